Source: an optimization exercise on an open RTL-to-GDS flow (aim: small area). Production flows keep margins and buffers that such runs may drop. In this exercise RTL edits were held to simulation tests only and were not proved equivalent to the original. The runs stand in the order in which they began. Some may have run side by side, so a run need not build on the results above it, and the first need not be the original design. Not every run is shown, and edits may drop behaviour that the tests do not exercise.

**design/flow/constraint.sdc**
```tcl
create_clock -name core_clock -period 10.0 [get_ports {clk}]
set_input_delay 2.0000 -clock core_clock [delete_from_list [all_inputs] [get_ports {clk}]]
set_output_delay 2.0000 -clock core_clock [all_outputs]
set_load 0.01 [all_outputs]
```
**design/flow/config.mk**
```make
export PLATFORM = sky130hd
export DESIGN_NAME = fir_wishbone
export DESIGN_NICKNAME = fir_wishbone
export VERILOG_FILES = /design/flow/design.v
export SDC_FILE = /design/flow/constraint.sdc
export NUM_CORES = 4
export LEC_CHECK = 0
export CAP_MARGIN = 20
export CORE_MARGIN = 2
export CORE_UTILIZATION = 40
export SLEW_MARGIN = 20
```
**design/flow/run.sh**
```bash
#!/bin/bash
# synth_recipe.tcl (not shown) runs the flow's synth.tcl, then flattens the netlist and writes it again
# the make line also repeats each setting of config.mk as NAME=value (left out here)
make -C /OpenROAD-flow-scripts/flow DESIGN_CONFIG=/design/flow/config.mk WORK_HOME=/design/flow/orfs CLKGATE_MAP_FILE= SYNTH_SCRIPT=/design/flow/synth_recipe.tcl finish
```
**design/flow/design.v**
```verilog
	module FIR #(parameter N=4, DATA_WIDTH=16) (
		 input wire clk,
		 input wire rst,
		 input wire valid,
		 input wire [DATA_WIDTH-1:0] sample,
		 output reg [DATA_WIDTH-1:0] result,
		 input wire we_coeff,
		 input wire [3:0] addr_coeff,
		 input wire [DATA_WIDTH-1:0] data_coeff_i,
		 input wire [3:0] rd_addr,
		 output wire [DATA_WIDTH-1:0] data_coeff_o
	);
		 reg signed [DATA_WIDTH-1:0] coeffs [0:N-1];
		 reg signed [DATA_WIDTH-1:0] samples [0:N-1];
		 reg signed [DATA_WIDTH*2-1:0] mult_stage [0:N-1];
		 reg signed [DATA_WIDTH*2-1:0] sum_stage [0:N-1];
		 integer i;
		 assign data_coeff_o = (rd_addr < N) ? coeffs[rd_addr[1:0]] : {DATA_WIDTH{1'b0}};
		 always @(posedge clk) begin
			  if (rst) begin
					for (i = 0; i < N; i = i + 1) begin
						 coeffs[i] <= 0;
						 samples[i] <= 0;
						 mult_stage[i] <= 0;
						 sum_stage[i] <= 0;
					end
					result <= 0;
			  end else begin
					if (we_coeff)
						 coeffs[addr_coeff] <= data_coeff_i;
					if (valid) begin
						 for (i = N-1; i > 0; i = i - 1)
							  samples[i] <= samples[i-1];
						 samples[0] <= sample;
					end
					for (i = 0; i < N; i = i + 1)
						 mult_stage[i] <= coeffs[i] * samples[i];
					sum_stage[0] <= mult_stage[0] + mult_stage[1];
					sum_stage[1] <= mult_stage[2] + mult_stage[3];
					sum_stage[2] <= sum_stage[0] + sum_stage[1];
					result <= sum_stage[2][DATA_WIDTH-1:0];
			  end
		 end
	endmodule
module wishbone #(parameter N=4, DATA_WIDTH=16) (
    input wire clk_i,
    input wire rst_i,
    input wire [3:0] adr_i,
    input wire [DATA_WIDTH-1:0] dat_i,
    output reg [DATA_WIDTH-1:0] dat_o,
    input wire we_i,
    input wire stb_i,
    input wire cyc_i,
    output reg ack_o,
    output reg we_coeff,
    output reg [3:0] addr_coeff,
    output wire [3:0] rd_addr,
    output reg [DATA_WIDTH-1:0] data_coeff_i,
    input wire [DATA_WIDTH-1:0] data_coeff_o,
    output reg valid,
    output reg [DATA_WIDTH-1:0] sample,
    input wire [DATA_WIDTH-1:0] result
);
assign rd_addr = adr_i;
always @(posedge clk_i or posedge rst_i) begin
    if (rst_i) begin
        ack_o <= 0;
        we_coeff <= 0;
        valid <= 0;
        addr_coeff <= 0;
        dat_o <= 0;
        sample <= 0;
        data_coeff_i <= 0;
    end else begin
        ack_o <= 0;
        we_coeff <= 0;
        valid <= 0;
        if (cyc_i && stb_i && !ack_o) begin
            ack_o <= 1;   
            addr_coeff <= adr_i;
            if (we_i) begin
                if (adr_i < N) begin
                    we_coeff <= 1;           
                    data_coeff_i <= dat_i;
                end else if (adr_i == N) begin
                    sample <= dat_i;         
                    valid <= 1;              
                end
            end else begin
                if (adr_i < N) begin
                    dat_o <= data_coeff_o;   
                end else if (adr_i == N + 1) begin
                    dat_o <= result;        
                end else begin
                    dat_o <= 0;              
                end
            end
        end
    end
end
endmodule
module fir_wishbone #(
    parameter N = 4,
    parameter DATA_WIDTH = 16
)(
    input  wire                  clk,
    input  wire                  rst,
    input  wire [3:0]            adr_i,
    input  wire [DATA_WIDTH-1:0] dat_i,
    output wire [DATA_WIDTH-1:0] dat_o,
    input  wire                  we_i,
    input  wire                  stb_i,
    input  wire                  cyc_i,
    output wire                  ack_o
);
    wire we_coeff;
    wire [3:0] addr_coeff, rd_addr;
    wire [DATA_WIDTH-1:0] data_coeff_i, data_coeff_o;
    wire valid;
    wire [DATA_WIDTH-1:0] sample, result;
    wishbone wb_inst (
        .clk_i(clk),
        .rst_i(rst),
        .adr_i(adr_i),
        .dat_i(dat_i),
        .dat_o(dat_o),
        .we_i(we_i),
        .stb_i(stb_i),
        .cyc_i(cyc_i),
        .ack_o(ack_o),
        .we_coeff(we_coeff),
        .addr_coeff(addr_coeff),
        .rd_addr(rd_addr),
        .data_coeff_i(data_coeff_i),
        .data_coeff_o(data_coeff_o),
        .valid(valid),
        .sample(sample),
        .result(result)
    );
    FIR fir_inst (
        .clk(clk),
        .rst(rst),
        .valid(valid),
        .sample(sample),
        .result(result),
        .we_coeff(we_coeff),
        .addr_coeff(addr_coeff),
        .rd_addr(rd_addr),
        .data_coeff_i(data_coeff_i),
        .data_coeff_o(data_coeff_o)
    );
endmodule
```
==> run_results.csv, run 1 <==
group,metric,value,unit
outcome,status,"no timing/DRC/antenna violations",
drt,dr.pass1.iters,5,
critical_path,cpPeakStageDelay,0.89,ns
placement,hpwlAfterDp,56300,um
critical_path,path_class,"flip-flop to flip-flop",
global_routing,met2_usage,33.1,%
clock_network,numCtsBuffers,36,
job,cap_viol_max_count,0,
sta,post-route-min-period,5.74,ns
layout,multi_input_area,19400,um2
sta,max_freq,174,MHz
yosys,synth-main-ff-cell,"dfxtp_1",
global_routing,grt_pass1_wl,117000,um
yosys,synthCells,3051,
clock_network,cts_buffer_depth,3,
clock_network,ctsHoldBuffers,0,
sta,finalHoldViolCount,0,
critical_path,rr_worst_depth,16,
critical_path,cp.arrival,6.20,ns
sta,rsz0062_at_grt,"false",
global_routing,overflow,0,
die,fp-row-count,98,
drt,drc,0,
critical_path,cp_max_fo,17,
clock_network,clkTransAtPathRegs,0.06,ns
sta,skew,0.0257,ns
layout,final_cell_mix,"506 x inv_1, 348 x nand2_1, 329 x and2_1",
clock_network,post_cts_resized,0,
yosys,ys_warn_count,5,
placement,place.port_buffers,41,
layout,syn2layout_area_growth,8.69,%
critical_path,slowest_stage,"dfxtp_1",
drt,avgViaCountPerCell,4.91,
global_routing,antenna_found_initial,0,
clock_network,clock_sinks,309,
die,start_util,40.4,%
clock_network,cts-root-buf,"clkbuf_16",
layout,drive_gt1_share,4.69,%
global_routing,grt_pass1_vias,20128,
sta,slew_violations,0,
yosys,synth_edf_count,64,
die,die_area,74400,um2
yosys,syn-cell-area,28900,um2
sta,slew_headroom,29.9,%
layout,nNetsFinal,3657,
die,fp.dieW,273,um
placement,gp_congestion,0.862,
layout,n_antenna_cell,0,
global_routing,grt_use_total,20.5,%
global_routing,grt_max_degree,72,
clock_network,cts_tree,"yes",
critical_path,cpMostUsedCell,"fa_1",
global_routing,use_met1,28.0,%
layout,post-route-util,43.9,%
clock_network,htreeDepth,2,
yosys,async_reset_ff_share,17.2,%
drt,drtIter0Drc,1137,
drt,vias,19645,
yosys,synth_nets,3684,
critical_path,startpoint_type,"flip-flop",
yosys,synth_area_per_cell,9.47,um2
sta,final.period_utilization,57.4,%
layout,nFillCells,6926,
clock_network,postCtsSetupBuffers,0,
global_routing,use_met3,3.20,%
die,ioPinCount,42,
critical_path,setup.worst_path.end_class,"flip-flop",
yosys,seq_area_frac_synth,24.6,%
drt,drtAntennaViolNets,0,
die,coreArea,71500,um2
sta,finalSetupTns,0,ns
hold_path,worstHoldPathType,"flip-flop to flip-flop",
layout,ff_latch_area,7100,um2
critical_path,worstPathRequired,10.46,ns
sta,setup_viol,0,
critical_path,crit_chain,"nand2_1, fa_1, fa_1, fa_1, fa_1, inv_1, fa_1, inv_1, fa_1, inv_1, ha_1, nand3_1, nor3_2, a2111oi_4, a21oi_2, mux2_4",
clock_network,clk_latency,0.57,ns
yosys,synth_seq_cells,309,
drt,wl_per_cell,18.5,um
drt,routed_wl,74200,um
yosys,synth_cell_types,64,
hold_path,hold_depth,1,
global_routing,grt_busiest_layer,"met2",
layout,mostFrequentLayoutCell,"inv_1",
sta,tightest_slew,1.05,ns
die,die_h,273,um
## per-layer routing
metal | part of all wire [%] | vias to the layer above
met5 | 0 | -
met1 | 45 | 9674
met4 | 3.5 | 0
met3 | 5.2 | 111
li1 | - | 9433
met2 | 46 | 427
## synth_stat cells, types with 3 or more instances
library cell	count	area share [%]
mux2_2	20	0.78
nor3_1	24	0.42
nor4_1	4	0.087
nor2_1	183	2.4
a22oi_1	16	0.42
nand3_1	8	0.14
nand2_1	348	4.5
edfxtp_1	64	6.7
nor3_2	3	0.10
a2111oi_4	6	0.57
xnor3_1	4	0.31
nor3b_1	3	0.078
o31ai_1	7	0.18
mux4_2	16	1.2
mux2_4	3	0.16
mux2i_1	66	2.3
a21oi_2	3	0.091
xor2_1	53	1.6
nand2b_1	22	0.48
or2_2	11	0.24
nor2b_1	52	1.1
or3_1	3	0.065
a211oi_1	7	0.18
xnor2_1	128	3.9
a21oi_1	67	1.2
o21ai_0	18	0.31
a21o_1	24	0.62
buf_1	13	0.17
a41oi_1	5	0.15
and3_1	16	0.35
o21a_1	17	0.44
inv_1	507	6.6
ha_1	289	13
a31oi_1	8	0.17
o31a_1	3	0.091
clkbuf_1	106	1.4
dfxtp_1	192	13
dfrtp_1	53	4.6
and2_1	329	7.1
fa_1	319	22
## worst max-delay path, delay by kind of cell (launching register included)
family                     cells  cell delay [ns]
muxes                          1             0.30
DFF                            1             0.89
and+or+nand+nor                3             0.37
adders and majority gates      7             3.45
AOI/OAI and AO/OA              2             0.50
buffers and inverters          3             0.14
## flip-flops by register name (all words and copies together), names as in the netlist
signal and count:
fir_inst.coeffs 64, fir_inst.mult_stage 64, fir_inst.samples 64, fir_inst.sum_stage 48
fir_inst.result 16, wb_inst.dat_o 16, wb_inst.data_coeff_i 16, wb_inst.sample 16
wb_inst.addr_coeff 2, wb_inst.ack_o 1, wb_inst.valid 1, wb_inst.we_coeff 1
## stage by stage
step	instance area, um2	hold slack, ns	instances	setup WS [ns]
3_3_place_gp	30200	0.417	3936	4.38
4_1_cts	31400	0.441	4002	4.29
2_1_floorplan	28900	0.414	3051	4.62
6_report	31400	0.439	4002	4.26
3_5_place_dp	30200	0.424	3936	4.30
5_1_grt	31400	0.448	4002	4.00
## worst paths after layout
path | to | slack [ns] | start
max in group asynchronous | wb_inst.valid | 7.68 | rst
min reg2reg | fir_inst.result[3] | 0.44 | fir_inst.sum_stage[2][3]
max | fir_inst.mult_stage[0][14] | 4.26 | fir_inst.samples[0][1]
min in group asynchronous | wb_inst.dat_o[6] | 1.89 | rst
max reg2reg | fir_inst.mult_stage[0][14] | 4.26 | fir_inst.samples[0][1]
min | fir_inst.result[3] | 0.44 | fir_inst.sum_stage[2][3]
## cell type report
cell class | instances | area share [%]
clock buffer | 49 | 3.15
inverter | 508 | 6.08
multi-input combinational | 2113 | 61.9
tap | 950 | 3.79
timing repair buffer | 56 | 1.71
clock inverter | 17 | 0.722
sequential | 309 | 22.6
## cell families after synthesis
group | Yosys count | synth area share [%]
DFF | 309 | 24.6
xor gates and xnor gates | 185 | 5.80
muxes | 105 | 4.47
and+or+nand+nor | 1013 | 17.3
AOI/OAI and AO/OA | 202 | 5.04
adders and majority gates | 608 | 34.6
buffers and inverters | 629 | 8.18
Power of run 1 is not shown: the default activity estimate is doubtful for this run.
==> run 2, diff against run 1 <==
==> design/flow/design.v (replaced) <==
module dot2 (
    input wire [15:0] a0,
    input wire [15:0] b0,
    input wire [15:0] a1,
    input wire [15:0] b1,
    input wire [15:0] p,
    output wire [15:0] y
);
    wire pp0_0_0 = a0[0] & b0[0];
    wire pp0_0_1 = a0[0] & b0[1];
    wire pp0_0_2 = a0[0] & b0[2];
    wire pp0_0_3 = a0[0] & b0[3];
    wire pp0_0_4 = a0[0] & b0[4];
    wire pp0_0_5 = a0[0] & b0[5];
    wire pp0_0_6 = a0[0] & b0[6];
    wire pp0_0_7 = a0[0] & b0[7];
    wire pp0_0_8 = a0[0] & b0[8];
    wire pp0_0_9 = a0[0] & b0[9];
    wire pp0_0_10 = a0[0] & b0[10];
    wire pp0_0_11 = a0[0] & b0[11];
    wire pp0_0_12 = a0[0] & b0[12];
    wire pp0_0_13 = a0[0] & b0[13];
    wire pp0_0_14 = a0[0] & b0[14];
    wire pp0_0_15 = a0[0] & b0[15];
    wire pp0_1_0 = a0[1] & b0[0];
    wire pp0_1_1 = a0[1] & b0[1];
    wire pp0_1_2 = a0[1] & b0[2];
    wire pp0_1_3 = a0[1] & b0[3];
    wire pp0_1_4 = a0[1] & b0[4];
    wire pp0_1_5 = a0[1] & b0[5];
    wire pp0_1_6 = a0[1] & b0[6];
    wire pp0_1_7 = a0[1] & b0[7];
    wire pp0_1_8 = a0[1] & b0[8];
    wire pp0_1_9 = a0[1] & b0[9];
    wire pp0_1_10 = a0[1] & b0[10];
    wire pp0_1_11 = a0[1] & b0[11];
    wire pp0_1_12 = a0[1] & b0[12];
    wire pp0_1_13 = a0[1] & b0[13];
    wire pp0_1_14 = a0[1] & b0[14];
    wire pp0_2_0 = a0[2] & b0[0];
    wire pp0_2_1 = a0[2] & b0[1];
    wire pp0_2_2 = a0[2] & b0[2];
    wire pp0_2_3 = a0[2] & b0[3];
    wire pp0_2_4 = a0[2] & b0[4];
    wire pp0_2_5 = a0[2] & b0[5];
    wire pp0_2_6 = a0[2] & b0[6];
    wire pp0_2_7 = a0[2] & b0[7];
    wire pp0_2_8 = a0[2] & b0[8];
    wire pp0_2_9 = a0[2] & b0[9];
    wire pp0_2_10 = a0[2] & b0[10];
    wire pp0_2_11 = a0[2] & b0[11];
    wire pp0_2_12 = a0[2] & b0[12];
    wire pp0_2_13 = a0[2] & b0[13];
    wire pp0_3_0 = a0[3] & b0[0];
    wire pp0_3_1 = a0[3] & b0[1];
    wire pp0_3_2 = a0[3] & b0[2];
    wire pp0_3_3 = a0[3] & b0[3];
    wire pp0_3_4 = a0[3] & b0[4];
    wire pp0_3_5 = a0[3] & b0[5];
    wire pp0_3_6 = a0[3] & b0[6];
    wire pp0_3_7 = a0[3] & b0[7];
    wire pp0_3_8 = a0[3] & b0[8];
    wire pp0_3_9 = a0[3] & b0[9];
    wire pp0_3_10 = a0[3] & b0[10];
    wire pp0_3_11 = a0[3] & b0[11];
    wire pp0_3_12 = a0[3] & b0[12];
    wire pp0_4_0 = a0[4] & b0[0];
    wire pp0_4_1 = a0[4] & b0[1];
    wire pp0_4_2 = a0[4] & b0[2];
    wire pp0_4_3 = a0[4] & b0[3];
    wire pp0_4_4 = a0[4] & b0[4];
    wire pp0_4_5 = a0[4] & b0[5];
    wire pp0_4_6 = a0[4] & b0[6];
    wire pp0_4_7 = a0[4] & b0[7];
    wire pp0_4_8 = a0[4] & b0[8];
    wire pp0_4_9 = a0[4] & b0[9];
    wire pp0_4_10 = a0[4] & b0[10];
    wire pp0_4_11 = a0[4] & b0[11];
    wire pp0_5_0 = a0[5] & b0[0];
    wire pp0_5_1 = a0[5] & b0[1];
    wire pp0_5_2 = a0[5] & b0[2];
    wire pp0_5_3 = a0[5] & b0[3];
    wire pp0_5_4 = a0[5] & b0[4];
    wire pp0_5_5 = a0[5] & b0[5];
    wire pp0_5_6 = a0[5] & b0[6];
    wire pp0_5_7 = a0[5] & b0[7];
    wire pp0_5_8 = a0[5] & b0[8];
    wire pp0_5_9 = a0[5] & b0[9];
    wire pp0_5_10 = a0[5] & b0[10];
    wire pp0_6_0 = a0[6] & b0[0];
    wire pp0_6_1 = a0[6] & b0[1];
    wire pp0_6_2 = a0[6] & b0[2];
    wire pp0_6_3 = a0[6] & b0[3];
    wire pp0_6_4 = a0[6] & b0[4];
    wire pp0_6_5 = a0[6] & b0[5];
    wire pp0_6_6 = a0[6] & b0[6];
    wire pp0_6_7 = a0[6] & b0[7];
    wire pp0_6_8 = a0[6] & b0[8];
    wire pp0_6_9 = a0[6] & b0[9];
    wire pp0_7_0 = a0[7] & b0[0];
    wire pp0_7_1 = a0[7] & b0[1];
    wire pp0_7_2 = a0[7] & b0[2];
    wire pp0_7_3 = a0[7] & b0[3];
    wire pp0_7_4 = a0[7] & b0[4];
    wire pp0_7_5 = a0[7] & b0[5];
    wire pp0_7_6 = a0[7] & b0[6];
    wire pp0_7_7 = a0[7] & b0[7];
    wire pp0_7_8 = a0[7] & b0[8];
    wire pp0_8_0 = a0[8] & b0[0];
    wire pp0_8_1 = a0[8] & b0[1];
    wire pp0_8_2 = a0[8] & b0[2];
    wire pp0_8_3 = a0[8] & b0[3];
    wire pp0_8_4 = a0[8] & b0[4];
    wire pp0_8_5 = a0[8] & b0[5];
    wire pp0_8_6 = a0[8] & b0[6];
    wire pp0_8_7 = a0[8] & b0[7];
    wire pp0_9_0 = a0[9] & b0[0];
    wire pp0_9_1 = a0[9] & b0[1];
    wire pp0_9_2 = a0[9] & b0[2];
    wire pp0_9_3 = a0[9] & b0[3];
    wire pp0_9_4 = a0[9] & b0[4];
    wire pp0_9_5 = a0[9] & b0[5];
    wire pp0_9_6 = a0[9] & b0[6];
    wire pp0_10_0 = a0[10] & b0[0];
    wire pp0_10_1 = a0[10] & b0[1];
    wire pp0_10_2 = a0[10] & b0[2];
    wire pp0_10_3 = a0[10] & b0[3];
    wire pp0_10_4 = a0[10] & b0[4];
    wire pp0_10_5 = a0[10] & b0[5];
    wire pp0_11_0 = a0[11] & b0[0];
    wire pp0_11_1 = a0[11] & b0[1];
    wire pp0_11_2 = a0[11] & b0[2];
    wire pp0_11_3 = a0[11] & b0[3];
    wire pp0_11_4 = a0[11] & b0[4];
    wire pp0_12_0 = a0[12] & b0[0];
    wire pp0_12_1 = a0[12] & b0[1];
    wire pp0_12_2 = a0[12] & b0[2];
    wire pp0_12_3 = a0[12] & b0[3];
    wire pp0_13_0 = a0[13] & b0[0];
    wire pp0_13_1 = a0[13] & b0[1];
    wire pp0_13_2 = a0[13] & b0[2];
    wire pp0_14_0 = a0[14] & b0[0];
    wire pp0_14_1 = a0[14] & b0[1];
    wire pp0_15_0 = a0[15] & b0[0];
    wire pp1_0_0 = a1[0] & b1[0];
    wire pp1_0_1 = a1[0] & b1[1];
    wire pp1_0_2 = a1[0] & b1[2];
    wire pp1_0_3 = a1[0] & b1[3];
    wire pp1_0_4 = a1[0] & b1[4];
    wire pp1_0_5 = a1[0] & b1[5];
    wire pp1_0_6 = a1[0] & b1[6];
    wire pp1_0_7 = a1[0] & b1[7];
    wire pp1_0_8 = a1[0] & b1[8];
    wire pp1_0_9 = a1[0] & b1[9];
    wire pp1_0_10 = a1[0] & b1[10];
    wire pp1_0_11 = a1[0] & b1[11];
    wire pp1_0_12 = a1[0] & b1[12];
    wire pp1_0_13 = a1[0] & b1[13];
    wire pp1_0_14 = a1[0] & b1[14];
    wire pp1_0_15 = a1[0] & b1[15];
    wire pp1_1_0 = a1[1] & b1[0];
    wire pp1_1_1 = a1[1] & b1[1];
    wire pp1_1_2 = a1[1] & b1[2];
    wire pp1_1_3 = a1[1] & b1[3];
    wire pp1_1_4 = a1[1] & b1[4];
    wire pp1_1_5 = a1[1] & b1[5];
    wire pp1_1_6 = a1[1] & b1[6];
    wire pp1_1_7 = a1[1] & b1[7];
    wire pp1_1_8 = a1[1] & b1[8];
    wire pp1_1_9 = a1[1] & b1[9];
    wire pp1_1_10 = a1[1] & b1[10];
    wire pp1_1_11 = a1[1] & b1[11];
    wire pp1_1_12 = a1[1] & b1[12];
    wire pp1_1_13 = a1[1] & b1[13];
    wire pp1_1_14 = a1[1] & b1[14];
    wire pp1_2_0 = a1[2] & b1[0];
    wire pp1_2_1 = a1[2] & b1[1];
    wire pp1_2_2 = a1[2] & b1[2];
    wire pp1_2_3 = a1[2] & b1[3];
    wire pp1_2_4 = a1[2] & b1[4];
    wire pp1_2_5 = a1[2] & b1[5];
    wire pp1_2_6 = a1[2] & b1[6];
    wire pp1_2_7 = a1[2] & b1[7];
    wire pp1_2_8 = a1[2] & b1[8];
    wire pp1_2_9 = a1[2] & b1[9];
    wire pp1_2_10 = a1[2] & b1[10];
    wire pp1_2_11 = a1[2] & b1[11];
    wire pp1_2_12 = a1[2] & b1[12];
    wire pp1_2_13 = a1[2] & b1[13];
    wire pp1_3_0 = a1[3] & b1[0];
    wire pp1_3_1 = a1[3] & b1[1];
    wire pp1_3_2 = a1[3] & b1[2];
    wire pp1_3_3 = a1[3] & b1[3];
    wire pp1_3_4 = a1[3] & b1[4];
    wire pp1_3_5 = a1[3] & b1[5];
    wire pp1_3_6 = a1[3] & b1[6];
    wire pp1_3_7 = a1[3] & b1[7];
    wire pp1_3_8 = a1[3] & b1[8];
    wire pp1_3_9 = a1[3] & b1[9];
    wire pp1_3_10 = a1[3] & b1[10];
    wire pp1_3_11 = a1[3] & b1[11];
    wire pp1_3_12 = a1[3] & b1[12];
    wire pp1_4_0 = a1[4] & b1[0];
    wire pp1_4_1 = a1[4] & b1[1];
    wire pp1_4_2 = a1[4] & b1[2];
    wire pp1_4_3 = a1[4] & b1[3];
    wire pp1_4_4 = a1[4] & b1[4];
    wire pp1_4_5 = a1[4] & b1[5];
    wire pp1_4_6 = a1[4] & b1[6];
    wire pp1_4_7 = a1[4] & b1[7];
    wire pp1_4_8 = a1[4] & b1[8];
    wire pp1_4_9 = a1[4] & b1[9];
    wire pp1_4_10 = a1[4] & b1[10];
    wire pp1_4_11 = a1[4] & b1[11];
    wire pp1_5_0 = a1[5] & b1[0];
    wire pp1_5_1 = a1[5] & b1[1];
    wire pp1_5_2 = a1[5] & b1[2];
    wire pp1_5_3 = a1[5] & b1[3];
    wire pp1_5_4 = a1[5] & b1[4];
    wire pp1_5_5 = a1[5] & b1[5];
    wire pp1_5_6 = a1[5] & b1[6];
    wire pp1_5_7 = a1[5] & b1[7];
    wire pp1_5_8 = a1[5] & b1[8];
    wire pp1_5_9 = a1[5] & b1[9];
    wire pp1_5_10 = a1[5] & b1[10];
    wire pp1_6_0 = a1[6] & b1[0];
    wire pp1_6_1 = a1[6] & b1[1];
    wire pp1_6_2 = a1[6] & b1[2];
    wire pp1_6_3 = a1[6] & b1[3];
    wire pp1_6_4 = a1[6] & b1[4];
    wire pp1_6_5 = a1[6] & b1[5];
    wire pp1_6_6 = a1[6] & b1[6];
    wire pp1_6_7 = a1[6] & b1[7];
    wire pp1_6_8 = a1[6] & b1[8];
    wire pp1_6_9 = a1[6] & b1[9];
    wire pp1_7_0 = a1[7] & b1[0];
    wire pp1_7_1 = a1[7] & b1[1];
    wire pp1_7_2 = a1[7] & b1[2];
    wire pp1_7_3 = a1[7] & b1[3];
    wire pp1_7_4 = a1[7] & b1[4];
    wire pp1_7_5 = a1[7] & b1[5];
    wire pp1_7_6 = a1[7] & b1[6];
    wire pp1_7_7 = a1[7] & b1[7];
    wire pp1_7_8 = a1[7] & b1[8];
    wire pp1_8_0 = a1[8] & b1[0];
    wire pp1_8_1 = a1[8] & b1[1];
    wire pp1_8_2 = a1[8] & b1[2];
    wire pp1_8_3 = a1[8] & b1[3];
    wire pp1_8_4 = a1[8] & b1[4];
    wire pp1_8_5 = a1[8] & b1[5];
    wire pp1_8_6 = a1[8] & b1[6];
    wire pp1_8_7 = a1[8] & b1[7];
    wire pp1_9_0 = a1[9] & b1[0];
    wire pp1_9_1 = a1[9] & b1[1];
    wire pp1_9_2 = a1[9] & b1[2];
    wire pp1_9_3 = a1[9] & b1[3];
    wire pp1_9_4 = a1[9] & b1[4];
    wire pp1_9_5 = a1[9] & b1[5];
    wire pp1_9_6 = a1[9] & b1[6];
    wire pp1_10_0 = a1[10] & b1[0];
    wire pp1_10_1 = a1[10] & b1[1];
    wire pp1_10_2 = a1[10] & b1[2];
    wire pp1_10_3 = a1[10] & b1[3];
    wire pp1_10_4 = a1[10] & b1[4];
    wire pp1_10_5 = a1[10] & b1[5];
    wire pp1_11_0 = a1[11] & b1[0];
    wire pp1_11_1 = a1[11] & b1[1];
    wire pp1_11_2 = a1[11] & b1[2];
    wire pp1_11_3 = a1[11] & b1[3];
    wire pp1_11_4 = a1[11] & b1[4];
    wire pp1_12_0 = a1[12] & b1[0];
    wire pp1_12_1 = a1[12] & b1[1];
    wire pp1_12_2 = a1[12] & b1[2];
    wire pp1_12_3 = a1[12] & b1[3];
    wire pp1_13_0 = a1[13] & b1[0];
    wire pp1_13_1 = a1[13] & b1[1];
    wire pp1_13_2 = a1[13] & b1[2];
    wire pp1_14_0 = a1[14] & b1[0];
    wire pp1_14_1 = a1[14] & b1[1];
    wire pp1_15_0 = a1[15] & b1[0];
    wire t1 = p[0] ^ pp0_0_0 ^ pp1_0_0;
    wire t2 = (p[0] & pp0_0_0) | (p[0] & pp1_0_0) | (pp0_0_0 & pp1_0_0);
    assign y[0] = t1;   
    wire t3 = p[1] ^ pp0_0_1 ^ pp0_1_0;
    wire t4 = (p[1] & pp0_0_1) | (p[1] & pp0_1_0) | (pp0_0_1 & pp0_1_0);
    wire t5 = pp1_0_1 ^ pp1_1_0 ^ t2;
    wire t6 = (pp1_0_1 & pp1_1_0) | (pp1_0_1 & t2) | (pp1_1_0 & t2);
    wire t7 = t3 ^ t5;
    wire t8 = t3 & t5;
    assign y[1] = t7;   
    wire t9 = p[2] ^ pp0_0_2 ^ pp0_1_1;
    wire t10 = (p[2] & pp0_0_2) | (p[2] & pp0_1_1) | (pp0_0_2 & pp0_1_1);
    wire t11 = pp0_2_0 ^ pp1_0_2 ^ pp1_1_1;
    wire t12 = (pp0_2_0 & pp1_0_2) | (pp0_2_0 & pp1_1_1) | (pp1_0_2 & pp1_1_1);
    wire t13 = pp1_2_0 ^ t4 ^ t11;
    wire t14 = (pp1_2_0 & t4) | (pp1_2_0 & t11) | (t4 & t11);
    wire t15 = t9 ^ t6 ^ t13;
    wire t16 = (t9 & t6) | (t9 & t13) | (t6 & t13);
    wire t17 = t8 ^ t15;
    wire t18 = t8 & t15;
    assign y[2] = t17;   
    wire t19 = p[3] ^ pp0_0_3 ^ pp0_1_2;
    wire t20 = (p[3] & pp0_0_3) | (p[3] & pp0_1_2) | (pp0_0_3 & pp0_1_2);
    wire t21 = pp0_2_1 ^ pp0_3_0 ^ pp1_0_3;
    wire t22 = (pp0_2_1 & pp0_3_0) | (pp0_2_1 & pp1_0_3) | (pp0_3_0 & pp1_0_3);
    wire t23 = pp1_1_2 ^ pp1_2_1 ^ pp1_3_0;
    wire t24 = (pp1_1_2 & pp1_2_1) | (pp1_1_2 & pp1_3_0) | (pp1_2_1 & pp1_3_0);
    wire t25 = t10 ^ t12 ^ t19;
    wire t26 = (t10 & t12) | (t10 & t19) | (t12 & t19);
    wire t27 = t21 ^ t23 ^ t14;
    wire t28 = (t21 & t23) | (t21 & t14) | (t23 & t14);
    wire t29 = t25 ^ t16 ^ t27;
    wire t30 = (t25 & t16) | (t25 & t27) | (t16 & t27);
    wire t31 = t18 ^ t29;
    wire t32 = t18 & t29;
    assign y[3] = t31;   
    wire t33 = p[4] ^ pp0_0_4 ^ pp0_1_3;
    wire t34 = (p[4] & pp0_0_4) | (p[4] & pp0_1_3) | (pp0_0_4 & pp0_1_3);
    wire t35 = pp0_2_2 ^ pp0_3_1 ^ pp0_4_0;
    wire t36 = (pp0_2_2 & pp0_3_1) | (pp0_2_2 & pp0_4_0) | (pp0_3_1 & pp0_4_0);
    wire t37 = pp1_0_4 ^ pp1_1_3 ^ pp1_2_2;
    wire t38 = (pp1_0_4 & pp1_1_3) | (pp1_0_4 & pp1_2_2) | (pp1_1_3 & pp1_2_2);
    wire t39 = pp1_3_1 ^ pp1_4_0 ^ t20;
    wire t40 = (pp1_3_1 & pp1_4_0) | (pp1_3_1 & t20) | (pp1_4_0 & t20);
    wire t41 = t22 ^ t24 ^ t33;
    wire t42 = (t22 & t24) | (t22 & t33) | (t24 & t33);
    wire t43 = t35 ^ t37 ^ t39;
    wire t44 = (t35 & t37) | (t35 & t39) | (t37 & t39);
    wire t45 = t26 ^ t41 ^ t28;
    wire t46 = (t26 & t41) | (t26 & t28) | (t41 & t28);
    wire t47 = t43 ^ t30 ^ t45;
    wire t48 = (t43 & t30) | (t43 & t45) | (t30 & t45);
    wire t49 = t32 ^ t47;
    wire t50 = t32 & t47;
    assign y[4] = t49;   
    wire t51 = p[5] ^ pp0_0_5 ^ pp0_1_4;
    wire t52 = (p[5] & pp0_0_5) | (p[5] & pp0_1_4) | (pp0_0_5 & pp0_1_4);
    wire t53 = pp0_2_3 ^ pp0_3_2 ^ pp0_4_1;
    wire t54 = (pp0_2_3 & pp0_3_2) | (pp0_2_3 & pp0_4_1) | (pp0_3_2 & pp0_4_1);
    wire t55 = pp0_5_0 ^ pp1_0_5 ^ pp1_1_4;
    wire t56 = (pp0_5_0 & pp1_0_5) | (pp0_5_0 & pp1_1_4) | (pp1_0_5 & pp1_1_4);
    wire t57 = pp1_2_3 ^ pp1_3_2 ^ pp1_4_1;
    wire t58 = (pp1_2_3 & pp1_3_2) | (pp1_2_3 & pp1_4_1) | (pp1_3_2 & pp1_4_1);
    wire t59 = pp1_5_0 ^ t34 ^ t36;
    wire t60 = (pp1_5_0 & t34) | (pp1_5_0 & t36) | (t34 & t36);
    wire t61 = t38 ^ t51 ^ t53;
    wire t62 = (t38 & t51) | (t38 & t53) | (t51 & t53);
    wire t63 = t55 ^ t57 ^ t40;
    wire t64 = (t55 & t57) | (t55 & t40) | (t57 & t40);
    wire t65 = t59 ^ t42 ^ t61;
    wire t66 = (t59 & t42) | (t59 & t61) | (t42 & t61);
    wire t67 = t63 ^ t44 ^ t65;
    wire t68 = (t63 & t44) | (t63 & t65) | (t44 & t65);
    wire t69 = t46 ^ t67 ^ t48;
    wire t70 = (t46 & t67) | (t46 & t48) | (t67 & t48);
    wire t71 = t50 ^ t69;
    wire t72 = t50 & t69;
    assign y[5] = t71;   
    wire t73 = p[6] ^ pp0_0_6 ^ pp0_1_5;
    wire t74 = (p[6] & pp0_0_6) | (p[6] & pp0_1_5) | (pp0_0_6 & pp0_1_5);
    wire t75 = pp0_2_4 ^ pp0_3_3 ^ pp0_4_2;
    wire t76 = (pp0_2_4 & pp0_3_3) | (pp0_2_4 & pp0_4_2) | (pp0_3_3 & pp0_4_2);
    wire t77 = pp0_5_1 ^ pp0_6_0 ^ pp1_0_6;
    wire t78 = (pp0_5_1 & pp0_6_0) | (pp0_5_1 & pp1_0_6) | (pp0_6_0 & pp1_0_6);
    wire t79 = pp1_1_5 ^ pp1_2_4 ^ pp1_3_3;
    wire t80 = (pp1_1_5 & pp1_2_4) | (pp1_1_5 & pp1_3_3) | (pp1_2_4 & pp1_3_3);
    wire t81 = pp1_4_2 ^ pp1_5_1 ^ pp1_6_0;
    wire t82 = (pp1_4_2 & pp1_5_1) | (pp1_4_2 & pp1_6_0) | (pp1_5_1 & pp1_6_0);
    wire t83 = t52 ^ t54 ^ t56;
    wire t84 = (t52 & t54) | (t52 & t56) | (t54 & t56);
    wire t85 = t58 ^ t73 ^ t75;
    wire t86 = (t58 & t73) | (t58 & t75) | (t73 & t75);
    wire t87 = t77 ^ t79 ^ t81;
    wire t88 = (t77 & t79) | (t77 & t81) | (t79 & t81);
    wire t89 = t60 ^ t83 ^ t62;
    wire t90 = (t60 & t83) | (t60 & t62) | (t83 & t62);
    wire t91 = t85 ^ t87 ^ t64;
    wire t92 = (t85 & t87) | (t85 & t64) | (t87 & t64);
    wire t93 = t66 ^ t89 ^ t91;
    wire t94 = (t66 & t89) | (t66 & t91) | (t89 & t91);
    wire t95 = t68 ^ t93 ^ t70;
    wire t96 = (t68 & t93) | (t68 & t70) | (t93 & t70);
    wire t97 = t72 ^ t95;
    wire t98 = t72 & t95;
    assign y[6] = t97;   
    wire t99 = p[7] ^ pp0_0_7 ^ pp0_1_6;
    wire t100 = (p[7] & pp0_0_7) | (p[7] & pp0_1_6) | (pp0_0_7 & pp0_1_6);
    wire t101 = pp0_2_5 ^ pp0_3_4 ^ pp0_4_3;
    wire t102 = (pp0_2_5 & pp0_3_4) | (pp0_2_5 & pp0_4_3) | (pp0_3_4 & pp0_4_3);
    wire t103 = pp0_5_2 ^ pp0_6_1 ^ pp0_7_0;
    wire t104 = (pp0_5_2 & pp0_6_1) | (pp0_5_2 & pp0_7_0) | (pp0_6_1 & pp0_7_0);
    wire t105 = pp1_0_7 ^ pp1_1_6 ^ pp1_2_5;
    wire t106 = (pp1_0_7 & pp1_1_6) | (pp1_0_7 & pp1_2_5) | (pp1_1_6 & pp1_2_5);
    wire t107 = pp1_3_4 ^ pp1_4_3 ^ pp1_5_2;
    wire t108 = (pp1_3_4 & pp1_4_3) | (pp1_3_4 & pp1_5_2) | (pp1_4_3 & pp1_5_2);
    wire t109 = pp1_6_1 ^ pp1_7_0 ^ t74;
    wire t110 = (pp1_6_1 & pp1_7_0) | (pp1_6_1 & t74) | (pp1_7_0 & t74);
    wire t111 = t76 ^ t78 ^ t80;
    wire t112 = (t76 & t78) | (t76 & t80) | (t78 & t80);
    wire t113 = t82 ^ t101 ^ t103;
    wire t114 = (t82 & t101) | (t82 & t103) | (t101 & t103);
    wire t115 = t105 ^ t107 ^ t99;
    wire t116 = (t105 & t107) | (t105 & t99) | (t107 & t99);
    wire t117 = t84 ^ t109 ^ t111;
    wire t118 = (t84 & t109) | (t84 & t111) | (t109 & t111);
    wire t119 = t86 ^ t88 ^ t113;
    wire t120 = (t86 & t88) | (t86 & t113) | (t88 & t113);
    wire t121 = t115 ^ t90 ^ t117;
    wire t122 = (t115 & t90) | (t115 & t117) | (t90 & t117);
    wire t123 = t119 ^ t92 ^ t121;
    wire t124 = (t119 & t92) | (t119 & t121) | (t92 & t121);
    wire t125 = t94 ^ t123 ^ t96;
    wire t126 = (t94 & t123) | (t94 & t96) | (t123 & t96);
    wire t127 = t98 ^ t125;
    wire t128 = t98 & t125;
    assign y[7] = t127;   
    wire t129 = p[8] ^ pp0_0_8 ^ pp0_1_7;
    wire t130 = (p[8] & pp0_0_8) | (p[8] & pp0_1_7) | (pp0_0_8 & pp0_1_7);
    wire t131 = pp0_2_6 ^ pp0_3_5 ^ pp0_4_4;
    wire t132 = (pp0_2_6 & pp0_3_5) | (pp0_2_6 & pp0_4_4) | (pp0_3_5 & pp0_4_4);
    wire t133 = pp0_5_3 ^ pp0_6_2 ^ pp0_7_1;
    wire t134 = (pp0_5_3 & pp0_6_2) | (pp0_5_3 & pp0_7_1) | (pp0_6_2 & pp0_7_1);
    wire t135 = pp0_8_0 ^ pp1_0_8 ^ pp1_1_7;
    wire t136 = (pp0_8_0 & pp1_0_8) | (pp0_8_0 & pp1_1_7) | (pp1_0_8 & pp1_1_7);
    wire t137 = pp1_2_6 ^ pp1_3_5 ^ pp1_4_4;
    wire t138 = (pp1_2_6 & pp1_3_5) | (pp1_2_6 & pp1_4_4) | (pp1_3_5 & pp1_4_4);
    wire t139 = pp1_5_3 ^ pp1_6_2 ^ pp1_7_1;
    wire t140 = (pp1_5_3 & pp1_6_2) | (pp1_5_3 & pp1_7_1) | (pp1_6_2 & pp1_7_1);
    wire t141 = pp1_8_0 ^ t100 ^ t102;
    wire t142 = (pp1_8_0 & t100) | (pp1_8_0 & t102) | (t100 & t102);
    wire t143 = t104 ^ t106 ^ t108;
    wire t144 = (t104 & t106) | (t104 & t108) | (t106 & t108);
    wire t145 = t129 ^ t131 ^ t133;
    wire t146 = (t129 & t131) | (t129 & t133) | (t131 & t133);
    wire t147 = t135 ^ t137 ^ t139;
    wire t148 = (t135 & t137) | (t135 & t139) | (t137 & t139);
    wire t149 = t110 ^ t112 ^ t141;
    wire t150 = (t110 & t112) | (t110 & t141) | (t112 & t141);
    wire t151 = t143 ^ t114 ^ t116;
    wire t152 = (t143 & t114) | (t143 & t116) | (t114 & t116);
    wire t153 = t145 ^ t147 ^ t118;
    wire t154 = (t145 & t147) | (t145 & t118) | (t147 & t118);
    wire t155 = t120 ^ t149 ^ t151;
    wire t156 = (t120 & t149) | (t120 & t151) | (t149 & t151);
    wire t157 = t122 ^ t153 ^ t155;
    wire t158 = (t122 & t153) | (t122 & t155) | (t153 & t155);
    wire t159 = t124 ^ t157 ^ t126;
    wire t160 = (t124 & t157) | (t124 & t126) | (t157 & t126);
    wire t161 = t128 ^ t159;
    wire t162 = t128 & t159;
    assign y[8] = t161;   
    wire t163 = p[9] ^ pp0_0_9 ^ pp0_1_8;
    wire t164 = (p[9] & pp0_0_9) | (p[9] & pp0_1_8) | (pp0_0_9 & pp0_1_8);
    wire t165 = pp0_2_7 ^ pp0_3_6 ^ pp0_4_5;
    wire t166 = (pp0_2_7 & pp0_3_6) | (pp0_2_7 & pp0_4_5) | (pp0_3_6 & pp0_4_5);
    wire t167 = pp0_5_4 ^ pp0_6_3 ^ pp0_7_2;
    wire t168 = (pp0_5_4 & pp0_6_3) | (pp0_5_4 & pp0_7_2) | (pp0_6_3 & pp0_7_2);
    wire t169 = pp0_8_1 ^ pp0_9_0 ^ pp1_0_9;
    wire t170 = (pp0_8_1 & pp0_9_0) | (pp0_8_1 & pp1_0_9) | (pp0_9_0 & pp1_0_9);
    wire t171 = pp1_1_8 ^ pp1_2_7 ^ pp1_3_6;
    wire t172 = (pp1_1_8 & pp1_2_7) | (pp1_1_8 & pp1_3_6) | (pp1_2_7 & pp1_3_6);
    wire t173 = pp1_4_5 ^ pp1_5_4 ^ pp1_6_3;
    wire t174 = (pp1_4_5 & pp1_5_4) | (pp1_4_5 & pp1_6_3) | (pp1_5_4 & pp1_6_3);
    wire t175 = pp1_7_2 ^ pp1_8_1 ^ pp1_9_0;
    wire t176 = (pp1_7_2 & pp1_8_1) | (pp1_7_2 & pp1_9_0) | (pp1_8_1 & pp1_9_0);
    wire t177 = t130 ^ t132 ^ t134;
    wire t178 = (t130 & t132) | (t130 & t134) | (t132 & t134);
    wire t179 = t136 ^ t138 ^ t140;
    wire t180 = (t136 & t138) | (t136 & t140) | (t138 & t140);
    wire t181 = t163 ^ t165 ^ t167;
    wire t182 = (t163 & t165) | (t163 & t167) | (t165 & t167);
    wire t183 = t169 ^ t171 ^ t173;
    wire t184 = (t169 & t171) | (t169 & t173) | (t171 & t173);
    wire t185 = t175 ^ t142 ^ t144;
    wire t186 = (t175 & t142) | (t175 & t144) | (t142 & t144);
    wire t187 = t177 ^ t179 ^ t146;
    wire t188 = (t177 & t179) | (t177 & t146) | (t179 & t146);
    wire t189 = t148 ^ t181 ^ t183;
    wire t190 = (t148 & t181) | (t148 & t183) | (t181 & t183);
    wire t191 = t185 ^ t150 ^ t152;
    wire t192 = (t185 & t150) | (t185 & t152) | (t150 & t152);
    wire t193 = t187 ^ t189 ^ t154;
    wire t194 = (t187 & t189) | (t187 & t154) | (t189 & t154);
    wire t195 = t156 ^ t191 ^ t193;
    wire t196 = (t156 & t191) | (t156 & t193) | (t191 & t193);
    wire t197 = t158 ^ t195 ^ t160;
    wire t198 = (t158 & t195) | (t158 & t160) | (t195 & t160);
    wire t199 = t162 ^ t197;
    wire t200 = t162 & t197;
    assign y[9] = t199;   
    wire t201 = p[10] ^ pp0_0_10 ^ pp0_10_0;
    wire t202 = (p[10] & pp0_0_10) | (p[10] & pp0_10_0) | (pp0_0_10 & pp0_10_0);
    wire t203 = pp0_1_9 ^ pp0_2_8 ^ pp0_3_7;
    wire t204 = (pp0_1_9 & pp0_2_8) | (pp0_1_9 & pp0_3_7) | (pp0_2_8 & pp0_3_7);
    wire t205 = pp0_4_6 ^ pp0_5_5 ^ pp0_6_4;
    wire t206 = (pp0_4_6 & pp0_5_5) | (pp0_4_6 & pp0_6_4) | (pp0_5_5 & pp0_6_4);
    wire t207 = pp0_7_3 ^ pp0_8_2 ^ pp0_9_1;
    wire t208 = (pp0_7_3 & pp0_8_2) | (pp0_7_3 & pp0_9_1) | (pp0_8_2 & pp0_9_1);
    wire t209 = pp1_0_10 ^ pp1_10_0 ^ pp1_1_9;
    wire t210 = (pp1_0_10 & pp1_10_0) | (pp1_0_10 & pp1_1_9) | (pp1_10_0 & pp1_1_9);
    wire t211 = pp1_2_8 ^ pp1_3_7 ^ pp1_4_6;
    wire t212 = (pp1_2_8 & pp1_3_7) | (pp1_2_8 & pp1_4_6) | (pp1_3_7 & pp1_4_6);
    wire t213 = pp1_5_5 ^ pp1_6_4 ^ pp1_7_3;
    wire t214 = (pp1_5_5 & pp1_6_4) | (pp1_5_5 & pp1_7_3) | (pp1_6_4 & pp1_7_3);
    wire t215 = pp1_8_2 ^ pp1_9_1 ^ t164;
    wire t216 = (pp1_8_2 & pp1_9_1) | (pp1_8_2 & t164) | (pp1_9_1 & t164);
    wire t217 = t166 ^ t168 ^ t170;
    wire t218 = (t166 & t168) | (t166 & t170) | (t168 & t170);
    wire t219 = t172 ^ t174 ^ t176;
    wire t220 = (t172 & t174) | (t172 & t176) | (t174 & t176);
    wire t221 = t201 ^ t203 ^ t205;
    wire t222 = (t201 & t203) | (t201 & t205) | (t203 & t205);
    wire t223 = t207 ^ t209 ^ t211;
    wire t224 = (t207 & t209) | (t207 & t211) | (t209 & t211);
    wire t225 = t213 ^ t178 ^ t180;
    wire t226 = (t213 & t178) | (t213 & t180) | (t178 & t180);
    wire t227 = t215 ^ t217 ^ t219;
    wire t228 = (t215 & t217) | (t215 & t219) | (t217 & t219);
    wire t229 = t182 ^ t184 ^ t221;
    wire t230 = (t182 & t184) | (t182 & t221) | (t184 & t221);
    wire t231 = t223 ^ t186 ^ t225;
    wire t232 = (t223 & t186) | (t223 & t225) | (t186 & t225);
    wire t233 = t188 ^ t190 ^ t227;
    wire t234 = (t188 & t190) | (t188 & t227) | (t190 & t227);
    wire t235 = t229 ^ t192 ^ t231;
    wire t236 = (t229 & t192) | (t229 & t231) | (t192 & t231);
    wire t237 = t233 ^ t194 ^ t235;
    wire t238 = (t233 & t194) | (t233 & t235) | (t194 & t235);
    wire t239 = t196 ^ t237 ^ t198;
    wire t240 = (t196 & t237) | (t196 & t198) | (t237 & t198);
    wire t241 = t200 ^ t239;
    wire t242 = t200 & t239;
    assign y[10] = t241;   
    wire t243 = p[11] ^ pp0_0_11 ^ pp0_10_1;
    wire t244 = (p[11] & pp0_0_11) | (p[11] & pp0_10_1) | (pp0_0_11 & pp0_10_1);
    wire t245 = pp0_11_0 ^ pp0_1_10 ^ pp0_2_9;
    wire t246 = (pp0_11_0 & pp0_1_10) | (pp0_11_0 & pp0_2_9) | (pp0_1_10 & pp0_2_9);
    wire t247 = pp0_3_8 ^ pp0_4_7 ^ pp0_5_6;
    wire t248 = (pp0_3_8 & pp0_4_7) | (pp0_3_8 & pp0_5_6) | (pp0_4_7 & pp0_5_6);
    wire t249 = pp0_6_5 ^ pp0_7_4 ^ pp0_8_3;
    wire t250 = (pp0_6_5 & pp0_7_4) | (pp0_6_5 & pp0_8_3) | (pp0_7_4 & pp0_8_3);
    wire t251 = pp0_9_2 ^ pp1_0_11 ^ pp1_10_1;
    wire t252 = (pp0_9_2 & pp1_0_11) | (pp0_9_2 & pp1_10_1) | (pp1_0_11 & pp1_10_1);
    wire t253 = pp1_11_0 ^ pp1_1_10 ^ pp1_2_9;
    wire t254 = (pp1_11_0 & pp1_1_10) | (pp1_11_0 & pp1_2_9) | (pp1_1_10 & pp1_2_9);
    wire t255 = pp1_3_8 ^ pp1_4_7 ^ pp1_5_6;
    wire t256 = (pp1_3_8 & pp1_4_7) | (pp1_3_8 & pp1_5_6) | (pp1_4_7 & pp1_5_6);
    wire t257 = pp1_6_5 ^ pp1_7_4 ^ pp1_8_3;
    wire t258 = (pp1_6_5 & pp1_7_4) | (pp1_6_5 & pp1_8_3) | (pp1_7_4 & pp1_8_3);
    wire t259 = pp1_9_2 ^ t202 ^ t204;
    wire t260 = (pp1_9_2 & t202) | (pp1_9_2 & t204) | (t202 & t204);
    wire t261 = t206 ^ t208 ^ t210;
    wire t262 = (t206 & t208) | (t206 & t210) | (t208 & t210);
    wire t263 = t212 ^ t214 ^ t243;
    wire t264 = (t212 & t214) | (t212 & t243) | (t214 & t243);
    wire t265 = t245 ^ t247 ^ t249;
    wire t266 = (t245 & t247) | (t245 & t249) | (t247 & t249);
    wire t267 = t251 ^ t253 ^ t255;
    wire t268 = (t251 & t253) | (t251 & t255) | (t253 & t255);
    wire t269 = t257 ^ t216 ^ t218;
    wire t270 = (t257 & t216) | (t257 & t218) | (t216 & t218);
    wire t271 = t220 ^ t259 ^ t261;
    wire t272 = (t220 & t259) | (t220 & t261) | (t259 & t261);
    wire t273 = t222 ^ t224 ^ t263;
    wire t274 = (t222 & t224) | (t222 & t263) | (t224 & t263);
    wire t275 = t265 ^ t267 ^ t226;
    wire t276 = (t265 & t267) | (t265 & t226) | (t267 & t226);
    wire t277 = t269 ^ t228 ^ t230;
    wire t278 = (t269 & t228) | (t269 & t230) | (t228 & t230);
    wire t279 = t271 ^ t273 ^ t232;
    wire t280 = (t271 & t273) | (t271 & t232) | (t273 & t232);
    wire t281 = t275 ^ t234 ^ t277;
    wire t282 = (t275 & t234) | (t275 & t277) | (t234 & t277);
    wire t283 = t236 ^ t279 ^ t281;
    wire t284 = (t236 & t279) | (t236 & t281) | (t279 & t281);
    wire t285 = t238 ^ t283 ^ t240;
    wire t286 = (t238 & t283) | (t238 & t240) | (t283 & t240);
    wire t287 = t242 ^ t285;
    wire t288 = t242 & t285;
    assign y[11] = t287;   
    wire t289 = p[12] ^ pp0_0_12 ^ pp0_10_2;
    wire t290 = (p[12] & pp0_0_12) | (p[12] & pp0_10_2) | (pp0_0_12 & pp0_10_2);
    wire t291 = pp0_11_1 ^ pp0_12_0 ^ pp0_1_11;
    wire t292 = (pp0_11_1 & pp0_12_0) | (pp0_11_1 & pp0_1_11) | (pp0_12_0 & pp0_1_11);
    wire t293 = pp0_2_10 ^ pp0_3_9 ^ pp0_4_8;
    wire t294 = (pp0_2_10 & pp0_3_9) | (pp0_2_10 & pp0_4_8) | (pp0_3_9 & pp0_4_8);
    wire t295 = pp0_5_7 ^ pp0_6_6 ^ pp0_7_5;
    wire t296 = (pp0_5_7 & pp0_6_6) | (pp0_5_7 & pp0_7_5) | (pp0_6_6 & pp0_7_5);
    wire t297 = pp0_8_4 ^ pp0_9_3 ^ pp1_0_12;
    wire t298 = (pp0_8_4 & pp0_9_3) | (pp0_8_4 & pp1_0_12) | (pp0_9_3 & pp1_0_12);
    wire t299 = pp1_10_2 ^ pp1_11_1 ^ pp1_12_0;
    wire t300 = (pp1_10_2 & pp1_11_1) | (pp1_10_2 & pp1_12_0) | (pp1_11_1 & pp1_12_0);
    wire t301 = pp1_1_11 ^ pp1_2_10 ^ pp1_3_9;
    wire t302 = (pp1_1_11 & pp1_2_10) | (pp1_1_11 & pp1_3_9) | (pp1_2_10 & pp1_3_9);
    wire t303 = pp1_4_8 ^ pp1_5_7 ^ pp1_6_6;
    wire t304 = (pp1_4_8 & pp1_5_7) | (pp1_4_8 & pp1_6_6) | (pp1_5_7 & pp1_6_6);
    wire t305 = pp1_7_5 ^ pp1_8_4 ^ pp1_9_3;
    wire t306 = (pp1_7_5 & pp1_8_4) | (pp1_7_5 & pp1_9_3) | (pp1_8_4 & pp1_9_3);
    wire t307 = t244 ^ t246 ^ t248;
    wire t308 = (t244 & t246) | (t244 & t248) | (t246 & t248);
    wire t309 = t250 ^ t252 ^ t254;
    wire t310 = (t250 & t252) | (t250 & t254) | (t252 & t254);
    wire t311 = t256 ^ t258 ^ t289;
    wire t312 = (t256 & t258) | (t256 & t289) | (t258 & t289);
    wire t313 = t291 ^ t293 ^ t295;
    wire t314 = (t291 & t293) | (t291 & t295) | (t293 & t295);
    wire t315 = t297 ^ t299 ^ t301;
    wire t316 = (t297 & t299) | (t297 & t301) | (t299 & t301);
    wire t317 = t303 ^ t305 ^ t260;
    wire t318 = (t303 & t305) | (t303 & t260) | (t305 & t260);
    wire t319 = t262 ^ t307 ^ t309;
    wire t320 = (t262 & t307) | (t262 & t309) | (t307 & t309);
    wire t321 = t264 ^ t266 ^ t268;
    wire t322 = (t264 & t266) | (t264 & t268) | (t266 & t268);
    wire t323 = t311 ^ t313 ^ t315;
    wire t324 = (t311 & t313) | (t311 & t315) | (t313 & t315);
    wire t325 = t270 ^ t317 ^ t272;
    wire t326 = (t270 & t317) | (t270 & t272) | (t317 & t272);
    wire t327 = t274 ^ t319 ^ t321;
    wire t328 = (t274 & t319) | (t274 & t321) | (t319 & t321);
    wire t329 = t323 ^ t276 ^ t278;
    wire t330 = (t323 & t276) | (t323 & t278) | (t276 & t278);
    wire t331 = t325 ^ t327 ^ t280;
    wire t332 = (t325 & t327) | (t325 & t280) | (t327 & t280);
    wire t333 = t282 ^ t329 ^ t331;
    wire t334 = (t282 & t329) | (t282 & t331) | (t329 & t331);
    wire t335 = t284 ^ t333 ^ t286;
    wire t336 = (t284 & t333) | (t284 & t286) | (t333 & t286);
    wire t337 = t288 ^ t335;
    wire t338 = t288 & t335;
    assign y[12] = t337;   
    wire t339 = p[13] ^ pp0_0_13 ^ pp0_10_3;
    wire t340 = (p[13] & pp0_0_13) | (p[13] & pp0_10_3) | (pp0_0_13 & pp0_10_3);
    wire t341 = pp0_11_2 ^ pp0_12_1 ^ pp0_13_0;
    wire t342 = (pp0_11_2 & pp0_12_1) | (pp0_11_2 & pp0_13_0) | (pp0_12_1 & pp0_13_0);
    wire t343 = pp0_1_12 ^ pp0_2_11 ^ pp0_3_10;
    wire t344 = (pp0_1_12 & pp0_2_11) | (pp0_1_12 & pp0_3_10) | (pp0_2_11 & pp0_3_10);
    wire t345 = pp0_4_9 ^ pp0_5_8 ^ pp0_6_7;
    wire t346 = (pp0_4_9 & pp0_5_8) | (pp0_4_9 & pp0_6_7) | (pp0_5_8 & pp0_6_7);
    wire t347 = pp0_7_6 ^ pp0_8_5 ^ pp0_9_4;
    wire t348 = (pp0_7_6 & pp0_8_5) | (pp0_7_6 & pp0_9_4) | (pp0_8_5 & pp0_9_4);
    wire t349 = pp1_0_13 ^ pp1_10_3 ^ pp1_11_2;
    wire t350 = (pp1_0_13 & pp1_10_3) | (pp1_0_13 & pp1_11_2) | (pp1_10_3 & pp1_11_2);
    wire t351 = pp1_12_1 ^ pp1_13_0 ^ pp1_1_12;
    wire t352 = (pp1_12_1 & pp1_13_0) | (pp1_12_1 & pp1_1_12) | (pp1_13_0 & pp1_1_12);
    wire t353 = pp1_2_11 ^ pp1_3_10 ^ pp1_4_9;
    wire t354 = (pp1_2_11 & pp1_3_10) | (pp1_2_11 & pp1_4_9) | (pp1_3_10 & pp1_4_9);
    wire t355 = pp1_5_8 ^ pp1_6_7 ^ pp1_7_6;
    wire t356 = (pp1_5_8 & pp1_6_7) | (pp1_5_8 & pp1_7_6) | (pp1_6_7 & pp1_7_6);
    wire t357 = pp1_8_5 ^ pp1_9_4 ^ t290;
    wire t358 = (pp1_8_5 & pp1_9_4) | (pp1_8_5 & t290) | (pp1_9_4 & t290);
    wire t359 = t292 ^ t294 ^ t296;
    wire t360 = (t292 & t294) | (t292 & t296) | (t294 & t296);
    wire t361 = t298 ^ t300 ^ t302;
    wire t362 = (t298 & t300) | (t298 & t302) | (t300 & t302);
    wire t363 = t304 ^ t306 ^ t339;
    wire t364 = (t304 & t306) | (t304 & t339) | (t306 & t339);
    wire t365 = t341 ^ t343 ^ t345;
    wire t366 = (t341 & t343) | (t341 & t345) | (t343 & t345);
    wire t367 = t347 ^ t349 ^ t351;
    wire t368 = (t347 & t349) | (t347 & t351) | (t349 & t351);
    wire t369 = t353 ^ t355 ^ t308;
    wire t370 = (t353 & t355) | (t353 & t308) | (t355 & t308);
    wire t371 = t310 ^ t357 ^ t359;
    wire t372 = (t310 & t357) | (t310 & t359) | (t357 & t359);
    wire t373 = t361 ^ t312 ^ t314;
    wire t374 = (t361 & t312) | (t361 & t314) | (t312 & t314);
    wire t375 = t316 ^ t363 ^ t365;
    wire t376 = (t316 & t363) | (t316 & t365) | (t363 & t365);
    wire t377 = t367 ^ t318 ^ t369;
    wire t378 = (t367 & t318) | (t367 & t369) | (t318 & t369);
    wire t379 = t320 ^ t322 ^ t324;
    wire t380 = (t320 & t322) | (t320 & t324) | (t322 & t324);
    wire t381 = t371 ^ t373 ^ t375;
    wire t382 = (t371 & t373) | (t371 & t375) | (t373 & t375);
    wire t383 = t326 ^ t377 ^ t328;
    wire t384 = (t326 & t377) | (t326 & t328) | (t377 & t328);
    wire t385 = t379 ^ t381 ^ t330;
    wire t386 = (t379 & t381) | (t379 & t330) | (t381 & t330);
    wire t387 = t383 ^ t332 ^ t385;
    wire t388 = (t383 & t332) | (t383 & t385) | (t332 & t385);
    wire t389 = t334 ^ t387 ^ t336;
    wire t390 = (t334 & t387) | (t334 & t336) | (t387 & t336);
    wire t391 = t338 ^ t389;
    wire t392 = t338 & t389;
    assign y[13] = t391;   
    wire t393 = p[14] ^ pp0_0_14 ^ pp0_10_4;
    wire t394 = (p[14] & pp0_0_14) | (p[14] & pp0_10_4) | (pp0_0_14 & pp0_10_4);
    wire t395 = pp0_11_3 ^ pp0_12_2 ^ pp0_13_1;
    wire t396 = (pp0_11_3 & pp0_12_2) | (pp0_11_3 & pp0_13_1) | (pp0_12_2 & pp0_13_1);
    wire t397 = pp0_14_0 ^ pp0_1_13 ^ pp0_2_12;
    wire t398 = (pp0_14_0 & pp0_1_13) | (pp0_14_0 & pp0_2_12) | (pp0_1_13 & pp0_2_12);
    wire t399 = pp0_3_11 ^ pp0_4_10 ^ pp0_5_9;
    wire t400 = (pp0_3_11 & pp0_4_10) | (pp0_3_11 & pp0_5_9) | (pp0_4_10 & pp0_5_9);
    wire t401 = pp0_6_8 ^ pp0_7_7 ^ pp0_8_6;
    wire t402 = (pp0_6_8 & pp0_7_7) | (pp0_6_8 & pp0_8_6) | (pp0_7_7 & pp0_8_6);
    wire t403 = pp0_9_5 ^ pp1_0_14 ^ pp1_10_4;
    wire t404 = (pp0_9_5 & pp1_0_14) | (pp0_9_5 & pp1_10_4) | (pp1_0_14 & pp1_10_4);
    wire t405 = pp1_11_3 ^ pp1_12_2 ^ pp1_13_1;
    wire t406 = (pp1_11_3 & pp1_12_2) | (pp1_11_3 & pp1_13_1) | (pp1_12_2 & pp1_13_1);
    wire t407 = pp1_14_0 ^ pp1_1_13 ^ pp1_2_12;
    wire t408 = (pp1_14_0 & pp1_1_13) | (pp1_14_0 & pp1_2_12) | (pp1_1_13 & pp1_2_12);
    wire t409 = pp1_3_11 ^ pp1_4_10 ^ pp1_5_9;
    wire t410 = (pp1_3_11 & pp1_4_10) | (pp1_3_11 & pp1_5_9) | (pp1_4_10 & pp1_5_9);
    wire t411 = pp1_6_8 ^ pp1_7_7 ^ pp1_8_6;
    wire t412 = (pp1_6_8 & pp1_7_7) | (pp1_6_8 & pp1_8_6) | (pp1_7_7 & pp1_8_6);
    wire t413 = pp1_9_5 ^ t340 ^ t342;
    wire t414 = (pp1_9_5 & t340) | (pp1_9_5 & t342) | (t340 & t342);
    wire t415 = t344 ^ t346 ^ t348;
    wire t416 = (t344 & t346) | (t344 & t348) | (t346 & t348);
    wire t417 = t350 ^ t352 ^ t354;
    wire t418 = (t350 & t352) | (t350 & t354) | (t352 & t354);
    wire t419 = t356 ^ t393 ^ t395;
    wire t420 = (t356 & t393) | (t356 & t395) | (t393 & t395);
    wire t421 = t397 ^ t399 ^ t401;
    wire t422 = (t397 & t399) | (t397 & t401) | (t399 & t401);
    wire t423 = t403 ^ t405 ^ t407;
    wire t424 = (t403 & t405) | (t403 & t407) | (t405 & t407);
    wire t425 = t409 ^ t411 ^ t358;
    wire t426 = (t409 & t411) | (t409 & t358) | (t411 & t358);
    wire t427 = t360 ^ t362 ^ t413;
    wire t428 = (t360 & t362) | (t360 & t413) | (t362 & t413);
    wire t429 = t415 ^ t417 ^ t364;
    wire t430 = (t415 & t417) | (t415 & t364) | (t417 & t364);
    wire t431 = t366 ^ t368 ^ t419;
    wire t432 = (t366 & t368) | (t366 & t419) | (t368 & t419);
    wire t433 = t421 ^ t423 ^ t370;
    wire t434 = (t421 & t423) | (t421 & t370) | (t423 & t370);
    wire t435 = t425 ^ t372 ^ t374;
    wire t436 = (t425 & t372) | (t425 & t374) | (t372 & t374);
    wire t437 = t376 ^ t427 ^ t429;
    wire t438 = (t376 & t427) | (t376 & t429) | (t427 & t429);
    wire t439 = t431 ^ t378 ^ t433;
    wire t440 = (t431 & t378) | (t431 & t433) | (t378 & t433);
    wire t441 = t380 ^ t435 ^ t382;
    wire t442 = (t380 & t435) | (t380 & t382) | (t435 & t382);
    wire t443 = t437 ^ t384 ^ t439;
    wire t444 = (t437 & t384) | (t437 & t439) | (t384 & t439);
    wire t445 = t441 ^ t386 ^ t443;
    wire t446 = (t441 & t386) | (t441 & t443) | (t386 & t443);
    wire t447 = t388 ^ t445 ^ t390;
    wire t448 = (t388 & t445) | (t388 & t390) | (t445 & t390);
    wire t449 = t392 ^ t447;
    wire t450 = t392 & t447;
    assign y[14] = t449;   
    wire t451 = p[15] ^ pp0_0_15 ^ pp0_10_5;
    wire t452 = pp0_11_4 ^ pp0_12_3 ^ pp0_13_2;
    wire t453 = pp0_14_1 ^ pp0_15_0 ^ pp0_1_14;
    wire t454 = pp0_2_13 ^ pp0_3_12 ^ pp0_4_11;
    wire t455 = pp0_5_10 ^ pp0_6_9 ^ pp0_7_8;
    wire t456 = pp0_8_7 ^ pp0_9_6 ^ pp1_0_15;
    wire t457 = pp1_10_5 ^ pp1_11_4 ^ pp1_12_3;
    wire t458 = pp1_13_2 ^ pp1_14_1 ^ pp1_15_0;
    wire t459 = pp1_1_14 ^ pp1_2_13 ^ pp1_3_12;
    wire t460 = pp1_4_11 ^ pp1_5_10 ^ pp1_6_9;
    wire t461 = pp1_7_8 ^ pp1_8_7 ^ pp1_9_6;
    wire t462 = t394 ^ t396 ^ t398;
    wire t463 = t400 ^ t402 ^ t404;
    wire t464 = t406 ^ t408 ^ t410;
    wire t465 = t412 ^ t451 ^ t452;
    wire t466 = t453 ^ t454 ^ t455;
    wire t467 = t456 ^ t457 ^ t458;
    wire t468 = t459 ^ t460 ^ t461;
    wire t469 = t414 ^ t416 ^ t418;
    wire t470 = t462 ^ t463 ^ t464;
    wire t471 = t420 ^ t422 ^ t424;
    wire t472 = t465 ^ t466 ^ t467;
    wire t473 = t468 ^ t426 ^ t469;
    wire t474 = t428 ^ t430 ^ t432;
    wire t475 = t470 ^ t471 ^ t472;
    wire t476 = t434 ^ t436 ^ t473;
    wire t477 = t438 ^ t474 ^ t475;
    wire t478 = t440 ^ t442 ^ t476;
    wire t479 = t477 ^ t444 ^ t478;
    wire t480 = t446 ^ t479 ^ t448;
    wire t481 = t450 ^ t480;
    assign y[15] = t481;   
endmodule
module fir_wishbone #(
    parameter N = 4,
    parameter DATA_WIDTH = 16
)(
    input  wire                  clk,
    input  wire                  rst,
    input  wire [3:0]            adr_i,
    input  wire [DATA_WIDTH-1:0] dat_i,
    output wire [DATA_WIDTH-1:0] dat_o,
    input  wire                  we_i,
    input  wire                  stb_i,
    input  wire                  cyc_i,
    output reg                   ack_o
);
    wire acc = cyc_i & stb_i & ~ack_o;
    wire wr  = acc & we_i;
    reg [15:0] c0, c1, c2, c3;
    wire [15:0] cd = rst ? 16'd0 : dat_i;
    always @(posedge clk) begin
        if (rst || (wr && adr_i == 4'd0)) c0 <= cd;
        if (rst || (wr && adr_i == 4'd1)) c1 <= cd;
        if (rst || (wr && adr_i == 4'd2)) c2 <= cd;
        if (rst || (wr && adr_i == 4'd3)) c3 <= cd;
    end
    reg [15:0] x0, x1, x2, x3;
    reg [3:0]  v;
    wire push = wr && adr_i == 4'd4;
    always @(posedge clk)
        if (push) begin
            x0 <= dat_i; x1 <= x0; x2 <= x1; x3 <= x2;
        end
    reg a1, a2, a3, a4;
    always @(posedge clk or posedge rst) begin
        if (rst) begin
            ack_o <= 1'b0; a1 <= 1'b0; a2 <= 1'b0; a3 <= 1'b0; a4 <= 1'b0;
            v <= 4'd0;
        end else begin
            ack_o <= acc; a1 <= ack_o; a2 <= a1; a3 <= a2; a4 <= a3;
            if (push) v <= {v[2:0], 1'b1};
        end
    end
    wire        ph = ack_o;
    wire [15:0] ca = ph ? c0 : c2;
    wire [15:0] cb = ph ? c1 : c3;
    wire        va = ph ? v[0] : v[2];
    wire        vb = ph ? v[1] : v[3];
    wire [15:0] xa = (ph ? x0 : x2) & {16{va}};
    wire [15:0] xb = (ph ? x1 : x3) & {16{vb}};
    reg  [15:0] p;
    wire [15:0] m;
    dot2 tree (.a0(ca), .b0(xa), .a1(cb), .b1(xb), .p(p & {16{~ph}}), .y(m));
    always @(posedge clk) p <= m;
    reg [15:0] y, r1, r2;
    always @(posedge clk or posedge rst)
        if (rst) y <= 16'd0;
        else if (a1) y <= m;
    always @(posedge clk) begin
        if (!a2) r1 <= y;
        if (!a4) r2 <= r1;
    end
    reg [3:0] rs;
    reg       rr;
    always @(posedge clk) begin
        rs <= {adr_i == 4'd3, adr_i == 4'd2, adr_i == 4'd1, adr_i == 4'd0};
        rr <= (adr_i == 4'd5);
    end
    assign dat_o = (c0 & {16{rs[0]}}) | (c1 & {16{rs[1]}}) |
                   (c2 & {16{rs[2]}}) | (c3 & {16{rs[3]}}) | (r2 & {16{rr}});
endmodule
==> run 2 against run 1 <==
Global-route usage increased by 3.9 points. Count of clock-buffer cells in the layout decreased by 16. Cell count decreased by 54%. Worst hold slack worse by 0.085 ns. Maximum frequency down 40%. Critical path depth grew 15. Largest cell class unchanged. First-iteration DRC count grew 3.3%. Die area is 48% lower.
==> run_results.csv, run 2 <==
group,metric,value,unit
global_routing,grt_max_degree,43,
yosys,synth_edf_count,160,
global_routing,use_met1,34.0,%
die,start_util,40.7,%
layout,nFillCells,3342,
outcome,status,"no timing/DRC/antenna violations",
global_routing,grt_use_total,24.4,%
clock_network,cts-root-buf,"clkbuf_16",
layout,nNetsFinal,1619,
sta,slew_violations,0,
critical_path,cpMostUsedCell,"fa_1",
die,die_area,38800,um2
critical_path,startpoint_type,"flip-flop",
layout,ff_latch_area,5850,um2
clock_network,clkTransAtPathRegs,0.06,ns
sta,skew,0.0306,ns
yosys,synth.most_common_cell,"inv_1",
yosys,seq_area_frac_synth,39.3,%
global_routing,antenna_found_initial,0,
yosys,synthCells,1278,
layout,final_cell_mix,"217 x inv_1, 209 x fa_1, 208 x nor2_1",
layout,drive_gt1_share,13.0,%
placement,dp_slack,0.0487,ns
layout,mostFrequentLayoutCell,"inv_1",
layout,n_antenna_cell,0,
sta,tightest_slew,0.889,ns
critical_path,cpPeakStageDelay,0.54,ns
critical_path,path_class,"flip-flop to flip-flop",
sta,max_freq,104,MHz
global_routing,overflow,0,
placement,place.port_buffers,41,
layout,post-route-util,46.6,%
clock_network,htreeDepth,1,
drt,drtIter0Drc,1175,
critical_path,cp_max_fo,12,
yosys,ys_top_cells_by_area,"edfxtp_1 32%, fa_1 28%, inv_1 5.5%",
yosys,syn-cell-area,14900,um2
drt,vias,10103,
sta,rsz0062_at_grt,"false",
global_routing,grt_pass1_vias,10869,
yosys,yosys-top-cells-count,"217 x inv_1, 211 x fa_1, 208 x nor2_1, 160 x edfxtp_1, 47 x a22oi_1",
global_routing,grt_busiest_layer,"met2",
yosys,synth_area_per_cell,11.7,um2
yosys,synth_top_cell_area_share,32.2,%
yosys,synth_nets,1528,
sta,post-route-min-period,9.65,ns
yosys,synth-main-ff-cell,"edfxtp_1",
sta,setup_viol,0,
sta,finalSetupTns,0,ns
sta,slew_headroom,40.7,%
layout,multi_input_area,8090,um2
placement,hpwlAfterDp,36200,um
drt,dr.pass1.iters,7,
global_routing,grt_pass1_wl,68900,um
clock_network,numCtsBuffers,22,
critical_path,worstPathRequired,10.41,ns
die,fp.dieW,197,um
sta,finalHoldViolCount,0,
yosys,ys_warn_count,1,
global_routing,met2_usage,37.4,%
clock_network,clk_latency,0.53,ns
die,fp-row-count,70,
yosys,synth_seq_cells,206,
critical_path,cp.arrival,10.06,ns
global_routing,use_met3,5.75,%
placement,gp_congestion,0.963,
clock_network,clock_sinks,206,
die,ioPinCount,42,
drt,drc,0,
yosys,async_reset_ff_share,12.1,%
job,cap_viol_max_count,0,
drt,avgViaCountPerCell,5.45,
clock_network,cts_buffer_depth,3,
sta,final.period_utilization,96.5,%
drt,routed_wl,45400,um
critical_path,slowest_stage,"fa_1",
layout,syn2layout_area_growth,14.4,%
clock_network,ctsHoldBuffers,0,
hold_path,worstHoldPathType,"flip-flop to flip-flop",
drt,drtAntennaViolNets,0,
yosys,synth_top_area_cell,"edfxtp_1",
critical_path,setup.worst_path.end_class,"flip-flop",
sta,setup_slack,0.349,ns
die,coreArea,36600,um2
clock_network,cts_tree,"yes",
die,die_h,197,um
yosys,synth_cell_types,48,
drt,wl_per_cell,24.5,um
==> run 2: cell count changes after synthesis, sizes merged, moves of 33 or more <==
cell	delta
a22oi	+33
ha	-275
xnor2	-87
edfxtp	+96
and2	-326
a21oi	-65
inv	-290
fa	-108
nand2	-308
clkbuf	-72
xor2	-44
dfxtp	-171
==> run 2: routing by layer <==
layer,wire (um),share of wire [%]
met5,0,0
met4,1970,4.3
met3,4420,9.7
met2,20000,44
met1,19100,42
==> run 2: cell type report <==
cell class / instances / area share (%)
Clock buffer: 33 / 3.65
Clock inverter: 7 / 0.440
Inverter: 217 / 4.78
Multi-Input combinational cell: 807 / 47.4
Sequential cell: 206 / 34.3
Tap cell: 468 / 3.43
Timing Repair Buffer: 115 / 5.91
==> run 2: per-stage QoR <==
| stage | hold WS, ns | cell area (um2) | instances |
|---|---|---|---|
| finish | 0.354 | 17100 | 1853 |
| global route | 0.366 | 17100 | 1853 |
| CTS | 0.361 | 17000 | 1849 |
| detailed placement | 0.347 | 16300 | 1809 |
| global placement | 0.333 | 16300 | 1809 |
| floorplan | 0.331 | 14900 | 1278 |
==> run 2: worst paths after layout <==
| check | end | depth (start not counted) | start | slack [ns] |
|---|---|---|---|---|
| max | y[15] | 31 | ack_o | 0.35 |
| min | a4 | 0 | a3 | 0.35 |
| max reg2reg | y[15] | 31 | ack_o | 0.35 |
| min reg2reg | a4 | 0 | a3 | 0.35 |
| max in group asynchronous | y[11] | 4 | rst | 7.44 |
| min in group asynchronous | v[0] | 4 | rst | 2.23 |
==> run 2: timing repair <==
item / in CTS / in global routing
buffers inserted: 0 / 4
endpoints found under the setup margin: 0 / 2
resized for setup: 0 / 16
==> run 2: logic make-up after synthesis <==
group / after synthesis / synth area share, %
AND/OR/NAND/NOR: 363 / 11.1
adder cells (fa/ha/maj): 225 / 29.5
XOR/XNOR: 53 / 3.44
AO/OA/AOI/OAI: 104 / 5.47
buffers and inverters: 265 / 6.88
multiplexers: 62 / 4.34
flip-flops: 206 / 39.3
==> run 2: critical path, delay by kind of cell (launching register included) <==
| kind | cells | cell delay (ns) |
|---|---|---|
| mux | 2 | 0.54 |
| xor+xnor | 7 | 1.43 |
| buf+inv | 6 | 0.63 |
| fa+ha+maj | 15 | 6.28 |
| flops | 1 | 0.52 |
| simple gates | 1 | 0.09 |
Power of run 2 is not shown: the default activity estimate is doubtful for this run.
==> run 3, diff against run 2 <==
==> design/flow/design.v (replaced) <==
module dot2 (
    input wire [15:0] a0,
    input wire [15:0] b0,
    input wire [15:0] a1,
    input wire [15:0] b1,
    input wire [15:0] p,
    output wire [15:0] y
);
    wire one0_0 = b0[0] ^ 1'b0;
    wire two0_0 = (b0[1] & ~b0[0] & ~1'b0) | (~b0[1] & b0[0] & 1'b0);
    wire neg0_0 = b0[1];
    wire pp0_0_0 = (a0[0] & one0_0) ^ neg0_0;
    wire pp0_0_1 = ((a0[1] & one0_0) | (a0[0] & two0_0)) ^ neg0_0;
    wire pp0_0_2 = ((a0[2] & one0_0) | (a0[1] & two0_0)) ^ neg0_0;
    wire pp0_0_3 = ((a0[3] & one0_0) | (a0[2] & two0_0)) ^ neg0_0;
    wire pp0_0_4 = ((a0[4] & one0_0) | (a0[3] & two0_0)) ^ neg0_0;
    wire pp0_0_5 = ((a0[5] & one0_0) | (a0[4] & two0_0)) ^ neg0_0;
    wire pp0_0_6 = ((a0[6] & one0_0) | (a0[5] & two0_0)) ^ neg0_0;
    wire pp0_0_7 = ((a0[7] & one0_0) | (a0[6] & two0_0)) ^ neg0_0;
    wire pp0_0_8 = ((a0[8] & one0_0) | (a0[7] & two0_0)) ^ neg0_0;
    wire pp0_0_9 = ((a0[9] & one0_0) | (a0[8] & two0_0)) ^ neg0_0;
    wire pp0_0_10 = ((a0[10] & one0_0) | (a0[9] & two0_0)) ^ neg0_0;
    wire pp0_0_11 = ((a0[11] & one0_0) | (a0[10] & two0_0)) ^ neg0_0;
    wire pp0_0_12 = ((a0[12] & one0_0) | (a0[11] & two0_0)) ^ neg0_0;
    wire pp0_0_13 = ((a0[13] & one0_0) | (a0[12] & two0_0)) ^ neg0_0;
    wire pp0_0_14 = ((a0[14] & one0_0) | (a0[13] & two0_0)) ^ neg0_0;
    wire pp0_0_15 = ((a0[15] & one0_0) | (a0[14] & two0_0)) ^ neg0_0;
    wire one0_1 = b0[2] ^ b0[1];
    wire two0_1 = (b0[3] & ~b0[2] & ~b0[1]) | (~b0[3] & b0[2] & b0[1]);
    wire neg0_1 = b0[3];
    wire pp0_1_0 = (a0[0] & one0_1) ^ neg0_1;
    wire pp0_1_1 = ((a0[1] & one0_1) | (a0[0] & two0_1)) ^ neg0_1;
    wire pp0_1_2 = ((a0[2] & one0_1) | (a0[1] & two0_1)) ^ neg0_1;
    wire pp0_1_3 = ((a0[3] & one0_1) | (a0[2] & two0_1)) ^ neg0_1;
    wire pp0_1_4 = ((a0[4] & one0_1) | (a0[3] & two0_1)) ^ neg0_1;
    wire pp0_1_5 = ((a0[5] & one0_1) | (a0[4] & two0_1)) ^ neg0_1;
    wire pp0_1_6 = ((a0[6] & one0_1) | (a0[5] & two0_1)) ^ neg0_1;
    wire pp0_1_7 = ((a0[7] & one0_1) | (a0[6] & two0_1)) ^ neg0_1;
    wire pp0_1_8 = ((a0[8] & one0_1) | (a0[7] & two0_1)) ^ neg0_1;
    wire pp0_1_9 = ((a0[9] & one0_1) | (a0[8] & two0_1)) ^ neg0_1;
    wire pp0_1_10 = ((a0[10] & one0_1) | (a0[9] & two0_1)) ^ neg0_1;
    wire pp0_1_11 = ((a0[11] & one0_1) | (a0[10] & two0_1)) ^ neg0_1;
    wire pp0_1_12 = ((a0[12] & one0_1) | (a0[11] & two0_1)) ^ neg0_1;
    wire pp0_1_13 = ((a0[13] & one0_1) | (a0[12] & two0_1)) ^ neg0_1;
    wire one0_2 = b0[4] ^ b0[3];
    wire two0_2 = (b0[5] & ~b0[4] & ~b0[3]) | (~b0[5] & b0[4] & b0[3]);
    wire neg0_2 = b0[5];
    wire pp0_2_0 = (a0[0] & one0_2) ^ neg0_2;
    wire pp0_2_1 = ((a0[1] & one0_2) | (a0[0] & two0_2)) ^ neg0_2;
    wire pp0_2_2 = ((a0[2] & one0_2) | (a0[1] & two0_2)) ^ neg0_2;
    wire pp0_2_3 = ((a0[3] & one0_2) | (a0[2] & two0_2)) ^ neg0_2;
    wire pp0_2_4 = ((a0[4] & one0_2) | (a0[3] & two0_2)) ^ neg0_2;
    wire pp0_2_5 = ((a0[5] & one0_2) | (a0[4] & two0_2)) ^ neg0_2;
    wire pp0_2_6 = ((a0[6] & one0_2) | (a0[5] & two0_2)) ^ neg0_2;
    wire pp0_2_7 = ((a0[7] & one0_2) | (a0[6] & two0_2)) ^ neg0_2;
    wire pp0_2_8 = ((a0[8] & one0_2) | (a0[7] & two0_2)) ^ neg0_2;
    wire pp0_2_9 = ((a0[9] & one0_2) | (a0[8] & two0_2)) ^ neg0_2;
    wire pp0_2_10 = ((a0[10] & one0_2) | (a0[9] & two0_2)) ^ neg0_2;
    wire pp0_2_11 = ((a0[11] & one0_2) | (a0[10] & two0_2)) ^ neg0_2;
    wire one0_3 = b0[6] ^ b0[5];
    wire two0_3 = (b0[7] & ~b0[6] & ~b0[5]) | (~b0[7] & b0[6] & b0[5]);
    wire neg0_3 = b0[7];
    wire pp0_3_0 = (a0[0] & one0_3) ^ neg0_3;
    wire pp0_3_1 = ((a0[1] & one0_3) | (a0[0] & two0_3)) ^ neg0_3;
    wire pp0_3_2 = ((a0[2] & one0_3) | (a0[1] & two0_3)) ^ neg0_3;
    wire pp0_3_3 = ((a0[3] & one0_3) | (a0[2] & two0_3)) ^ neg0_3;
    wire pp0_3_4 = ((a0[4] & one0_3) | (a0[3] & two0_3)) ^ neg0_3;
    wire pp0_3_5 = ((a0[5] & one0_3) | (a0[4] & two0_3)) ^ neg0_3;
    wire pp0_3_6 = ((a0[6] & one0_3) | (a0[5] & two0_3)) ^ neg0_3;
    wire pp0_3_7 = ((a0[7] & one0_3) | (a0[6] & two0_3)) ^ neg0_3;
    wire pp0_3_8 = ((a0[8] & one0_3) | (a0[7] & two0_3)) ^ neg0_3;
    wire pp0_3_9 = ((a0[9] & one0_3) | (a0[8] & two0_3)) ^ neg0_3;
    wire one0_4 = b0[8] ^ b0[7];
    wire two0_4 = (b0[9] & ~b0[8] & ~b0[7]) | (~b0[9] & b0[8] & b0[7]);
    wire neg0_4 = b0[9];
    wire pp0_4_0 = (a0[0] & one0_4) ^ neg0_4;
    wire pp0_4_1 = ((a0[1] & one0_4) | (a0[0] & two0_4)) ^ neg0_4;
    wire pp0_4_2 = ((a0[2] & one0_4) | (a0[1] & two0_4)) ^ neg0_4;
    wire pp0_4_3 = ((a0[3] & one0_4) | (a0[2] & two0_4)) ^ neg0_4;
    wire pp0_4_4 = ((a0[4] & one0_4) | (a0[3] & two0_4)) ^ neg0_4;
    wire pp0_4_5 = ((a0[5] & one0_4) | (a0[4] & two0_4)) ^ neg0_4;
    wire pp0_4_6 = ((a0[6] & one0_4) | (a0[5] & two0_4)) ^ neg0_4;
    wire pp0_4_7 = ((a0[7] & one0_4) | (a0[6] & two0_4)) ^ neg0_4;
    wire one0_5 = b0[10] ^ b0[9];
    wire two0_5 = (b0[11] & ~b0[10] & ~b0[9]) | (~b0[11] & b0[10] & b0[9]);
    wire neg0_5 = b0[11];
    wire pp0_5_0 = (a0[0] & one0_5) ^ neg0_5;
    wire pp0_5_1 = ((a0[1] & one0_5) | (a0[0] & two0_5)) ^ neg0_5;
    wire pp0_5_2 = ((a0[2] & one0_5) | (a0[1] & two0_5)) ^ neg0_5;
    wire pp0_5_3 = ((a0[3] & one0_5) | (a0[2] & two0_5)) ^ neg0_5;
    wire pp0_5_4 = ((a0[4] & one0_5) | (a0[3] & two0_5)) ^ neg0_5;
    wire pp0_5_5 = ((a0[5] & one0_5) | (a0[4] & two0_5)) ^ neg0_5;
    wire one0_6 = b0[12] ^ b0[11];
    wire two0_6 = (b0[13] & ~b0[12] & ~b0[11]) | (~b0[13] & b0[12] & b0[11]);
    wire neg0_6 = b0[13];
    wire pp0_6_0 = (a0[0] & one0_6) ^ neg0_6;
    wire pp0_6_1 = ((a0[1] & one0_6) | (a0[0] & two0_6)) ^ neg0_6;
    wire pp0_6_2 = ((a0[2] & one0_6) | (a0[1] & two0_6)) ^ neg0_6;
    wire pp0_6_3 = ((a0[3] & one0_6) | (a0[2] & two0_6)) ^ neg0_6;
    wire one0_7 = b0[14] ^ b0[13];
    wire two0_7 = (b0[15] & ~b0[14] & ~b0[13]) | (~b0[15] & b0[14] & b0[13]);
    wire neg0_7 = b0[15];
    wire pp0_7_0 = (a0[0] & one0_7) ^ neg0_7;
    wire pp0_7_1 = ((a0[1] & one0_7) | (a0[0] & two0_7)) ^ neg0_7;
    wire one1_0 = b1[0] ^ 1'b0;
    wire two1_0 = (b1[1] & ~b1[0] & ~1'b0) | (~b1[1] & b1[0] & 1'b0);
    wire neg1_0 = b1[1];
    wire pp1_0_0 = (a1[0] & one1_0) ^ neg1_0;
    wire pp1_0_1 = ((a1[1] & one1_0) | (a1[0] & two1_0)) ^ neg1_0;
    wire pp1_0_2 = ((a1[2] & one1_0) | (a1[1] & two1_0)) ^ neg1_0;
    wire pp1_0_3 = ((a1[3] & one1_0) | (a1[2] & two1_0)) ^ neg1_0;
    wire pp1_0_4 = ((a1[4] & one1_0) | (a1[3] & two1_0)) ^ neg1_0;
    wire pp1_0_5 = ((a1[5] & one1_0) | (a1[4] & two1_0)) ^ neg1_0;
    wire pp1_0_6 = ((a1[6] & one1_0) | (a1[5] & two1_0)) ^ neg1_0;
    wire pp1_0_7 = ((a1[7] & one1_0) | (a1[6] & two1_0)) ^ neg1_0;
    wire pp1_0_8 = ((a1[8] & one1_0) | (a1[7] & two1_0)) ^ neg1_0;
    wire pp1_0_9 = ((a1[9] & one1_0) | (a1[8] & two1_0)) ^ neg1_0;
    wire pp1_0_10 = ((a1[10] & one1_0) | (a1[9] & two1_0)) ^ neg1_0;
    wire pp1_0_11 = ((a1[11] & one1_0) | (a1[10] & two1_0)) ^ neg1_0;
    wire pp1_0_12 = ((a1[12] & one1_0) | (a1[11] & two1_0)) ^ neg1_0;
    wire pp1_0_13 = ((a1[13] & one1_0) | (a1[12] & two1_0)) ^ neg1_0;
    wire pp1_0_14 = ((a1[14] & one1_0) | (a1[13] & two1_0)) ^ neg1_0;
    wire pp1_0_15 = ((a1[15] & one1_0) | (a1[14] & two1_0)) ^ neg1_0;
    wire one1_1 = b1[2] ^ b1[1];
    wire two1_1 = (b1[3] & ~b1[2] & ~b1[1]) | (~b1[3] & b1[2] & b1[1]);
    wire neg1_1 = b1[3];
    wire pp1_1_0 = (a1[0] & one1_1) ^ neg1_1;
    wire pp1_1_1 = ((a1[1] & one1_1) | (a1[0] & two1_1)) ^ neg1_1;
    wire pp1_1_2 = ((a1[2] & one1_1) | (a1[1] & two1_1)) ^ neg1_1;
    wire pp1_1_3 = ((a1[3] & one1_1) | (a1[2] & two1_1)) ^ neg1_1;
    wire pp1_1_4 = ((a1[4] & one1_1) | (a1[3] & two1_1)) ^ neg1_1;
    wire pp1_1_5 = ((a1[5] & one1_1) | (a1[4] & two1_1)) ^ neg1_1;
    wire pp1_1_6 = ((a1[6] & one1_1) | (a1[5] & two1_1)) ^ neg1_1;
    wire pp1_1_7 = ((a1[7] & one1_1) | (a1[6] & two1_1)) ^ neg1_1;
    wire pp1_1_8 = ((a1[8] & one1_1) | (a1[7] & two1_1)) ^ neg1_1;
    wire pp1_1_9 = ((a1[9] & one1_1) | (a1[8] & two1_1)) ^ neg1_1;
    wire pp1_1_10 = ((a1[10] & one1_1) | (a1[9] & two1_1)) ^ neg1_1;
    wire pp1_1_11 = ((a1[11] & one1_1) | (a1[10] & two1_1)) ^ neg1_1;
    wire pp1_1_12 = ((a1[12] & one1_1) | (a1[11] & two1_1)) ^ neg1_1;
    wire pp1_1_13 = ((a1[13] & one1_1) | (a1[12] & two1_1)) ^ neg1_1;
    wire one1_2 = b1[4] ^ b1[3];
    wire two1_2 = (b1[5] & ~b1[4] & ~b1[3]) | (~b1[5] & b1[4] & b1[3]);
    wire neg1_2 = b1[5];
    wire pp1_2_0 = (a1[0] & one1_2) ^ neg1_2;
    wire pp1_2_1 = ((a1[1] & one1_2) | (a1[0] & two1_2)) ^ neg1_2;
    wire pp1_2_2 = ((a1[2] & one1_2) | (a1[1] & two1_2)) ^ neg1_2;
    wire pp1_2_3 = ((a1[3] & one1_2) | (a1[2] & two1_2)) ^ neg1_2;
    wire pp1_2_4 = ((a1[4] & one1_2) | (a1[3] & two1_2)) ^ neg1_2;
    wire pp1_2_5 = ((a1[5] & one1_2) | (a1[4] & two1_2)) ^ neg1_2;
    wire pp1_2_6 = ((a1[6] & one1_2) | (a1[5] & two1_2)) ^ neg1_2;
    wire pp1_2_7 = ((a1[7] & one1_2) | (a1[6] & two1_2)) ^ neg1_2;
    wire pp1_2_8 = ((a1[8] & one1_2) | (a1[7] & two1_2)) ^ neg1_2;
    wire pp1_2_9 = ((a1[9] & one1_2) | (a1[8] & two1_2)) ^ neg1_2;
    wire pp1_2_10 = ((a1[10] & one1_2) | (a1[9] & two1_2)) ^ neg1_2;
    wire pp1_2_11 = ((a1[11] & one1_2) | (a1[10] & two1_2)) ^ neg1_2;
    wire one1_3 = b1[6] ^ b1[5];
    wire two1_3 = (b1[7] & ~b1[6] & ~b1[5]) | (~b1[7] & b1[6] & b1[5]);
    wire neg1_3 = b1[7];
    wire pp1_3_0 = (a1[0] & one1_3) ^ neg1_3;
    wire pp1_3_1 = ((a1[1] & one1_3) | (a1[0] & two1_3)) ^ neg1_3;
    wire pp1_3_2 = ((a1[2] & one1_3) | (a1[1] & two1_3)) ^ neg1_3;
    wire pp1_3_3 = ((a1[3] & one1_3) | (a1[2] & two1_3)) ^ neg1_3;
    wire pp1_3_4 = ((a1[4] & one1_3) | (a1[3] & two1_3)) ^ neg1_3;
    wire pp1_3_5 = ((a1[5] & one1_3) | (a1[4] & two1_3)) ^ neg1_3;
    wire pp1_3_6 = ((a1[6] & one1_3) | (a1[5] & two1_3)) ^ neg1_3;
    wire pp1_3_7 = ((a1[7] & one1_3) | (a1[6] & two1_3)) ^ neg1_3;
    wire pp1_3_8 = ((a1[8] & one1_3) | (a1[7] & two1_3)) ^ neg1_3;
    wire pp1_3_9 = ((a1[9] & one1_3) | (a1[8] & two1_3)) ^ neg1_3;
    wire one1_4 = b1[8] ^ b1[7];
    wire two1_4 = (b1[9] & ~b1[8] & ~b1[7]) | (~b1[9] & b1[8] & b1[7]);
    wire neg1_4 = b1[9];
    wire pp1_4_0 = (a1[0] & one1_4) ^ neg1_4;
    wire pp1_4_1 = ((a1[1] & one1_4) | (a1[0] & two1_4)) ^ neg1_4;
    wire pp1_4_2 = ((a1[2] & one1_4) | (a1[1] & two1_4)) ^ neg1_4;
    wire pp1_4_3 = ((a1[3] & one1_4) | (a1[2] & two1_4)) ^ neg1_4;
    wire pp1_4_4 = ((a1[4] & one1_4) | (a1[3] & two1_4)) ^ neg1_4;
    wire pp1_4_5 = ((a1[5] & one1_4) | (a1[4] & two1_4)) ^ neg1_4;
    wire pp1_4_6 = ((a1[6] & one1_4) | (a1[5] & two1_4)) ^ neg1_4;
    wire pp1_4_7 = ((a1[7] & one1_4) | (a1[6] & two1_4)) ^ neg1_4;
    wire one1_5 = b1[10] ^ b1[9];
    wire two1_5 = (b1[11] & ~b1[10] & ~b1[9]) | (~b1[11] & b1[10] & b1[9]);
    wire neg1_5 = b1[11];
    wire pp1_5_0 = (a1[0] & one1_5) ^ neg1_5;
    wire pp1_5_1 = ((a1[1] & one1_5) | (a1[0] & two1_5)) ^ neg1_5;
    wire pp1_5_2 = ((a1[2] & one1_5) | (a1[1] & two1_5)) ^ neg1_5;
    wire pp1_5_3 = ((a1[3] & one1_5) | (a1[2] & two1_5)) ^ neg1_5;
    wire pp1_5_4 = ((a1[4] & one1_5) | (a1[3] & two1_5)) ^ neg1_5;
    wire pp1_5_5 = ((a1[5] & one1_5) | (a1[4] & two1_5)) ^ neg1_5;
    wire one1_6 = b1[12] ^ b1[11];
    wire two1_6 = (b1[13] & ~b1[12] & ~b1[11]) | (~b1[13] & b1[12] & b1[11]);
    wire neg1_6 = b1[13];
    wire pp1_6_0 = (a1[0] & one1_6) ^ neg1_6;
    wire pp1_6_1 = ((a1[1] & one1_6) | (a1[0] & two1_6)) ^ neg1_6;
    wire pp1_6_2 = ((a1[2] & one1_6) | (a1[1] & two1_6)) ^ neg1_6;
    wire pp1_6_3 = ((a1[3] & one1_6) | (a1[2] & two1_6)) ^ neg1_6;
    wire one1_7 = b1[14] ^ b1[13];
    wire two1_7 = (b1[15] & ~b1[14] & ~b1[13]) | (~b1[15] & b1[14] & b1[13]);
    wire neg1_7 = b1[15];
    wire pp1_7_0 = (a1[0] & one1_7) ^ neg1_7;
    wire pp1_7_1 = ((a1[1] & one1_7) | (a1[0] & two1_7)) ^ neg1_7;
    wire t1 = p[0] ^ neg0_0 ^ neg1_0;
    wire t2 = (p[0] & neg0_0) | (p[0] & neg1_0) | (neg0_0 & neg1_0);
    wire t3 = t1 ^ pp0_0_0 ^ pp1_0_0;
    wire t4 = (t1 & pp0_0_0) | (t1 & pp1_0_0) | (pp0_0_0 & pp1_0_0);
    assign y[0] = t3;   
    wire t5 = p[1] ^ t2 ^ pp0_0_1;
    wire t6 = (p[1] & t2) | (p[1] & pp0_0_1) | (t2 & pp0_0_1);
    wire t7 = pp1_0_1 ^ t4 ^ t5;
    wire t8 = (pp1_0_1 & t4) | (pp1_0_1 & t5) | (t4 & t5);
    assign y[1] = t7;   
    wire t9 = p[2] ^ neg0_1 ^ neg1_1;
    wire t10 = (p[2] & neg0_1) | (p[2] & neg1_1) | (neg0_1 & neg1_1);
    wire t11 = t9 ^ pp0_0_2 ^ pp0_1_0;
    wire t12 = (t9 & pp0_0_2) | (t9 & pp0_1_0) | (pp0_0_2 & pp0_1_0);
    wire t13 = pp1_0_2 ^ pp1_1_0 ^ t6;
    wire t14 = (pp1_0_2 & pp1_1_0) | (pp1_0_2 & t6) | (pp1_1_0 & t6);
    wire t15 = t11 ^ t13 ^ t8;
    wire t16 = (t11 & t13) | (t11 & t8) | (t13 & t8);
    assign y[2] = t15;   
    wire t17 = p[3] ^ t10 ^ pp0_0_3;
    wire t18 = (p[3] & t10) | (p[3] & pp0_0_3) | (t10 & pp0_0_3);
    wire t19 = pp0_1_1 ^ pp1_0_3 ^ pp1_1_1;
    wire t20 = (pp0_1_1 & pp1_0_3) | (pp0_1_1 & pp1_1_1) | (pp1_0_3 & pp1_1_1);
    wire t21 = t12 ^ t17 ^ t19;
    wire t22 = (t12 & t17) | (t12 & t19) | (t17 & t19);
    wire t23 = t14 ^ t21 ^ t16;
    wire t24 = (t14 & t21) | (t14 & t16) | (t21 & t16);
    assign y[3] = t23;   
    wire t25 = p[4] ^ neg0_2 ^ neg1_2;
    wire t26 = (p[4] & neg0_2) | (p[4] & neg1_2) | (neg0_2 & neg1_2);
    wire t27 = t25 ^ pp0_0_4 ^ pp0_1_2;
    wire t28 = (t25 & pp0_0_4) | (t25 & pp0_1_2) | (pp0_0_4 & pp0_1_2);
    wire t29 = pp0_2_0 ^ pp1_0_4 ^ pp1_1_2;
    wire t30 = (pp0_2_0 & pp1_0_4) | (pp0_2_0 & pp1_1_2) | (pp1_0_4 & pp1_1_2);
    wire t31 = pp1_2_0 ^ t18 ^ t20;
    wire t32 = (pp1_2_0 & t18) | (pp1_2_0 & t20) | (t18 & t20);
    wire t33 = t27 ^ t29 ^ t31;
    wire t34 = (t27 & t29) | (t27 & t31) | (t29 & t31);
    wire t35 = t22 ^ t33 ^ t24;
    wire t36 = (t22 & t33) | (t22 & t24) | (t33 & t24);
    assign y[4] = t35;   
    wire t37 = p[5] ^ t26 ^ pp0_0_5;
    wire t38 = (p[5] & t26) | (p[5] & pp0_0_5) | (t26 & pp0_0_5);
    wire t39 = pp0_1_3 ^ pp0_2_1 ^ pp1_0_5;
    wire t40 = (pp0_1_3 & pp0_2_1) | (pp0_1_3 & pp1_0_5) | (pp0_2_1 & pp1_0_5);
    wire t41 = pp1_1_3 ^ pp1_2_1 ^ t28;
    wire t42 = (pp1_1_3 & pp1_2_1) | (pp1_1_3 & t28) | (pp1_2_1 & t28);
    wire t43 = t30 ^ t37 ^ t39;
    wire t44 = (t30 & t37) | (t30 & t39) | (t37 & t39);
    wire t45 = t32 ^ t41 ^ t43;
    wire t46 = (t32 & t41) | (t32 & t43) | (t41 & t43);
    wire t47 = t34 ^ t45 ^ t36;
    wire t48 = (t34 & t45) | (t34 & t36) | (t45 & t36);
    assign y[5] = t47;   
    wire t49 = p[6] ^ neg0_3 ^ neg1_3;
    wire t50 = (p[6] & neg0_3) | (p[6] & neg1_3) | (neg0_3 & neg1_3);
    wire t51 = t49 ^ pp0_0_6 ^ pp0_1_4;
    wire t52 = (t49 & pp0_0_6) | (t49 & pp0_1_4) | (pp0_0_6 & pp0_1_4);
    wire t53 = pp0_2_2 ^ pp0_3_0 ^ pp1_0_6;
    wire t54 = (pp0_2_2 & pp0_3_0) | (pp0_2_2 & pp1_0_6) | (pp0_3_0 & pp1_0_6);
    wire t55 = pp1_1_4 ^ pp1_2_2 ^ pp1_3_0;
    wire t56 = (pp1_1_4 & pp1_2_2) | (pp1_1_4 & pp1_3_0) | (pp1_2_2 & pp1_3_0);
    wire t57 = t38 ^ t40 ^ t51;
    wire t58 = (t38 & t40) | (t38 & t51) | (t40 & t51);
    wire t59 = t53 ^ t55 ^ t42;
    wire t60 = (t53 & t55) | (t53 & t42) | (t55 & t42);
    wire t61 = t44 ^ t57 ^ t59;
    wire t62 = (t44 & t57) | (t44 & t59) | (t57 & t59);
    wire t63 = t46 ^ t61 ^ t48;
    wire t64 = (t46 & t61) | (t46 & t48) | (t61 & t48);
    assign y[6] = t63;   
    wire t65 = p[7] ^ t50 ^ pp0_0_7;
    wire t66 = (p[7] & t50) | (p[7] & pp0_0_7) | (t50 & pp0_0_7);
    wire t67 = pp0_1_5 ^ pp0_2_3 ^ pp0_3_1;
    wire t68 = (pp0_1_5 & pp0_2_3) | (pp0_1_5 & pp0_3_1) | (pp0_2_3 & pp0_3_1);
    wire t69 = pp1_0_7 ^ pp1_1_5 ^ pp1_2_3;
    wire t70 = (pp1_0_7 & pp1_1_5) | (pp1_0_7 & pp1_2_3) | (pp1_1_5 & pp1_2_3);
    wire t71 = pp1_3_1 ^ t52 ^ t54;
    wire t72 = (pp1_3_1 & t52) | (pp1_3_1 & t54) | (t52 & t54);
    wire t73 = t56 ^ t65 ^ t67;
    wire t74 = (t56 & t65) | (t56 & t67) | (t65 & t67);
    wire t75 = t69 ^ t71 ^ t58;
    wire t76 = (t69 & t71) | (t69 & t58) | (t71 & t58);
    wire t77 = t73 ^ t60 ^ t75;
    wire t78 = (t73 & t60) | (t73 & t75) | (t60 & t75);
    wire t79 = t62 ^ t77 ^ t64;
    wire t80 = (t62 & t77) | (t62 & t64) | (t77 & t64);
    assign y[7] = t79;   
    wire t81 = p[8] ^ neg0_4 ^ neg1_4;
    wire t82 = (p[8] & neg0_4) | (p[8] & neg1_4) | (neg0_4 & neg1_4);
    wire t83 = t81 ^ pp0_0_8 ^ pp0_1_6;
    wire t84 = (t81 & pp0_0_8) | (t81 & pp0_1_6) | (pp0_0_8 & pp0_1_6);
    wire t85 = pp0_2_4 ^ pp0_3_2 ^ pp0_4_0;
    wire t86 = (pp0_2_4 & pp0_3_2) | (pp0_2_4 & pp0_4_0) | (pp0_3_2 & pp0_4_0);
    wire t87 = pp1_0_8 ^ pp1_1_6 ^ pp1_2_4;
    wire t88 = (pp1_0_8 & pp1_1_6) | (pp1_0_8 & pp1_2_4) | (pp1_1_6 & pp1_2_4);
    wire t89 = pp1_3_2 ^ pp1_4_0 ^ t66;
    wire t90 = (pp1_3_2 & pp1_4_0) | (pp1_3_2 & t66) | (pp1_4_0 & t66);
    wire t91 = t68 ^ t70 ^ t83;
    wire t92 = (t68 & t70) | (t68 & t83) | (t70 & t83);
    wire t93 = t85 ^ t87 ^ t72;
    wire t94 = (t85 & t87) | (t85 & t72) | (t87 & t72);
    wire t95 = t89 ^ t74 ^ t91;
    wire t96 = (t89 & t74) | (t89 & t91) | (t74 & t91);
    wire t97 = t76 ^ t93 ^ t95;
    wire t98 = (t76 & t93) | (t76 & t95) | (t93 & t95);
    wire t99 = t78 ^ t97 ^ t80;
    wire t100 = (t78 & t97) | (t78 & t80) | (t97 & t80);
    assign y[8] = t99;   
    wire t101 = p[9] ^ t82 ^ pp0_0_9;
    wire t102 = (p[9] & t82) | (p[9] & pp0_0_9) | (t82 & pp0_0_9);
    wire t103 = pp0_1_7 ^ pp0_2_5 ^ pp0_3_3;
    wire t104 = (pp0_1_7 & pp0_2_5) | (pp0_1_7 & pp0_3_3) | (pp0_2_5 & pp0_3_3);
    wire t105 = pp0_4_1 ^ pp1_0_9 ^ pp1_1_7;
    wire t106 = (pp0_4_1 & pp1_0_9) | (pp0_4_1 & pp1_1_7) | (pp1_0_9 & pp1_1_7);
    wire t107 = pp1_2_5 ^ pp1_3_3 ^ pp1_4_1;
    wire t108 = (pp1_2_5 & pp1_3_3) | (pp1_2_5 & pp1_4_1) | (pp1_3_3 & pp1_4_1);
    wire t109 = t84 ^ t86 ^ t88;
    wire t110 = (t84 & t86) | (t84 & t88) | (t86 & t88);
    wire t111 = t101 ^ t103 ^ t105;
    wire t112 = (t101 & t103) | (t101 & t105) | (t103 & t105);
    wire t113 = t107 ^ t90 ^ t109;
    wire t114 = (t107 & t90) | (t107 & t109) | (t90 & t109);
    wire t115 = t92 ^ t111 ^ t94;
    wire t116 = (t92 & t111) | (t92 & t94) | (t111 & t94);
    wire t117 = t113 ^ t96 ^ t115;
    wire t118 = (t113 & t96) | (t113 & t115) | (t96 & t115);
    wire t119 = t98 ^ t117 ^ t100;
    wire t120 = (t98 & t117) | (t98 & t100) | (t117 & t100);
    assign y[9] = t119;   
    wire t121 = p[10] ^ neg0_5 ^ neg1_5;
    wire t122 = (p[10] & neg0_5) | (p[10] & neg1_5) | (neg0_5 & neg1_5);
    wire t123 = t121 ^ pp0_0_10 ^ pp0_1_8;
    wire t124 = (t121 & pp0_0_10) | (t121 & pp0_1_8) | (pp0_0_10 & pp0_1_8);
    wire t125 = pp0_2_6 ^ pp0_3_4 ^ pp0_4_2;
    wire t126 = (pp0_2_6 & pp0_3_4) | (pp0_2_6 & pp0_4_2) | (pp0_3_4 & pp0_4_2);
    wire t127 = pp0_5_0 ^ pp1_0_10 ^ pp1_1_8;
    wire t128 = (pp0_5_0 & pp1_0_10) | (pp0_5_0 & pp1_1_8) | (pp1_0_10 & pp1_1_8);
    wire t129 = pp1_2_6 ^ pp1_3_4 ^ pp1_4_2;
    wire t130 = (pp1_2_6 & pp1_3_4) | (pp1_2_6 & pp1_4_2) | (pp1_3_4 & pp1_4_2);
    wire t131 = pp1_5_0 ^ t102 ^ t104;
    wire t132 = (pp1_5_0 & t102) | (pp1_5_0 & t104) | (t102 & t104);
    wire t133 = t106 ^ t108 ^ t123;
    wire t134 = (t106 & t108) | (t106 & t123) | (t108 & t123);
    wire t135 = t125 ^ t127 ^ t129;
    wire t136 = (t125 & t127) | (t125 & t129) | (t127 & t129);
    wire t137 = t110 ^ t131 ^ t112;
    wire t138 = (t110 & t131) | (t110 & t112) | (t131 & t112);
    wire t139 = t133 ^ t135 ^ t114;
    wire t140 = (t133 & t135) | (t133 & t114) | (t135 & t114);
    wire t141 = t137 ^ t116 ^ t139;
    wire t142 = (t137 & t116) | (t137 & t139) | (t116 & t139);
    wire t143 = t118 ^ t141 ^ t120;
    wire t144 = (t118 & t141) | (t118 & t120) | (t141 & t120);
    assign y[10] = t143;   
    wire t145 = p[11] ^ t122 ^ pp0_0_11;
    wire t146 = (p[11] & t122) | (p[11] & pp0_0_11) | (t122 & pp0_0_11);
    wire t147 = pp0_1_9 ^ pp0_2_7 ^ pp0_3_5;
    wire t148 = (pp0_1_9 & pp0_2_7) | (pp0_1_9 & pp0_3_5) | (pp0_2_7 & pp0_3_5);
    wire t149 = pp0_4_3 ^ pp0_5_1 ^ pp1_0_11;
    wire t150 = (pp0_4_3 & pp0_5_1) | (pp0_4_3 & pp1_0_11) | (pp0_5_1 & pp1_0_11);
    wire t151 = pp1_1_9 ^ pp1_2_7 ^ pp1_3_5;
    wire t152 = (pp1_1_9 & pp1_2_7) | (pp1_1_9 & pp1_3_5) | (pp1_2_7 & pp1_3_5);
    wire t153 = pp1_4_3 ^ pp1_5_1 ^ t124;
    wire t154 = (pp1_4_3 & pp1_5_1) | (pp1_4_3 & t124) | (pp1_5_1 & t124);
    wire t155 = t126 ^ t128 ^ t130;
    wire t156 = (t126 & t128) | (t126 & t130) | (t128 & t130);
    wire t157 = t145 ^ t147 ^ t149;
    wire t158 = (t145 & t147) | (t145 & t149) | (t147 & t149);
    wire t159 = t151 ^ t132 ^ t153;
    wire t160 = (t151 & t132) | (t151 & t153) | (t132 & t153);
    wire t161 = t155 ^ t134 ^ t136;
    wire t162 = (t155 & t134) | (t155 & t136) | (t134 & t136);
    wire t163 = t157 ^ t138 ^ t159;
    wire t164 = (t157 & t138) | (t157 & t159) | (t138 & t159);
    wire t165 = t161 ^ t140 ^ t163;
    wire t166 = (t161 & t140) | (t161 & t163) | (t140 & t163);
    wire t167 = t142 ^ t165 ^ t144;
    wire t168 = (t142 & t165) | (t142 & t144) | (t165 & t144);
    assign y[11] = t167;   
    wire t169 = p[12] ^ neg0_6 ^ neg1_6;
    wire t170 = (p[12] & neg0_6) | (p[12] & neg1_6) | (neg0_6 & neg1_6);
    wire t171 = t169 ^ pp0_0_12 ^ pp0_1_10;
    wire t172 = (t169 & pp0_0_12) | (t169 & pp0_1_10) | (pp0_0_12 & pp0_1_10);
    wire t173 = pp0_2_8 ^ pp0_3_6 ^ pp0_4_4;
    wire t174 = (pp0_2_8 & pp0_3_6) | (pp0_2_8 & pp0_4_4) | (pp0_3_6 & pp0_4_4);
    wire t175 = pp0_5_2 ^ pp0_6_0 ^ pp1_0_12;
    wire t176 = (pp0_5_2 & pp0_6_0) | (pp0_5_2 & pp1_0_12) | (pp0_6_0 & pp1_0_12);
    wire t177 = pp1_1_10 ^ pp1_2_8 ^ pp1_3_6;
    wire t178 = (pp1_1_10 & pp1_2_8) | (pp1_1_10 & pp1_3_6) | (pp1_2_8 & pp1_3_6);
    wire t179 = pp1_4_4 ^ pp1_5_2 ^ pp1_6_0;
    wire t180 = (pp1_4_4 & pp1_5_2) | (pp1_4_4 & pp1_6_0) | (pp1_5_2 & pp1_6_0);
    wire t181 = t146 ^ t148 ^ t150;
    wire t182 = (t146 & t148) | (t146 & t150) | (t148 & t150);
    wire t183 = t152 ^ t171 ^ t173;
    wire t184 = (t152 & t171) | (t152 & t173) | (t171 & t173);
    wire t185 = t175 ^ t177 ^ t179;
    wire t186 = (t175 & t177) | (t175 & t179) | (t177 & t179);
    wire t187 = t154 ^ t156 ^ t181;
    wire t188 = (t154 & t156) | (t154 & t181) | (t156 & t181);
    wire t189 = t158 ^ t183 ^ t185;
    wire t190 = (t158 & t183) | (t158 & t185) | (t183 & t185);
    wire t191 = t160 ^ t162 ^ t187;
    wire t192 = (t160 & t162) | (t160 & t187) | (t162 & t187);
    wire t193 = t189 ^ t164 ^ t191;
    wire t194 = (t189 & t164) | (t189 & t191) | (t164 & t191);
    wire t195 = t166 ^ t193 ^ t168;
    wire t196 = (t166 & t193) | (t166 & t168) | (t193 & t168);
    assign y[12] = t195;   
    wire t197 = p[13] ^ t170 ^ pp0_0_13;
    wire t198 = (p[13] & t170) | (p[13] & pp0_0_13) | (t170 & pp0_0_13);
    wire t199 = pp0_1_11 ^ pp0_2_9 ^ pp0_3_7;
    wire t200 = (pp0_1_11 & pp0_2_9) | (pp0_1_11 & pp0_3_7) | (pp0_2_9 & pp0_3_7);
    wire t201 = pp0_4_5 ^ pp0_5_3 ^ pp0_6_1;
    wire t202 = (pp0_4_5 & pp0_5_3) | (pp0_4_5 & pp0_6_1) | (pp0_5_3 & pp0_6_1);
    wire t203 = pp1_0_13 ^ pp1_1_11 ^ pp1_2_9;
    wire t204 = (pp1_0_13 & pp1_1_11) | (pp1_0_13 & pp1_2_9) | (pp1_1_11 & pp1_2_9);
    wire t205 = pp1_3_7 ^ pp1_4_5 ^ pp1_5_3;
    wire t206 = (pp1_3_7 & pp1_4_5) | (pp1_3_7 & pp1_5_3) | (pp1_4_5 & pp1_5_3);
    wire t207 = pp1_6_1 ^ t172 ^ t174;
    wire t208 = (pp1_6_1 & t172) | (pp1_6_1 & t174) | (t172 & t174);
    wire t209 = t176 ^ t178 ^ t180;
    wire t210 = (t176 & t178) | (t176 & t180) | (t178 & t180);
    wire t211 = t197 ^ t199 ^ t201;
    wire t212 = (t197 & t199) | (t197 & t201) | (t199 & t201);
    wire t213 = t203 ^ t205 ^ t182;
    wire t214 = (t203 & t205) | (t203 & t182) | (t205 & t182);
    wire t215 = t207 ^ t209 ^ t184;
    wire t216 = (t207 & t209) | (t207 & t184) | (t209 & t184);
    wire t217 = t186 ^ t211 ^ t188;
    wire t218 = (t186 & t211) | (t186 & t188) | (t211 & t188);
    wire t219 = t213 ^ t190 ^ t215;
    wire t220 = (t213 & t190) | (t213 & t215) | (t190 & t215);
    wire t221 = t192 ^ t217 ^ t219;
    wire t222 = (t192 & t217) | (t192 & t219) | (t217 & t219);
    wire t223 = t194 ^ t221 ^ t196;
    wire t224 = (t194 & t221) | (t194 & t196) | (t221 & t196);
    assign y[13] = t223;   
    wire t225 = p[14] ^ neg0_7 ^ neg1_7;
    wire t226 = (p[14] & neg0_7) | (p[14] & neg1_7) | (neg0_7 & neg1_7);
    wire t227 = t225 ^ pp0_0_14 ^ pp0_1_12;
    wire t228 = (t225 & pp0_0_14) | (t225 & pp0_1_12) | (pp0_0_14 & pp0_1_12);
    wire t229 = pp0_2_10 ^ pp0_3_8 ^ pp0_4_6;
    wire t230 = (pp0_2_10 & pp0_3_8) | (pp0_2_10 & pp0_4_6) | (pp0_3_8 & pp0_4_6);
    wire t231 = pp0_5_4 ^ pp0_6_2 ^ pp0_7_0;
    wire t232 = (pp0_5_4 & pp0_6_2) | (pp0_5_4 & pp0_7_0) | (pp0_6_2 & pp0_7_0);
    wire t233 = pp1_0_14 ^ pp1_1_12 ^ pp1_2_10;
    wire t234 = (pp1_0_14 & pp1_1_12) | (pp1_0_14 & pp1_2_10) | (pp1_1_12 & pp1_2_10);
    wire t235 = pp1_3_8 ^ pp1_4_6 ^ pp1_5_4;
    wire t236 = (pp1_3_8 & pp1_4_6) | (pp1_3_8 & pp1_5_4) | (pp1_4_6 & pp1_5_4);
    wire t237 = pp1_6_2 ^ pp1_7_0 ^ t198;
    wire t238 = (pp1_6_2 & pp1_7_0) | (pp1_6_2 & t198) | (pp1_7_0 & t198);
    wire t239 = t200 ^ t202 ^ t204;
    wire t240 = (t200 & t202) | (t200 & t204) | (t202 & t204);
    wire t241 = t206 ^ t227 ^ t229;
    wire t242 = (t206 & t227) | (t206 & t229) | (t227 & t229);
    wire t243 = t231 ^ t233 ^ t235;
    wire t244 = (t231 & t233) | (t231 & t235) | (t233 & t235);
    wire t245 = t208 ^ t210 ^ t237;
    wire t246 = (t208 & t210) | (t208 & t237) | (t210 & t237);
    wire t247 = t239 ^ t212 ^ t241;
    wire t248 = (t239 & t212) | (t239 & t241) | (t212 & t241);
    wire t249 = t243 ^ t214 ^ t216;
    wire t250 = (t243 & t214) | (t243 & t216) | (t214 & t216);
    wire t251 = t245 ^ t247 ^ t218;
    wire t252 = (t245 & t247) | (t245 & t218) | (t247 & t218);
    wire t253 = t220 ^ t249 ^ t251;
    wire t254 = (t220 & t249) | (t220 & t251) | (t249 & t251);
    wire t255 = t222 ^ t253 ^ t224;
    wire t256 = (t222 & t253) | (t222 & t224) | (t253 & t224);
    assign y[14] = t255;   
    wire t257 = p[15] ^ t226 ^ pp0_0_15;
    wire t258 = pp0_1_13 ^ pp0_2_11 ^ pp0_3_9;
    wire t259 = pp0_4_7 ^ pp0_5_5 ^ pp0_6_3;
    wire t260 = pp0_7_1 ^ pp1_0_15 ^ pp1_1_13;
    wire t261 = pp1_2_11 ^ pp1_3_9 ^ pp1_4_7;
    wire t262 = pp1_5_5 ^ pp1_6_3 ^ pp1_7_1;
    wire t263 = t228 ^ t230 ^ t232;
    wire t264 = t234 ^ t236 ^ t257;
    wire t265 = t258 ^ t259 ^ t260;
    wire t266 = t261 ^ t262 ^ t238;
    wire t267 = t240 ^ t263 ^ t242;
    wire t268 = t244 ^ t264 ^ t265;
    wire t269 = t246 ^ t266 ^ t248;
    wire t270 = t267 ^ t268 ^ t250;
    wire t271 = t269 ^ t252 ^ t270;
    wire t272 = t254 ^ t271 ^ t256;
    assign y[15] = t272;   
endmodule
module fir_wishbone #(
    parameter N = 4,
    parameter DATA_WIDTH = 16
)(
    input  wire                  clk,
    input  wire                  rst,
    input  wire [3:0]            adr_i,
    input  wire [DATA_WIDTH-1:0] dat_i,
    output wire [DATA_WIDTH-1:0] dat_o,
    input  wire                  we_i,
    input  wire                  stb_i,
    input  wire                  cyc_i,
    output reg                   ack_o
);
    wire acc = cyc_i & stb_i & ~ack_o;
    wire wr  = acc & we_i;
    reg [15:0] c0, c1, c2, c3;
    wire [15:0] cd = rst ? 16'd0 : dat_i;
    always @(posedge clk) begin
        if (rst || (wr && adr_i == 4'd0)) c0 <= cd;
        if (rst || (wr && adr_i == 4'd1)) c1 <= cd;
        if (rst || (wr && adr_i == 4'd2)) c2 <= cd;
        if (rst || (wr && adr_i == 4'd3)) c3 <= cd;
    end
    reg [15:0] x0, x1, x2, x3;
    reg [3:0]  v;
    wire push = wr && adr_i == 4'd4;
    always @(posedge clk)
        if (push) begin
            x0 <= dat_i; x1 <= x0; x2 <= x1; x3 <= x2;
        end
    reg a1, a2, a3, a4;
    always @(posedge clk or posedge rst) begin
        if (rst) begin
            ack_o <= 1'b0; a1 <= 1'b0; a2 <= 1'b0; a3 <= 1'b0; a4 <= 1'b0;
            v <= 4'd0;
        end else begin
            ack_o <= acc; a1 <= ack_o; a2 <= a1; a3 <= a2; a4 <= a3;
            if (push) v <= {v[2:0], 1'b1};
        end
    end
    wire        ph = ack_o;
    wire [15:0] ca = ph ? c0 : c2;
    wire [15:0] cb = ph ? c1 : c3;
    wire        va = ph ? v[0] : v[2];
    wire        vb = ph ? v[1] : v[3];
    wire [15:0] xa = (ph ? x0 : x2) & {16{va}};
    wire [15:0] xb = (ph ? x1 : x3) & {16{vb}};
    reg  [15:0] p;
    wire [15:0] m;
    dot2 tree (.a0(ca), .b0(xa), .a1(cb), .b1(xb), .p(p & {16{~ph}}), .y(m));
    always @(posedge clk) p <= m;
    reg [15:0] y, r1, r2;
    always @(posedge clk or posedge rst)
        if (rst) y <= 16'd0;
        else if (a1) y <= m;
    always @(posedge clk) begin
        if (!a2) r1 <= y;
        if (!a4) r2 <= r1;
    end
    reg [3:0] rs;
    reg       rr;
    always @(posedge clk) begin
        rs <= {adr_i == 4'd3, adr_i == 4'd2, adr_i == 4'd1, adr_i == 4'd0};
        rr <= (adr_i == 4'd5);
    end
    assign dat_o = (c0 & {16{rs[0]}}) | (c1 & {16{rs[1]}}) |
                   (c2 & {16{rs[2]}}) | (c3 & {16{rs[3]}}) | (r2 & {16{rr}});
endmodule
==> design/flow/flow/run.sh (new file) <==
#!/bin/bash
# Own flow: the standard layout, except that synthesis extracts the
# design's full adders before Yosys's "abc -fast" (ORFS's synth.tcl otherwise
# runs the whole fine stage of synth first, which restructures them and
# leaves inverters between adder cells).  Everything else, including the
# registers, is as in the standard synthesis.
set -euo pipefail
WORK=$(pwd)

# Our synthesis script: ORFS's synth.tcl with the fine stage spelled out.
python3 - "$FLOW_HOME/scripts/synth.tcl" "$WORK/synth_own.tcl" <<'PY'
import sys
s = open(sys.argv[1]).read()
old = "  synth -top $::env(DESIGN_NAME) -run fine: {*}$synth_full_args\n"
new = """  opt -fast -full
  memory_map
  opt -full
  techmap -map +/techmap.v -map $::env(FLOW_HOME)/platforms/common/lcu_kogge_stone.v
  opt -fast
  extract_fa
  techmap -map $::env(ADDER_MAP_FILE)
  techmap
  opt -fast
  abc -fast
  opt -fast
  synth -top $::env(DESIGN_NAME) -run check: {*}$synth_full_args
"""
assert s.count(old) == 1, "synth.tcl changed"
open(sys.argv[2], "w").write(s.replace(old, new))
PY
# The standard flow's synthesis wrapper (synth -nofsm -noshare, flatten, renames), sourcing ours
grep -q 'source $::env(SCRIPTS_DIR)/synth.tcl' synth_recipe.tcl
sed "s#source \$::env(SCRIPTS_DIR)/synth.tcl#source $WORK/synth_own.tcl#" synth_recipe.tcl > own_synth.tcl
# standard.sh with our synthesis script and the extra make variables in
# flow/extra.txt (one NAME=value per line)
python3 - "$WORK" <<'PY'
import shlex, sys
work = sys.argv[1]
s = open("standard.sh").read()
old = "SYNTH_SCRIPT=" + shlex.quote(work + "/synth_recipe.tcl")
assert s.count(old) == 1, "standard.sh changed"
s = s.replace(old, "SYNTH_SCRIPT=" + shlex.quote(work + "/own_synth.tcl"))
extra = [l.strip() for l in open("flow/extra.txt") if l.strip() and not l.startswith("#")]
tail = '"${@:-finish}"'
assert s.count(tail) == 1
s = s.replace(tail, " ".join(shlex.quote(e) for e in extra) + " " + tail)
open("standard_own.sh", "w").write(s)
PY

bash standard_own.sh synth > synth.log 2>&1
bash standard_own.sh > layout.log 2>&1
test -f out/final.def
==> design/flow/flow/extra.txt (new file) <==
# extra ORFS make variables for this flow
BUFFER_PORTS_ARGS=-buffer_cell sky130_fd_sc_hd__buf_1
CTS_ARGS=-sink_clustering_enable -repair_clock_nets -sink_clustering_size 25 -sink_clustering_max_diameter 100 -dont_use_dummy_load
==> design/flow/standard.sh (new file) <==
#!/bin/bash
# synth_recipe.tcl (not shown) runs the flow's synth.tcl, then flattens the netlist and writes it again
# the make line also repeats each setting of config.mk as NAME=value (left out here)
make -C /OpenROAD-flow-scripts/flow DESIGN_CONFIG=/design/flow/config.mk WORK_HOME=/design/flow/orfs CLKGATE_MAP_FILE= SYNTH_SCRIPT=/design/flow/synth_recipe.tcl "${@:-finish}"
--- a/design/flow/config.mk
+++ b/design/flow/config.mk
@@ -9,3 +9,6 @@
 export CORE_MARGIN = 2
 export CORE_UTILIZATION = 40
+export CTS_CLUSTER_DIAMETER = 100
+export CTS_CLUSTER_SIZE = 25
+export PLACE_DENSITY = 0.85
 export SLEW_MARGIN = 20
removed: design/flow/run.sh
==> run 3 against run 2 <==
Design area shrank 11%. Count of clock-buffer cells in the layout shrank 20. Clock skew grew 0.027 ns. Synthesized cell count shrank 15%. Register-to-register slack lost 0.05 ns. Highest routed layer unchanged.
==> run_results.csv, run 3 <==
group,metric,value,unit
yosys,synth_edf_count,160,
global_routing,antenna_found_initial,0,
drt,routed_wl,39200,um
hold_path,hp-start,"a3",
job,cap_viol_max_count,0,
yosys,synth_area_per_cell,12.9,um2
drt,drc,0,
critical_path,startpoint_type,"flip-flop",
yosys,synth_nets,1236,
placement,hpwlAfterDp,29600,um
drt,drtAntennaViolNets,0,
global_routing,grt_pass1_wl,59500,um
critical_path,cpMostUsedCell,"fa_1",
yosys,seq_area_frac_synth,41.9,%
sta,slew_violations,0,
hold_path,worstHoldPathType,"flip-flop to flip-flop",
die,start_util,40.6,%
layout,nNetsFinal,1279,
sta,post-route-min-period,9.70,ns
global_routing,grt_use_total,21.9,%
placement,place.port_buffers,41,
clock_network,cts_buffer_depth,3,
yosys,async_reset_ff_share,12.1,%
critical_path,cpPeakStageDelay,0.54,ns
clock_network,numCtsBuffers,13,
yosys,ys_warn_count,1,
yosys,syn-cell-area,14000,um2
critical_path,rr_startpoint,"ack_o",
sta,slew_headroom,39.0,%
drt,dr.pass1.iters,7,
clock_network,cts-root-buf,"clkbuf_16",
clock_network,clock_sinks,206,
yosys,synth_seq_cells,206,
clock_network,clk_latency,0.48,ns
global_routing,grt_pass1_vias,9656,
layout,drive_gt1_share,14.9,%
die,ioPinCount,42,
clock_network,htreeDepth,1,
critical_path,setup.worst_path.end_class,"flip-flop",
clock_network,clkTransAtPathRegs,0.09,ns
die,die_h,191,um
yosys,synth_top_area_cell,"edfxtp_1",
layout,syn2layout_area_growth,8.98,%
die,fp-row-count,68,
yosys,synthCells,1083,
drt,wl_per_cell,24.8,um
critical_path,cp.arrival,10.03,ns
die,coreArea,34500,um2
yosys,synth_top_cell_area_share,34.4,%
layout,final_cell_mix,"160 x edfxtp_1, 137 x xnor2_1, 134 x a22oi_1",
sta,final.period_utilization,97.0,%
sta,max_freq,103,MHz
critical_path,path_class,"flip-flop to flip-flop",
sta,tightest_slew,0.916,ns
sta,rsz0062_at_grt,"false",
yosys,synth_cell_types,53,
layout,mostFrequentLayoutCell,"edfxtp_1",
sta,finalHoldViolCount,0,
critical_path,crit_path_start,"ack_o",
sta,setup_viol,0,
placement,gp_congestion,0.951,
yosys,ys_top_cells_by_area,"edfxtp_1 34%, fa_1 18%, xnor2_1 8.6%",
yosys,yosys-top-cells-count,"160 x edfxtp_1, 138 x xnor2_1, 134 x a22oi_1, 128 x fa_1, 64 x nor2_1",
drt,vias,9521,
drt,drtIter0Drc,1052,
clock_network,ctsHoldBuffers,0,
die,fp.dieW,191,um
global_routing,overflow,0,
critical_path,cp_max_fo,6,
sta,skew,0.0579,ns
sta,finalSetupTns,0,ns
placement,dpl_cell_area,14900,um2
clock_network,cts_tree,"yes",
layout,nFillCells,3068,
layout,final_cell_area,15200,um2
yosys,synth.most_common_cell,"edfxtp_1",
critical_path,slowest_stage,"dfrtp_4",
yosys,synth-main-ff-cell,"edfxtp_1",
die,die_area,36400,um2
critical_path,worstPathRequired,10.33,ns
global_routing,grt_max_degree,69,
drt,avgViaCountPerCell,6.03,
outcome,status,"no timing/DRC/antenna violations",
run 3: cell count changes after synthesis, sizes merged, moves of 19 or more:
cell / change
xnor2: +98
mux2i: +19
inv: -212
a22oi: +86
or2: -31
fa: -83
nor2: -142
mux2: +35
run 3: final cells by class:
type / count / area [um2] / share of cell area, %
antenna: 1 / 2.50 / 0.0164
inverter: 5 / 18.8 / 0.123
sequential: 206 / 5850 / 38.4
clock buffer: 13 / 325 / 2.14
timing repair buffer: 102 / 649 / 4.26
multi-input combinational: 798 / 7810 / 51.3
tap: 455 / 569 / 3.74
run 3: logic make-up after synthesis:
kind of cell | Yosys count | synth area share (%)
multiplexers | 116 | 9.45
flip-flops | 206 | 41.9
adder cells (fa/ha/maj) | 128 | 18.3
XOR/XNOR | 154 | 9.80
AO/OA/AOI/OAI | 208 | 11.3
buffers and inverters | 79 | 2.66
AND/OR/NAND/NOR | 192 | 6.60
run 3: final timing paths:
check	endpoint	slack (ns)	cells after the start
worst max-delay path	y[15]	0.30	28
worst min-delay path	a4	0.37	0
worst max register to register	y[15]	0.30	28
worst min register to register	a4	0.37	0
max in group asynchronous	y[15]	7.67	3
min in group asynchronous	v[2]	1.97	3
run 3: what timing repair did:
item / CTS / global route
setup buffers: 0 / 1
gates resized for setup: 0 / 8
setup endpoints to repair: 0 / 2
run 3: per-layer routing:
layer	track usage [%]	wire, um	up-vias
met5	0	0	-
met1	30.4	15700	4823
li1	-	-	4015
met4	7.75	1430	0
met3	3.86	3920	84
met2	34.5	18100	599
run 3: worst max-delay path: cells and delay by family, from the launching register on:
family          cells  cell delay (ns)
compound gates      2             0.25
flops               1             0.54
mux                 2             0.58
fa+ha+maj          14             6.15
buf+inv             1             0.19
simple gates        1             0.38
xor+xnor            8             1.44
run 3: stage by stage:
stage | hold WS [ns] | instances | setup WS, ns | util (%)
finish | 0.366 | 1580 | 0.299 | 44.2
global placement | 0.336 | 1565 | 0.233 | 43.1
detailed placement | 0.340 | 1565 | 0.157 | 43.1
floorplan | 0.331 | 1083 | 0.000187 | -
global route | 0.383 | 1579 | 0.00895 | 44.2
CTS | 0.370 | 1578 | 0.0947 | 44.1
Power of run 3 is not shown: the default activity estimate is doubtful for this run.
==> run 4, diff against run 3 <==
==> design/flow/flow/extra.txt (replaced) <==
# extra ORFS make variables for this flow
BUFFER_PORTS_ARGS=-buffer_cell sky130_fd_sc_hd__buf_1
CTS_ARGS=-sink_clustering_enable -repair_clock_nets -sink_clustering_size 18 -sink_clustering_max_diameter 60 -dont_use_dummy_load -buf_list sky130_fd_sc_hd__clkbuf_8
RECOVER_POWER=100
--- a/design/flow/config.mk
+++ b/design/flow/config.mk
@@ -8,7 +8,7 @@
 export CAP_MARGIN = 20
 export CORE_MARGIN = 2
-export CORE_UTILIZATION = 40
-export CTS_CLUSTER_DIAMETER = 100
-export CTS_CLUSTER_SIZE = 25
+export CORE_UTILIZATION = 65
+export CTS_CLUSTER_DIAMETER = 60
+export CTS_CLUSTER_SIZE = 18
 export PLACE_DENSITY = 0.85
 export SLEW_MARGIN = 20
==> run 4 against run 3 <==
Register-to-register slack got worse by 0.02 ns. Critical path type unchanged. First-iteration DRC count increased by 17%. Design area decreased by 2.5%. Highest routed layer unchanged. Now fails the layout checks on capacitance limit, slew limit. Sequential cell count unchanged. Die area decreased by 38%. Worst setup slack got worse by 0.020 ns. Sequential share of layout area increased by 1.0 points.
==> run_results.csv, run 4 <==
group,metric,value,unit
drt,vias,9520,
drt,routed_wl,38900,um
global_routing,grt_max_degree,69,
critical_path,setup.worst_path.end_class,"flip-flop",
layout,stdcell_count,1400,
global_routing,overflow,0,
drt,wl_per_cell,27.8,um
layout,final_cell_mix,"160 x edfxtp_1, 137 x xnor2_1, 134 x a22oi_1",
critical_path,r2r_slack,0.28,ns
clock_network,htreeDepth,1,
outcome,so_faults,"capacitance limit, slew limit",
yosys,ys_warn_count,1,
critical_path,cp.arrival,10.10,ns
yosys,synth_top_area_cell,"edfxtp_1",
critical_path,cp-endpoint,"y[15]",
drt,drc,0,
critical_path,cp_max_fo,7,
critical_path,worstPathRequired,10.38,ns
layout,nNetsFinal,1280,
sta,slew_headroom,-134,%
critical_path,rr_worst_depth,28,
layout,syn2layout_area_growth,6.21,%
yosys,synthMuxAreaShare,9.45,%
yosys,ys_top_cells_by_area,"edfxtp_1 34%, fa_1 18%, xnor2_1 8.6%",
critical_path,crit_path_start,"ack_o",
yosys,synth_edf_count,160,
yosys,syn-cell-area,14000,um2
clock_network,cts_buffer_depth,3,
die,coreArea,21100,um2
yosys,synth_cell_types,53,
yosys,synth-adder-area-share,18.3,%
clock_network,cts_tree,"yes",
layout,post-route-util,70.4,%
die,fp-row-count,53,
job,cap_viol_max_count,2,
sta,tightest_slew,3.50,ns
layout,mostFrequentLayoutCell,"edfxtp_1",
clock_network,clkTransAtPathRegs,0.11,ns
sta,slew_violations,99,
sta,max_freq,103,MHz
global_routing,grt_pass1_wl,58600,um
critical_path,startpoint_type,"flip-flop",
layout,drive_gt1_share,14.5,%
placement,dpl_cell_area,14600,um2
clock_network,clock_sinks,206,
placement,hpwlAfterDp,29600,um
yosys,synthCells,1083,
global_routing,grt_pass1_vias,9634,
die,ioPinCount,42,
die,die_h,151,um
yosys,synth_nets,1236,
critical_path,rr_startpoint,"ack_o",
yosys,synth-main-ff-cell,"edfxtp_1",
layout,final_cell_area,14800,um2
critical_path,path_class,"flip-flop to flip-flop",
global_routing,grt_use_total,35.7,%
sta,skew,0.0507,ns
clock_network,clk_latency,0.52,ns
drt,drtAntennaViolNets,0,
yosys,synth_top_family_by_area,"adder cells",
critical_path,cpPeakStageDelay,0.55,ns
yosys,synthXorXnorAreaFrac,9.80,%
placement,numPlacedInstances,1384,
die,start_util,66.3,%
yosys,seq_area_frac_synth,41.9,%
placement,gp_congestion,0.968,
sta,fin_worst_hold_slack,0.358,ns
outcome,status,"complete, but fails checks",
sta,setup_viol,0,
critical_path,cpMostUsedCell,"fa_1",
critical_path,slowest_stage,"fa_1",
clock_network,numCtsBuffers,16,
yosys,synth.most_common_cell,"edfxtp_1",
clock_network,cts-root-buf,"clkbuf_8",
yosys,synth_top_cell_area_share,34.4,%
drt,avgViaCountPerCell,6.80,
die,fp.dieW,151,um
yosys,yosys.area_share.simple,6.60,%
drt,dr.pass1.iters,6,
hold_path,worstHoldPathType,"flip-flop to flip-flop",
sta,post-route-min-period,9.72,ns
clock_network,postCtsSetupBuffers,0,
sta,final.period_utilization,97.2,%
yosys,synth_area_per_cell,12.9,um2
yosys,async_reset_ff_share,12.1,%
yosys,synth_seq_cells,206,
yosys,synth-compound-area-share,11.3,%
critical_path,reg2reg_to,"y[15]",
global_routing,antenna_found_initial,1,
sta,finalHoldViolCount,0,
yosys,yosys-top-cells-count,"160 x edfxtp_1, 138 x xnor2_1, 134 x a22oi_1, 128 x fa_1, 64 x nor2_1",
placement,place.port_buffers,41,
layout,n_antenna_cell,0,
drt,drtIter0Drc,1236,
die,die_area,22700,um2
run 4: cell counts after synthesis:
No cell type changed its count.
run 4: cell type report:
class | count | area, um2
Timing Repair Buffer | 100 | 589
Inverter | 5 | 18.8
Fill cell | 1448 | 6240
Clock buffer | 16 | 220
Tap cell | 275 | 344
Multi-Input combinational cell | 798 | 7820
Sequential cell | 206 | 5850
run 4: metrics by stage:
| step | TNS, ns | setup WS (ns) |
|---|---|---|
| global placement | 0 | 0.245 |
| finish | 0 | 0.279 |
| floorplan | 0 | 0.000187 |
| detailed placement | 0 | 0.124 |
| global route | -0.0185 | -0.0185 |
| CTS | 0 | 0.0363 |
run 4: per-layer routing:
metal	vias to the layer above	share of wire, %	GRT usage [%]
met5	-	0	0
met4	0	4.2	13.1
met3	112	11	5.94
met2	635	47	56.5
met1	4762	38	50.6
li1	4011	-	-
run 4: how the worst min path moves through the flow:
stage               start  endpoint  depth (start not counted)  slack [ns]
finish                 a3        a4                          0        0.36
global route           a3        a4                          0        0.38
CTS                    a3        a4                          0        0.36
detailed placement     a3        a4                          0        0.34
global placement       a3        a4                          0        0.33
floorplan              a3        a4                          0        0.33
run 4: repair_timing:
action                                  in CTS  in global routing
hold buffers                                 0                  0
resized for setup                            0                  9
endpoints found under the setup margin       0                  2
run 4: kinds of logic (layout without fill, tap and decap cells):
kind of cell               count (synthesis)  count (layout)
AOI/OAI and AO/OA                        208             208
DFF                                      206             206
and+or+nand+nor                          192             192
xor gates and xnor gates                 154             154
adders and majority gates                128             128
muxes                                    116             116
buffers and inverters                     79             121
run 4: critical path: cells and delay by family, from the launching register on:
kind | cells | cell delay [ns]
xor gates and xnor gates | 8 | 1.43
and+or+nand+nor | 1 | 0.38
AOI/OAI and AO/OA | 2 | 0.25
muxes | 2 | 0.58
adders and majority gates | 14 | 6.23
buffers and inverters | 1 | 0.19
DFF | 1 | 0.53
Power of run 4 is not shown: the default activity estimate is doubtful for this run.
==> run 5, diff against run 4 <==
==> design/flow/flow/extra.txt (replaced) <==
# extra ORFS make variables for this flow
BUFFER_PORTS_ARGS=-buffer_cell sky130_fd_sc_hd__buf_1
CTS_ARGS=-sink_clustering_enable -repair_clock_nets -sink_clustering_size 18 -sink_clustering_max_diameter 60 -dont_use_dummy_load -buf_list sky130_fd_sc_hd__clkbuf_8
==> run 5 against run 4 <==
Now clean on timing, DRC and antenna. Register-to-register slack is essentially flat. Maximum frequency about the same. Via count barely moved. Count of clock-buffer cells in the layout did not move. Core utilization is 0.071 points higher. Critical path depth did not move. Worst setup slack got worse by 0.0016 ns. Worst hold slack hardly changed. Global-route usage unchanged. Die area unchanged. Design area grew 0.10%.
==> run_results.csv, run 5 <==
group,metric,value,unit
outcome,status,"no timing/DRC/antenna violations",
global_routing,grt_pass1_wl,58600,um
critical_path,cpPeakStageDelay,0.55,ns
yosys,synth_area_per_cell,12.9,um2
yosys,synth.most_common_cell,"edfxtp_1",
clock_network,cts-root-buf,"clkbuf_8",
die,die_h,151,um
clock_network,clock_sinks,206,
drt,avgViaCountPerCell,6.80,
sta,setup_viol,0,
yosys,synth-main-ff-cell,"edfxtp_1",
layout,nFillCells,1440,
sta,final.period_utilization,97.2,%
yosys,async_reset_ff_share,12.1,%
yosys,synth_seq_cells,206,
clock_network,post_cts_resized,0,
layout,nNetsFinal,1280,
critical_path,startpoint_type,"flip-flop",
yosys,synth_top_cell_area_share,34.4,%
yosys,ys_warn_count,1,
placement,dp_slack,0.124,ns
die,start_util,66.3,%
layout,drive_gt1_share,14.9,%
drt,wl_per_cell,27.8,um
layout,n_antenna_cell,0,
critical_path,slowest_stage,"fa_1",
critical_path,cpMostUsedCell,"fa_1",
global_routing,grt_pass1_vias,9634,
critical_path,path_class,"flip-flop to flip-flop",
yosys,syn-cell-area,14000,um2
sta,setup_slack,0.277,ns
critical_path,worstPathRequired,10.38,ns
clock_network,clkTransAtPathRegs,0.11,ns
layout,syn2layout_area_growth,6.32,%
drt,vias,9515,
yosys,yosys.area_share.simple,6.60,%
yosys,synth_edf_count,160,
drt,routed_wl,38900,um
global_routing,grt_max_degree,69,
sta,finalHoldViolCount,0,
clock_network,clk_latency,0.52,ns
drt,dr.pass1.iters,6,
layout,final_cell_mix,"160 x edfxtp_1, 137 x xnor2_1, 134 x a22oi_1",
die,fp.dieW,151,um
die,ioPinCount,42,
placement,gp_congestion,0.968,
yosys,synth_top_area_cell,"edfxtp_1",
clock_network,htreeDepth,1,
critical_path,rr_startpoint,"ack_o",
global_routing,overflow,0,
yosys,seq_area_frac_synth,41.9,%
clock_network,cts_buffer_depth,3,
yosys,synth_nets,1236,
clock_network,numCtsBuffers,16,
sta,max_freq,103,MHz
yosys,synth-compound-area-share,11.3,%
yosys,ys_top_cells_by_area,"edfxtp_1 34%, fa_1 18%, xnor2_1 8.6%",
yosys,synth-adder-area-share,18.3,%
yosys,synthCells,1083,
global_routing,grt_use_total,35.7,%
global_routing,antenna_found_initial,1,
sta,slew_violations,0,
die,die_area,22700,um2
layout,mostFrequentLayoutCell,"edfxtp_1",
job,cap_viol_max_count,0,
critical_path,cp_max_fo,7,
critical_path,cp.arrival,10.10,ns
drt,drtIter0Drc,1265,
die,coreArea,21100,um2
sta,skew,0.0500,ns
yosys,synth_cell_types,53,
placement,place.port_buffers,41,
drt,drtAntennaViolNets,0,
yosys,yosys-top-cells-count,"160 x edfxtp_1, 138 x xnor2_1, 134 x a22oi_1, 128 x fa_1, 64 x nor2_1",
die,fp-row-count,53,
drt,drc,0,
yosys,synthXorXnorAreaFrac,9.80,%
sta,post-route-min-period,9.72,ns
clock_network,cts_tree,"yes",
hold_path,worstHoldPathType,"flip-flop to flip-flop",
yosys,synthMuxAreaShare,9.45,%
placement,hpwlAfterDp,29600,um
critical_path,crit_path_start,"ack_o",
clock_network,postCtsSetupBuffers,0,
sta,tightest_slew,0.991,ns
hold_path,hp-start,"a3",
sta,slew_headroom,33.9,%
critical_path,setup.worst_path.end_class,"flip-flop",
clock_network,ctsHoldBuffers,0,
yosys,synth_top_family_by_area,"adder cells",
-- run 5: changes by cell type in the layout (fill, tap and decap cells not counted) --
cell | before | now
clkbuf_1 | 7 | 0
buf_4 | 53 | 57
buf_1 | 38 | 41
mux2_1 | 1 | 0
mux2_2 | 49 | 50
-- run 5: metal layers --
layer,track usage (%),vias up,share of wire [%]
li1,-,4005,-
met1,50.6,4750,39
met2,56.5,649,47
met3,5.94,111,11
met4,13.1,0,4.1
met5,0,-,0
-- run 5: logic make-up after synthesis --
| logic type | after synthesis |
|---|---|
| buffers and inverters | 79 |
| XOR/XNOR | 154 |
| multiplexers | 116 |
| flip-flops | 206 |
| AO/OA/AOI/OAI | 208 |
| adder cells (fa/ha/maj) | 128 |
| AND/OR/NAND/NOR | 192 |
-- run 5: area by class of cell --
type                       instances  area (um2)  share of cell area, %
clock buffer                      16         220                   1.48
inverter                           5        18.8                  0.126
multi-input combinational        798        7820                   52.6
sequential                       206        5850                   39.4
tap                              275         344                   2.32
timing repair buffer             100         604                   4.07
-- run 5: final timing paths --
check | cells after the start | slack (ns) | end
max in group asynchronous | 3 | 7.73 | y[11]
setup / recovery | 28 | 0.28 | y[15]
hold / removal | 0 | 0.36 | a4
min in group asynchronous | 3 | 1.86 | ack_o
setup reg to reg | 28 | 0.28 | y[15]
hold reg to reg | 0 | 0.36 | a4
-- run 5: through the flow --
step | std cells | instance area [um2] | util, % | hold slack (ns) | TNS (ns)
6_report | 1400 | 14900 | 70.5 | 0.358 | 0
3_3_place_gp | 1384 | 14600 | 69.2 | 0.334 | 0
4_1_cts | 1400 | 14800 | 70.3 | 0.361 | 0
2_1_floorplan | 1083 | 14000 | - | 0.331 | 0
3_5_place_dp | 1384 | 14600 | 69.2 | 0.339 | 0
5_1_grt | 1400 | 14900 | 70.5 | 0.376 | -0.0175
-- run 5: worst max-delay path, delay by kind of cell (launching register included) --
| family | cells | cell delay (ns) |
|---|---|---|
| adders and majority gates | 14 | 6.22 |
| xor gates and xnor gates | 8 | 1.44 |
| muxes | 2 | 0.58 |
| DFF | 1 | 0.53 |
| and+or+nand+nor | 1 | 0.38 |
| AOI/OAI and AO/OA | 2 | 0.25 |
| buffers and inverters | 1 | 0.19 |
Power of run 5 is not shown: the default activity estimate is doubtful for this run.

afterwards: timing with drivers on the ports:
In the flow no input, the clock included, has a driving cell. The finished layouts below were timed again as built, in two steps. Step 1 assumes that a clkbuf_16 drives the clock port and a buf_2 every other input. Step 2, shift: input delay + t, output delay - t, t = (earliest + latest rising clock arrival at the registers) / 2. This alone moves slack from input paths to output paths. Three values: ideal ports, drivers, drivers and shift; two values: the first two.
| run | shift t [ns] | setup slack, ns | pins driven straight from the clock port |
|---|---|---|---|
| run 1 | 0.613 | 4.258 / 4.258 / 4.258 | 1 |
| run 2 | 0.567 | 0.349 / 0.349 / 0.349 | 1 |
| run 3 | 0.504 | 0.299 / 0.299 / 0.299 | 1 |
| run 4 | 0.538 | 0.279 / 0.279 / 0.279 | 1 |
| run 5 | 0.536 | 0.277 / 0.277 / 0.277 | 1 |
